This design comes from an exercise in tuning for small area on the open sky130 flow, not from production work. Where RTL was checked, it was by simulation tests only, not by an equivalence proof against the original. Order is by start time. A run may have started before the one above it ended, and the first run may already hold edits. Some runs may be left out. An edit can pass the tests and still lose a function that they never use. No functional check of the RTL was part of runs 3 to 7. In runs 8 to 12 the design's own scripts or RTL, not TritonCTS, make the clock network. The flow treats the clock pin as an ideal source. Dropping or thinning the clock tree relies on that and would not hold on a real chip.

$ cat design.v
module spi_clk_gen
  # (
    parameter SYSTEM_CLK_FREQ = 100_000_000,
    parameter SCLK_FREQ = 1_000_000,
    parameter CPOL = 1'b0,
    parameter CPHA = 1'b0)
  (
    input  clkIn,
    input  rstIn,
    input  enIn,
    output risingSpiClkEdgePulseOut,
    output fallingSpiClkEdgePulseOut,
    output spiClkOut);
  localparam SPI_PERIOD_COUNT   = SYSTEM_CLK_FREQ / SCLK_FREQ;
  localparam SPI_CLK_HIGH_COUNT = (SPI_PERIOD_COUNT / 2) - 2;  
  localparam SPI_CLK_LOW_COUNT  = (SPI_PERIOD_COUNT / 2) - 2;  
  parameter STATE_CLK_WIDTH = 2;
  parameter STATE_CLK_LOW    = 2'b00;
  parameter STATE_CLK_L_TO_H = 2'b01;
  parameter STATE_CLK_HIGH   = 2'b10;
  parameter STATE_CLK_H_TO_L = 2'b11;
  reg [STATE_CLK_WIDTH-1:0] spiClkState;
  reg spiClkLocal;
  reg risingSpiClkEdgePulse;
  reg fallingSpiClkEdgePulse;
  integer spiClkPeriodCount;
  reg [STATE_CLK_WIDTH-1:0] spiClkStateN;
  reg spiClkLocalN;
  reg risingSpiClkEdgePulseN;
  reg fallingSpiClkEdgePulseN;
  integer spiClkPeriodCountN;
  assign spiClkOut                 = (enIn == 1'b1) ? ((CPOL == 1'b0) ? spiClkLocal : ~spiClkLocal) : CPOL;
  assign risingSpiClkEdgePulseOut  = (CPOL == 1'b0) ? risingSpiClkEdgePulse : fallingSpiClkEdgePulse;
  assign fallingSpiClkEdgePulseOut = (CPOL == 1'b0) ? fallingSpiClkEdgePulse : risingSpiClkEdgePulse;
  always @ (posedge clkIn) begin
    if (rstIn == 1'b1) begin
      spiClkLocal            <= 1'b0;
      spiClkState            <= STATE_CLK_LOW;
      spiClkPeriodCount      <= 0;
      risingSpiClkEdgePulse  <= 1'b0;
      fallingSpiClkEdgePulse <= 1'b0;
    end
    else begin
      spiClkStateN       = spiClkState;
      spiClkLocalN       = spiClkLocal;
      spiClkPeriodCountN = spiClkPeriodCount;
      risingSpiClkEdgePulseN  = 1'b0;
      fallingSpiClkEdgePulseN = 1'b0;
      if (enIn == 1'b1) begin
        case (spiClkStateN)
          STATE_CLK_LOW :
            begin
              spiClkLocalN = 1'b0;
              if (spiClkPeriodCountN == SPI_CLK_LOW_COUNT) begin
                spiClkStateN = STATE_CLK_L_TO_H;
              end
              else begin
                spiClkPeriodCountN = spiClkPeriodCountN + 1;
              end
            end
          STATE_CLK_L_TO_H :
            begin
              risingSpiClkEdgePulseN = 1'b1;
              spiClkPeriodCountN     = 0;
              spiClkStateN = STATE_CLK_HIGH;
            end
          STATE_CLK_HIGH :
            begin
              spiClkLocalN = 1'b1;
              if (spiClkPeriodCountN == SPI_CLK_HIGH_COUNT) begin
                spiClkStateN = STATE_CLK_H_TO_L;
              end
              else begin
                spiClkPeriodCountN = spiClkPeriodCountN + 1;
              end
            end
          STATE_CLK_H_TO_L :
            begin
              fallingSpiClkEdgePulseN = 1'b1;
              spiClkPeriodCountN      = 0;
              spiClkStateN = STATE_CLK_LOW;
            end
          default :
            spiClkStateN = STATE_CLK_LOW;
        endcase
      end
      else begin
        spiClkStateN       = STATE_CLK_LOW;
        spiClkPeriodCountN = 0;
      end
      spiClkState            <= spiClkStateN;
      spiClkLocal            <= spiClkLocalN;
      spiClkPeriodCount      <= spiClkPeriodCountN;
      risingSpiClkEdgePulse  <= risingSpiClkEdgePulseN;
      fallingSpiClkEdgePulse <= fallingSpiClkEdgePulseN;
    end
  end
endmodule
module spi_master
  # (
    parameter SYSTEM_CLK_FREQ = 100_000_000,
    parameter SCLK_FREQ       = 1_000_000,
    parameter SYSTEM_CLK_PER  = 10,
    parameter MIN_CS_SETUP    = 100,
    parameter MIN_CS_HOLD     = 20,
    parameter MIN_CS_DISABLE  = 20,
    parameter CPOL            = 1'b0,
    parameter CPHA            = 1'b0,
    parameter SPI_DATA_WIDTH  = 8,
    parameter CS_DEVICE_COUNT = 1)
  (
    input  clkIn,
    input  rstIn,
    input  enIn,
    output busyOut,
    input  loadDataIn,
    output validDataOut,
    input  [SPI_DATA_WIDTH-1:0] dataRxIn,
    output [SPI_DATA_WIDTH-1:0] dataTxOut,
    output spiClkOut,
    output [CS_DEVICE_COUNT-1:0] spiCsLowOut,
    output spiMosiOut,
    input  spiMisoIn);
  localparam CS_SETUP_COUNT   = MIN_CS_SETUP   / SYSTEM_CLK_PER;
  localparam CS_HOLD_COUNT    = MIN_CS_HOLD    / SYSTEM_CLK_PER;
  localparam CS_DISABLE_COUNT = MIN_CS_DISABLE / SYSTEM_CLK_PER;
  parameter STATE_WIDTH = 3;
  parameter STATE_IDLE             = 3'b000;
  parameter STATE_CS_H_TO_L        = 3'b001;
  parameter STATE_CS_SETUP_DELAY   = 3'b010;
  parameter STATE_TRANSMIT         = 3'b011;
  parameter STATE_CS_HOLD_DELAY    = 3'b100;
  parameter STATE_CS_L_TO_H        = 3'b101;
  parameter STATE_CS_DISABLE_DELAY = 3'b110;
  reg [STATE_WIDTH-1:0] spiState;
  reg [SPI_DATA_WIDTH-1:0] txData;
  reg [SPI_DATA_WIDTH-1:0] rxData;
  wire txShiftEn;  
  wire rxShiftEn;  
  reg spiClkEnIn;
  wire spiClkLocal;
  wire risingSpiClkEdgePulse;
  wire fallingSpiClkEdgePulse;
  reg spiCsLowLocal;
  reg spiMosiLocal;
  reg validDataLocal;
  reg [SPI_DATA_WIDTH-1:0] dataTxLocal;
  integer csSetupDelayCount;
  integer csHoldDelayCount;
  integer csDisableDelayCount;
  integer bitCount;  
  integer byteCount;
  reg [STATE_WIDTH-1:0] spiStateN;
  reg [SPI_DATA_WIDTH-1:0] txDataN;
  reg [SPI_DATA_WIDTH-1:0] rxDataN;
  reg spiClkEnInN;
  reg spiCsLowLocalN;
  reg spiMosiLocalN;
  reg validDataLocalN;
  reg [SPI_DATA_WIDTH-1:0] dataTxLocalN;
  integer csSetupDelayCountN;
  integer csHoldDelayCountN;
  integer csDisableDelayCountN;
  integer bitCountN;
  integer byteCountN;
  assign spiClkOut    = spiClkLocal;
  assign spiCsLowOut  = spiCsLowLocal;
  assign spiMosiOut   = spiMosiLocal;
  assign validDataOut = validDataLocal;
  assign dataTxOut    = dataTxLocal;
  assign busyOut      = (spiState != STATE_IDLE) ? 1'b1 : 1'b0;
  always @ (posedge clkIn) begin
    if (rstIn == 1'b1) begin
      spiState            <= STATE_IDLE;
      spiClkEnIn          <= 1'b0;
      spiCsLowLocal       <= 1'b1;
      spiMosiLocal        <= 1'b0;
      csSetupDelayCount   <= 0;
      csHoldDelayCount    <= 0;
      csDisableDelayCount <= 0;
      txData              <= 0;
      rxData              <= 0;
      bitCount            <= 0;
      byteCount           <= 0;
      validDataLocal      <= 0;
      dataTxLocal         <= 0;
    end
    else begin
      spiStateN            = spiState;
      spiClkEnInN          = spiClkEnIn;
      spiCsLowLocalN       = spiCsLowLocal;
      spiMosiLocalN        = spiMosiLocal;
      csSetupDelayCountN   = csSetupDelayCount;
      csHoldDelayCountN    = csHoldDelayCount;
      csDisableDelayCountN = csDisableDelayCount;
      txDataN              = txData;
      rxDataN              = rxData;
      bitCountN            = bitCount;
      byteCountN           = byteCount;
      dataTxLocalN         = dataTxLocal;
      validDataLocalN = 1'b0;
      case (spiStateN)
        STATE_IDLE :
          begin
            spiCsLowLocalN = 1'b1;
            if (enIn == 1'b1) begin
              spiStateN = STATE_CS_H_TO_L;
            end
          end
        STATE_CS_H_TO_L :
          begin
            spiCsLowLocalN = 1'b0;
            spiStateN = STATE_CS_SETUP_DELAY;
          end
        STATE_CS_SETUP_DELAY :
          begin
            if (csSetupDelayCountN == CS_SETUP_COUNT-1) begin
              csSetupDelayCountN = 0;
              rxDataN = dataRxIn;
              spiMosiLocalN = rxDataN[SPI_DATA_WIDTH-1];
              spiStateN = STATE_TRANSMIT;
            end
            else begin
              csSetupDelayCountN = csSetupDelayCountN + 1;
            end
          end
        STATE_TRANSMIT :
          begin
            spiClkEnInN = 1'b1;
            spiMosiLocalN = rxDataN[SPI_DATA_WIDTH-1];
            if (bitCountN == 0) begin
              rxDataN = dataRxIn;
            end
            if (txShiftEn == 1'b1) begin
              txDataN = {txDataN[SPI_DATA_WIDTH-2:0], spiMisoIn};
            end
            if (rxShiftEn == 1'b1) begin
              rxDataN = {rxDataN[SPI_DATA_WIDTH-2:0], 1'b0};
              bitCountN = bitCountN + 1;
              if (bitCountN == SPI_DATA_WIDTH) begin
                validDataLocalN = 1'b1;
                dataTxLocalN    = txDataN;
                byteCountN      = byteCountN + 1;
                bitCountN       = 0;
                if (enIn == 1'b0) begin
                  spiClkEnInN = 1'b0;
                  spiStateN = STATE_CS_HOLD_DELAY;
                end
              end
            end
          end
        STATE_CS_HOLD_DELAY :
          begin
            if (csHoldDelayCountN == CS_HOLD_COUNT-1) begin
              csHoldDelayCountN = 0;
              spiStateN = STATE_CS_L_TO_H;
            end
            else begin
              csHoldDelayCountN = csHoldDelayCountN + 1;
            end
          end
        STATE_CS_L_TO_H :
          begin
            spiCsLowLocalN = 1'b1;
            spiMosiLocalN  = 1'b0;
            spiStateN = STATE_CS_DISABLE_DELAY;
          end
        STATE_CS_DISABLE_DELAY :
          begin
            if (csDisableDelayCountN == CS_DISABLE_COUNT-1) begin
              csDisableDelayCountN = 0;
              spiStateN = STATE_IDLE;
            end
            else begin
              csDisableDelayCountN = csDisableDelayCountN + 1;
            end
          end
        default :
          spiStateN = STATE_IDLE;
      endcase
      spiState            <= spiStateN;
      spiClkEnIn          <= spiClkEnInN;
      spiCsLowLocal       <= spiCsLowLocalN;
      spiMosiLocal        <= spiMosiLocalN;
      csSetupDelayCount   <= csSetupDelayCountN;
      csHoldDelayCount    <= csHoldDelayCountN;
      csDisableDelayCount <= csDisableDelayCountN;
      txData              <= txDataN;
      rxData              <= rxDataN;
      bitCount            <= bitCountN;
      byteCount           <= byteCountN;
      validDataLocal      <= validDataLocalN;
      dataTxLocal         <= dataTxLocalN;
    end
  end
  spi_clk_gen # (
    .SYSTEM_CLK_FREQ(SYSTEM_CLK_FREQ),
    .SCLK_FREQ(SCLK_FREQ),
    .CPOL(CPOL),
    .CPHA(CPOL))
   SPI_CLK (
    .clkIn(clkIn),
    .rstIn(rstIn),
    .enIn(spiClkEnIn),
    .risingSpiClkEdgePulseOut(risingSpiClkEdgePulse),
    .fallingSpiClkEdgePulseOut(fallingSpiClkEdgePulse),
    .spiClkOut(spiClkLocal));
  assign txShiftEn = (CPOL == 1'b0)  ?
                     ((CPHA == 1'b0) ? risingSpiClkEdgePulse  : fallingSpiClkEdgePulse) : 
                     ((CPHA == 1'b0) ? fallingSpiClkEdgePulse : risingSpiClkEdgePulse);
  assign rxShiftEn = (CPOL == 1'b0)  ?
                     ((CPHA == 1'b0) ? fallingSpiClkEdgePulse : risingSpiClkEdgePulse) : 
                     ((CPHA == 1'b0) ? risingSpiClkEdgePulse  : fallingSpiClkEdgePulse);
endmodule
$ cat run.sh
#!/bin/bash
# synth_recipe.tcl (not shown) runs the flow's synth.tcl, then flattens the netlist and writes it again
# the make line also repeats each setting of config.mk as NAME=value (left out here)
make -C /OpenROAD-flow-scripts/flow DESIGN_CONFIG=/design/flow/config.mk WORK_HOME=/design/flow/orfs CLKGATE_MAP_FILE= SYNTH_SCRIPT=/design/flow/synth_recipe.tcl finish
$ cat config.mk
export PLATFORM = sky130hd
export DESIGN_NAME = spi_master
export DESIGN_NICKNAME = spi_master
export VERILOG_FILES = /design/flow/design.v
export SDC_FILE = /design/flow/constraint.sdc
export NUM_CORES = 4
export LEC_CHECK = 0
export CAP_MARGIN = 20
export CORE_MARGIN = 2
export CORE_UTILIZATION = 40
export SLEW_MARGIN = 20
$ cat constraint.sdc
create_clock -name core_clock -period 6.0 [get_ports {clkIn}]
set_input_delay 1.2000 -clock core_clock [delete_from_list [all_inputs] [get_ports {clkIn}]]
set_output_delay 1.2000 -clock core_clock [all_outputs]
set_load 0.01 [all_outputs]
==> results of run 1 <==
-- registers in the layout, summed over array words and instances, names as in the netlist --
signal / flops
SPI_CLK.spiClkPeriodCount: 32
bitCount: 32
csDisableDelayCount: 32
csHoldDelayCount: 32
csSetupDelayCount: 32
dataTxLocal: 8
rxData: 8
txData: 8
spiState: 3
SPI_CLK.spiClkState: 2
SPI_CLK.fallingSpiClkEdgePulse: 1
SPI_CLK.risingSpiClkEdgePulse: 1
SPI_CLK.spiClkLocal: 1
spiClkEnIn: 1
spiCsLowLocal: 1
spiMosiLocal: 1
validDataLocal: 1
-- layer usage --
layer	share of wire, %	global-route usage (%)	routed length [µm]	vias up
li1	-	-	-	4309
met1	50	24.1	11200	3941
met3	3.6	3.42	814	21
met4	1.6	5.59	369	0
met2	45	27.3	10000	143
met5	0	0	0	-
-- final cells by class --
cell class / count / area share, %
clock inverters: 15 / 1.91
repair buffers: 29 / 2.47
flip-flops and latches: 196 / 35.5
inverters: 31 / 1.05
multi-input cells: 931 / 51.6
clock buffers: 17 / 3.85
well taps: 324 / 3.67
-- layout by cell type, fill, tap and decap left out, types with 6 or more instances in the layout --
cell type,n
a21oi_1,42
and3_1,30
o22ai_1,7
nor4_1,44
nor3_1,32
nor2b_1,6
mux2i_1,19
nand2_1,97
and4_1,21
xnor2_1,41
clkbuf_16,17
and2_1,15
or3_1,21
o21ai_0,38
a31oi_1,6
a22oi_1,6
a211oi_1,9
a41oi_1,9
clkdlybuf4s50_1,23
inv_1,30
nand4_1,50
nor2_1,181
nand3_1,74
xor2_1,97
a311oi_1,9
dfxtp_1,196
ha_1,14
-- metrics by stage --
step | cell area, µm² | utilization (%)
finish | 11100 | 45.2
global route | 11100 | 45.2
CTS | 11100 | 45.2
detailed placement | 10400 | 42.6
global placement | 10400 | 42.6
floorplan | 10000 | -
-- tightest hold or removal path: stages (launching register included) --
cell and delay, ns:
dfxtp_1 0.31, nand2_1 0.05, a21oi_1 0.05
-- kinds of logic (layout without fill, tap and decap cells) --
logic type / count (synthesis) / count (layout) / share of synthesized area (%)
buffers and inverters: 94 / 92 / 3.85
muxes: 20 / 20 / 2.01
xor gates and xnor gates: 138 / 138 / 12.1
and+or+nand+nor: 608 / 608 / 31.4
DFF: 196 / 196 / 39.2
AOI/OAI and AO/OA: 151 / 151 / 9.68
adders and majority gates: 14 / 14 / 1.75
-- worst max path at each step --
stage                              from                     endpoint
3_3_place_gp   bitCount[6]$_SDFFE_PP0P_  dataTxLocal[0]$_SDFFE_PP0P_
5_1_grt        bitCount[6]$_SDFFE_PP0P_  dataTxLocal[0]$_SDFFE_PP0P_
6_report       bitCount[6]$_SDFFE_PP0P_  dataTxLocal[7]$_SDFFE_PP0P_
2_1_floorplan  bitCount[0]$_SDFFE_PP0P_  dataTxLocal[0]$_SDFFE_PP0P_
4_1_cts        bitCount[6]$_SDFFE_PP0P_  dataTxLocal[7]$_SDFFE_PP0P_
3_5_place_dp   bitCount[6]$_SDFFE_PP0P_  dataTxLocal[7]$_SDFFE_PP0P_
==> results_dict.tcl, run 1 <==
set metrics [dict create \
    nets 1233 \
    rows 57 \
    grt_max_degree 73 \
    synth_top_cell_by_area "dfxtp_1" \
    antenna_found_initial 0 \
    postLayoutSetupSlackWorst_ns 2.78 \
    dpl.hpwl_mm 15.3 \
    hold_viol 0 \
    drive_above_1_share_pct 4.59 \
    crit_fanout 12 \
    place_ws_ns 2.79 \
    whs_endpoint "SPI_CLK.spiClkLocal$_SDFFE_PP0P_" \
    end_kind "flop" \
    hold_ws_ns 0.456 \
    synth_edf_count 0 \
    gp_congestion 0.875 \
    post_drt_wl_per_cell_um 14.5 \
    path_class "reg -> reg" \
    syn_nets 1248 \
    io_pins 26 \
    syn_area_um2 10000 \
    antenna_cells 0 \
    async_flop_share_pct 0 \
    synth_flop_cell "dfxtp_1" \
    path_delay_family "simple AND/OR/NAND/NOR gates" \
    ys_seq_area_share_pct 39.2 \
    min_from "SPI_CLK.spiClkLocal$_SDFFE_PP0P_" \
    wl_mm 22.4 \
    path_buf_inv 0 \
    grt_pass1_vias 7705 \
    clk_pin_slew_ns 0.07 \
    holdPathStages 2 \
    cts_setup_buffers 0 \
    ys_ff_latch 196 \
    hold_buffers 0 \
    worst_pin_slew_ns 1.00 \
    reg2reg_to "dataTxLocal[7]$_SDFFE_PP0P_" \
    cts_sinks 196 \
    dp.cells 1511 \
    final_cells 1543 \
    hp-class "reg -> reg" \
    routed_via_density 5.45 \
    overflow 0 \
    cp_data_arrival_time_ns 3.50 \
    core_um2 24500 \
    tns_ns 0 \
    min_period_over_period_pct 53.6 \
    setup_viol 0 \
    critPathLaunchType "flop" \
    fillers 2419 \
    die_area_um2 26300 \
    port_buffers 24 \
    crit_cells 7 \
    die_w_um 162 \
    worst_path_largest_cell_delay_ns 0.62 \
    maxCapViolations 0 \
    cts_buffer_depth 2 \
    finClkSkew_ns 0.0146 \
    drt_iter0_markers 605 \
    avgSynthCellArea_um2 8.20 \
    cp_data_required_time_ns 6.28 \
    cp_cell_sequence "nand4_2, or4_4, or4_1, nand3_1, and3_1, and3_4, a311oi_1" \
    drt_pass1_iterations 5 \
    netlist_instances 1221 \
    critPathSlowestCell "dfxtp_1" \
    track_usage_pct 17.4 \
    fmax_mhz 311 \
    synth_most_common_cell "dfxtp_1" \
    clkLatencyLatePin_ns 0.44 \
    netlist_top_cells_count "dfxtp_1 (196), nor2_1 (181), nand2_1 (97), xor2_1 (97), nand3_1 (74)" \
    areaGrowthSynthToFinish_pct 10.5 \
    grt_pass1_wl_mm 38.1 \
    yosysTopAreaCellShare_pct 39.2 \
    rrSetupSlack_ns 2.78 \
    seq_area_um2 3920 \
    drtAntennaViolNets 0 \
    min_period_ns 3.22 \
    ys_types 68 \
    cts_tree "built" \
    r2r-start "bitCount[6]$_SDFFE_PP0P_" \
    die_h_um 162 \
    cts_resized 0 \
    status "finished clean" \
    drc_errors 0 \
    ys_warn_count 2 \
    numCtsBuffers 17 \
    initial_core_util_pct 40.9 \
    slew_headroom_pct 33.1 \
    num_vias 8414 \
    rsz0062_at_grt "false" \
    htree_levels 4 \
    synthTopCellsByArea "dfxtp_1 (39%), xor2_1 (8.5%), nor2_1 (6.8%)" \
    root_buffer "clkbuf_16" \
    r2r_cells 7 \
    multi_input_area_um2 5700 \
    drv_slew 0 \
]
Power of run 1 is not shown: the default activity estimate is doubtful for this run.
==> run 2: changes to the inputs <==
==> design.v (replaced) <==
module spi_master
  # (
    parameter SYSTEM_CLK_FREQ = 100_000_000,
    parameter SCLK_FREQ       = 1_000_000,
    parameter SYSTEM_CLK_PER  = 10,
    parameter MIN_CS_SETUP    = 100,
    parameter MIN_CS_HOLD     = 20,
    parameter MIN_CS_DISABLE  = 20,
    parameter CPOL            = 1'b0,
    parameter CPHA            = 1'b0,
    parameter SPI_DATA_WIDTH  = 8,
    parameter CS_DEVICE_COUNT = 1)
  (
    input  clkIn,
    input  rstIn,
    input  enIn,
    output busyOut,
    input  loadDataIn,
    output validDataOut,
    input  [SPI_DATA_WIDTH-1:0] dataRxIn,
    output [SPI_DATA_WIDTH-1:0] dataTxOut,
    output spiClkOut,
    output [CS_DEVICE_COUNT-1:0] spiCsLowOut,
    output spiMosiOut,
    input  spiMisoIn);
  localparam [5:0] C_TX_START = 6'd14;
  localparam [5:0] C_HOLD     = 6'd45;
  localparam [5:0] C_CS_HIGH  = 6'd47;
  localparam [5:0] C_IDLE     = 6'd50;
  localparam [5:0] C_LAST_SU  = 6'd61;
  reg       txMode;
  reg [5:0] cnt;
  reg       sclkQ;
  reg [2:0] bitCnt;
  reg [7:0] shReg;
  reg       mosiQ;
  reg       validQ;
  reg [7:0] dataTxQ;
  wire edge_   = &cnt;
  wire rise    = txMode & edge_ & ~sclkQ;
  wire fall    = txMode & edge_ & sclkQ;
  wire firstBit = (bitCnt == 3'd0);
  wire lastFall = fall & (&bitCnt);
  assign busyOut      = txMode | (cnt != C_IDLE);
  assign spiCsLowOut  = ~txMode & (cnt[5:2] == 4'b1100);
  assign spiClkOut    = sclkQ;
  assign spiMosiOut   = mosiQ;
  assign validDataOut = validQ;
  assign dataTxOut    = dataTxQ;
  always @ (posedge clkIn) begin
    if (rstIn) begin
      txMode  <= 1'b0;
      cnt     <= C_IDLE;
      sclkQ   <= 1'b0;
      bitCnt  <= 3'd0;
      mosiQ   <= 1'b0;
      validQ  <= 1'b0;
      dataTxQ <= 8'd0;
    end
    else begin
      validQ <= lastFall;
      if (lastFall)
        dataTxQ <= shReg;
      if (txMode) begin
        if (edge_)
          {bitCnt, sclkQ} <= {bitCnt, sclkQ} + 4'd1;
        if (lastFall & ~enIn) begin
          txMode <= 1'b0;
          cnt    <= C_HOLD;
        end
        else
          cnt <= edge_ ? C_TX_START : cnt + 6'd1;
        if (firstBit | ~sclkQ)
          mosiQ <= shReg[7];
      end
      else begin
        if (cnt != C_IDLE || enIn)
          cnt <= edge_ ? C_TX_START : cnt + 6'd1;
        if (edge_)
          txMode <= 1'b1;
        if (cnt == C_LAST_SU)
          mosiQ <= dataRxIn[7];
        else if (cnt > C_LAST_SU)
          mosiQ <= shReg[7];
        else if (cnt == C_CS_HIGH)
          mosiQ <= 1'b0;
      end
    end
  end
  always @ (posedge clkIn) begin
    if (rise)
      shReg[6:0] <= {shReg[5:0], spiMisoIn};
    else if (fall & firstBit)
      shReg[6:1] <= dataRxIn[5:0];
    if (txMode & ~firstBit)
      shReg[7] <= rise ? shReg[6] : (lastFall ? 1'b0 : shReg[7]);
    else
      shReg[7] <= fall ? dataRxIn[6] : dataRxIn[7];
  end
endmodule
==> run 2 against run 1 <==
Compared with the run above:
- non-clock buffer count decreased by 5
- critical path type is now reg -> out
- largest cell class unchanged
- hold slack improved by 0.044 ns
- wire length decreased by 87%
- design area decreased by 84%
==> results_dict.tcl, run 2 <==
set metrics [dict create \
    status "finished clean" \
    cts_tree "built" \
    num_vias 1128 \
    synth-xor-area-share_pct 2.42 \
    hp-class "reg -> reg" \
    cts_setup_buffers 0 \
    dpl-instance-area_um2 1690 \
    holdPathStages 2 \
    yosys.area_share.simple_pct 19.3 \
    cts_buffer_depth 2 \
    ys_types 43 \
    synth_compound_area_share_pct 8.97 \
    drt_pass1_iterations 4 \
    r2r_cells 4 \
    synthTopCellsByArea "dfxtp_1 (29%), edfxtp_1 (17%), mux2i_1 (7.6%)" \
    die_w_um 64.2 \
    antenna_found_initial 0 \
    grt_pass1_wl_mm 5.00 \
    drv_slew 0 \
    worst_pin_slew_ns 0.826 \
    syn_nets 157 \
    clkLatencyLatePin_ns 0.32 \
    synthAdderAreaFrac_pct 4.31 \
    drc_errors 0 \
    slew_headroom_pct 44.8 \
    track_usage_pct 15.8 \
    ys_ff_latch 29 \
    post_drt_wl_per_cell_um 14.5 \
    synth_edf_count 8 \
    final_area_um2 1740 \
    synth_most_common_cell "dfxtp_1" \
    wl_mm 2.99 \
    synth_flop_cell "dfxtp_1" \
    gp_congestion 0.805 \
    yosysTopAreaCellShare_pct 29.0 \
    clk_pin_slew_ns 0.09 \
    crit_fanout 8 \
    die_area_um2 4120 \
    fmax_mhz 322 \
    synth_top_family_by_area "simple AND/OR/NAND/NOR gates" \
    netlist_top_cells_count "dfxtp_1 (21), nor2_1 (16), mux2i_1 (11)" \
    cp_data_arrival_time_ns 1.91 \
    ys_warn_count 1 \
    cts_sinks 29 \
    hold_buffers 0 \
    routed_via_density 5.45 \
    async_flop_share_pct 0 \
    cts_resized 0 \
    overflow 0 \
    avgSynthCellArea_um2 10.4 \
    grt_max_degree 19 \
    maxCapViolations 0 \
    synth_top_cell_by_area "dfxtp_1" \
    min_period_over_period_pct 51.8 \
    rsz0062_at_grt "false" \
    ys_seq_area_share_pct 45.6 \
    drive_above_1_share_pct 11.2 \
    core_um2 3420 \
    final_common_cell "clkdlybuf4s50_1" \
    io_pins 26 \
    numCtsBuffers 5 \
    min_period_ns 3.11 \
    end_kind "output pin" \
    dpl.hpwl_mm 2.11 \
    cp_data_required_time_ns 4.80 \
    hold_viol 0 \
    grt_pass1_vias 1071 \
    path_class "reg -> out" \
    initial_core_util_pct 42.5 \
    antenna_cells 0 \
    fillers 348 \
    syn_area_um2 1450 \
    die_h_um 64.2 \
    synth.area.mux_share_pct 13.8 \
    finish.utilization_pct 50.8 \
    areaGrowthSynthToFinish_pct 19.8 \
    mostFrequentLayoutCells "clkdlybuf4s50_1 (24), dfxtp_1 (21), nor2_1 (16)" \
    netlist_instances 139 \
    critPathLaunchType "flop" \
    tns_ns 0 \
    root_buffer "clkbuf_4" \
    nets 178 \
    drt_iter0_markers 42 \
    drtAntennaViolNets 0 \
    port_buffers 24 \
    setup_viol 0 \
    rows 21 \
    finClkSkew_ns 0.00807 \
    top_regs "dataTxQ x8, shReg x8, cnt x6" \
    htree_levels 2 \
]
[run 2: worst max-delay path, stage by stage (launching register included)]
cell and delay [ns]:
dfxtp_1 0.47, inv_1 0.10, ha_1 0.21, nand4_1 0.22, clkdlybuf4s50_1 0.58
[run 2: path summary, 6_finish.rpt]
| path | start | to | slack [ns] |
|---|---|---|---|
| max | cnt[0]$_SDFFE_PP0P_ | busyOut | 2.89 |
| min reg2reg | dataTxQ[0]$_SDFFE_PP0P_ | dataTxQ[0]$_SDFFE_PP0P_ | 0.50 |
| max reg2reg | cnt[0]$_SDFFE_PP0P_ | cnt[1]$_SDFFE_PP1P_ | 3.75 |
| min | dataTxQ[0]$_SDFFE_PP0P_ | dataTxQ[0]$_SDFFE_PP0P_ | 0.50 |
[run 2: layout make-up]
class,count,area [µm²],area share (%)
tap,46,57.6,3.31
sequential,29,661,38.0
clock buffer,6,41.3,2.38
timing repair buffer,24,240,13.8
inverter,5,18.8,1.08
clock inverter,2,10.0,0.576
multi-input combinational,95,708,40.8
[run 2: cell families after synthesis]
group | Yosys count
buffers and inverters | 15
XOR/XNOR | 4
adder cells (fa/ha/maj) | 5
multiplexers | 17
AND/OR/NAND/NOR | 51
flip-flops | 29
AO/OA/AOI/OAI | 18
[run 2: per-layer routing]
metal	part of all wire [%]	track usage, %	vias to the layer above
li1	-	-	544
met3	5.6	4.23	6
met2	46	24.6	48
met4	1.6	7.98	0
met1	46	20.2	530
met5	0	0	-
[run 2: metrics by stage]
step,worst slack (ns),hold slack (ns),instances
global placement,3.29,0.481,199
global route,2.69,0.541,207
CTS,2.87,0.505,207
detailed placement,3.24,0.483,199
finish,2.89,0.500,207
floorplan,3.93,0.478,139
Power of run 2 is not shown: the default activity estimate is doubtful for this run.
==> run 3: changes to the inputs <==
--- a/design.v
+++ b/design.v
@@ -47,6 +47,10 @@
   assign spiMosiOut   = mosiQ;
   assign validDataOut = validQ;
   assign dataTxOut    = dataTxQ;
+  wire inc    = busyOut | enIn;
+  wire tick   = txMode & edge_;
+  wire exitTx = lastFall & ~enIn;
+  wire [5:0] cntInc = cnt + {5'd0, inc};
   always @ (posedge clkIn) begin
     if (rstIn) begin
       txMode  <= 1'b0;
@@ -61,23 +65,14 @@
       validQ <= lastFall;
       if (lastFall)
         dataTxQ <= shReg;
+      {bitCnt, sclkQ} <= {bitCnt, sclkQ} + {3'd0, tick};
+      cnt <= cntInc | (edge_ ? (exitTx ? C_HOLD : C_TX_START) : 6'd0);
+      txMode <= txMode ? ~exitTx : edge_;
       if (txMode) begin
-        if (edge_)
-          {bitCnt, sclkQ} <= {bitCnt, sclkQ} + 4'd1;
-        if (lastFall & ~enIn) begin
-          txMode <= 1'b0;
-          cnt    <= C_HOLD;
-        end
-        else
-          cnt <= edge_ ? C_TX_START : cnt + 6'd1;
         if (firstBit | ~sclkQ)
           mosiQ <= shReg[7];
       end
       else begin
-        if (cnt != C_IDLE || enIn)
-          cnt <= edge_ ? C_TX_START : cnt + 6'd1;
-        if (edge_)
-          txMode <= 1'b1;
         if (cnt == C_LAST_SU)
           mosiQ <= dataRxIn[7];
         else if (cnt > C_LAST_SU)
==> flow/run.sh (new file) <==
#!/bin/bash
set -euo pipefail
export BUFFER_PORTS_ARGS="-buffer_cell sky130_fd_sc_hd__buf_1"
bash standard.sh > standard.log 2>&1
==> standard.sh (new file) <==
#!/bin/bash
# synth_recipe.tcl (not shown) runs the flow's synth.tcl, then flattens the netlist and writes it again
# the make line also repeats each setting of config.mk as NAME=value (left out here)
make -C /OpenROAD-flow-scripts/flow DESIGN_CONFIG=/design/flow/config.mk WORK_HOME=/design/flow/orfs CLKGATE_MAP_FILE= SYNTH_SCRIPT=/design/flow/synth_recipe.tcl "${@:-finish}"
removed: run.sh
==> run 3 against run 2 <==
Compared with the run above:
- via count fell by 16%
- critical path type unchanged
- critical path depth did not move
- synthesized cell count fell by 10%
- hold slack got worse by 0.042 ns
- non-clock buffer count did not move
- first-iteration DRC count fell by 29%
- wire length fell by 22%
- still clean
- synthesized area fell by 13%
- final cell count fell by 5.3%
- worst setup slack improved by 0.50 ns
- utilization fell by 3.5 points
==> results_dict.tcl, run 3 <==
set metrics [dict create \
    finClkSkew_ns 0.00717 \
    tns_ns 0 \
    crit_fanout 6 \
    drt_iter0_markers 30 \
    die_w_um 60.1 \
    rsz0062_at_grt "false" \
    clk_pin_slew_ns 0.09 \
    htree_levels 2 \
    yosysTopAreaCellShare_pct 33.4 \
    ys_types 33 \
    track_usage_pct 14.5 \
    synth_most_common_cell "dfxtp_1" \
    num_vias 948 \
    hold_ws_ns 0.458 \
    gp_congestion 0.749 \
    cts_sinks 29 \
    die_h_um 60.1 \
    syn_nets 143 \
    route.met3.wl_um 126 \
    slew_headroom_pct 36.7 \
    wl_met2_mm 1.05 \
    top_regs "dataTxQ x8, shReg x8, cnt x6" \
    routed_via_density 4.84 \
    root_buffer "clkbuf_4" \
    core_um2 3030 \
    seq_area_um2 661 \
    synth.area.mux_share_pct 6.16 \
    path_class "reg -> out" \
    ys_warn_count 1 \
    drtAntennaViolNets 0 \
    cts_setup_buffers 0 \
    cts_resized 0 \
    synth_top_family_by_area "simple AND/OR/NAND/NOR gates" \
    final_area_um2 1430 \
    fillers 283 \
    grt_pass1_vias 862 \
    clkLatencyLatePin_ns 0.32 \
    drv_slew 0 \
    netlist_instances 125 \
    initial_core_util_pct 41.6 \
    drt_pass1_iterations 4 \
    fmax_mhz 382 \
    ys_ff_latch 29 \
    top_layer "met4" \
    areaGrowthSynthToFinish_pct 13.8 \
    synth_flop_cell "dfxtp_1" \
    async_flop_share_pct 0 \
    wl_mm 2.33 \
    critPathLaunchType "flop" \
    ys_seq_area_share_pct 52.4 \
    dpl-instance-area_um2 1380 \
    syn_area_um2 1260 \
    hold_viol 0 \
    antenna_found_initial 0 \
    drive_above_1_share_pct 10.5 \
    synthTopCellsByArea "dfxtp_1 (33%), edfxtp_1 (19%), mux2_2 (5.4%)" \
    final_common_cell "buf_1" \
    cp_data_required_time_ns 4.80 \
    numCtsBuffers 5 \
    cts_buffer_depth 2 \
    avgSynthCellArea_um2 10.1 \
    worst_pin_slew_ns 0.949 \
    synth-xor-area-share_pct 4.87 \
    min_period_ns 2.62 \
    mostFrequentLayoutCells "buf_1 (24), dfxtp_1 (21), nand2_1 (17)" \
    end_kind "output pin" \
    status "finished clean" \
    cp_data_arrival_time_ns 1.42 \
    synth_top_cell_by_area "dfxtp_1" \
    setup_viol 0 \
    post_drt_wl_per_cell_um 11.9 \
    grt_pass1_wl_mm 3.81 \
    netlist_top_cells_count "dfxtp_1 (21), nand2_1 (17), a21oi_1 (12)" \
    dpl.hpwl_mm 1.66 \
    maxCapViolations 0 \
    synth_edf_count 8 \
    hold_buffers 0 \
    io_pins 26 \
    grt_max_degree 22 \
    antenna_cells 0 \
    hp-class "reg -> reg" \
    overflow 0 \
    rows 20 \
    multi_input_area_um2 562 \
    drc_errors 0 \
    die_area_um2 3620 \
    yosys.area_share.simple_pct 17.9 \
    synthAdderAreaFrac_pct 4.97 \
    min_period_over_period_pct 43.6 \
    nets 169 \
    synth_compound_area_share_pct 10.7 \
    port_buffers 24 \
    m1WireLength_mm 1.12 \
    cts_tree "built" \
]
## run 3: cell types whose count changed after synthesis, sizes merged, moves of 3 or more
cell,previous run,this run
xnor2,1,4
buf,6,1
nand3b,0,3
nor2,16,11
mux2i,11,1
and4,3,0
nand2,5,17
a21oi,5,12
## run 3: logic make-up after synthesis
family / Yosys count
compound gates: 21
xor+xnor: 7
fa+ha+maj: 5
buf+inv: 9
flops: 29
mux: 7
simple gates: 47
## run 3: final timing paths
path / from / to / slack (ns) / cells after the start
hold / removal: dataTxQ[6]$_SDFFE_PP0N_ / dataTxQ[6]$_SDFFE_PP0N_ / 0.46 / 2
setup reg to reg: cnt[1]$_SDFF_PP1_ / txMode$_SDFF_PP0_ / 3.50 / 7
setup / recovery: txMode$_SDFF_PP0_ / busyOut / 3.38 / 4
hold reg to reg: dataTxQ[6]$_SDFFE_PP0N_ / dataTxQ[6]$_SDFFE_PP0N_ / 0.46 / 2
## run 3: layer usage
metal,global-route usage [%],up-vias
met5,0,-
met2,21.9,18
met1,18.0,435
met3,6.71,4
met4,5.40,0
li1,-,491
## run 3: final cells by class
cell class,instances,share of cell area (%)
clock buffers,6,2.88
clock inverters,2,0.698
repair buffers,24,6.28
multi-input cells,87,39.2
flip-flops and latches,29,46.1
inverters,4,1.05
well taps,44,3.84
## run 3: through the flow
step	std cells	utilization, %	worst slack [ns]
after CTS	196	47.4	3.37
after global placement	188	45.7	3.50
after global routing	196	47.4	3.17
after floorplan	125	-	3.78
after detailed placement	188	45.7	3.47
final	196	47.4	3.38
## run 3: worst max-delay path: stages (launching register included)
cell      delay (ns)
dfxtp_1         0.38
nand3b_1        0.21
nor3_1          0.23
nand3b_1        0.13
buf_1           0.14
Power of run 3 is not shown: the default activity estimate is doubtful for this run.
==> run 4: changes to the inputs <==
==> flow/run.sh (replaced) <==
#!/bin/bash
# The standard layout with two changes:
#  - yosys maps the logic with an area-oriented ABC script (flow/abc_area.script)
#  - the port buffers are the smallest buffer cell
set -euo pipefail
rm -rf scripts
cp -r "$FLOW_HOME/scripts" scripts
cp flow/abc_area.script scripts/abc_speed.script
export SCRIPTS_DIR="$PWD/scripts"
export BUFFER_PORTS_ARGS="-buffer_cell sky130_fd_sc_hd__buf_1"
bash standard.sh > standard.log 2>&1
==> flow/abc_area.script (new file) <==
strash
&get -n
&st
&dc2
&dch -f
&nf -R 1000 -a
&put
==> run 4 against run 3 <==
Compared with the run above:
- still clean
- maximum frequency up 0.34%
- synthesized cell count down 17%
- hold slack worse by 0.0045 ns
- worst setup slack better by 0.0088 ns
- design area down 4.7%
- clock skew down 0.0023 ns
- flip-flop and latch count unchanged
- first-iteration DRC count down 63%
- critical path type unchanged
==> results_dict.tcl, run 4 <==
set metrics [dict create \
    initial_core_util_pct 42.3 \
    num_vias 880 \
    grt_pass1_vias 814 \
    reg2reg_to "dataTxQ[2]$_SDFFE_PP0N_" \
    wl_mm 2.07 \
    core_um2 2780 \
    netlist_instances 104 \
    rsz0062_at_grt "false" \
    synth_top_cell_by_area "dfxtp_1" \
    ys_warn_count 1 \
    whs_endpoint "mosiQ$_SDFFE_PP0P_" \
    seq_area_um2 661 \
    syn_area_um2 1180 \
    slew_headroom_pct 59.9 \
    synthAdderAreaFrac_pct 5.31 \
    overflow 0 \
    ys_seq_area_share_pct 56.1 \
    min_from "mosiQ$_SDFFE_PP0P_" \
    drv_slew 0 \
    clkLatencyLatePin_ns 0.33 \
    synth_most_common_cell "dfxtp_1" \
    path_delay_family "simple AND/OR/NAND/NOR gates" \
    grt_pass1_wl_mm 3.55 \
    yosys.area_share.simple_pct 13.7 \
    track_usage_pct 14.8 \
    synth.area.mux_share_pct 6.59 \
    rows 19 \
    post_drt_wl_per_cell_um 12.4 \
    fmax_mhz 384 \
    synth_compound_area_share_pct 14.0 \
    antenna_found_initial 0 \
    die_w_um 58.3 \
    numCtsBuffers 5 \
    synth_top_family_by_area "compound AO/OA/AOI/OAI gates" \
    grt_max_degree 15 \
    cp_cell_sequence "nand2_1, nor4_1, nand3b_1, buf_1" \
    multi_input_area_um2 502 \
    port_buffers 24 \
    fillers 270 \
    critPathLaunchType "flop" \
    die_area_um2 3390 \
    htree_levels 2 \
    cts_buffer_depth 2 \
    yosysTopAreaCellShare_pct 35.7 \
    root_buffer "clkbuf_4" \
    cts_resized 0 \
    rrSetupSlack_ns 3.62 \
    path_class "reg -> out" \
    cts_setup_buffers 0 \
    worst_path_largest_cell_delay_ns 0.39 \
    path_buf_inv 1 \
    netlist_top_cells_count "dfxtp_1 (21), nor2_1 (11), a22o_1 (8), edfxtp_1 (8), a21oi_1 (7)" \
    worst_pin_slew_ns 0.601 \
    gp_congestion 0.817 \
    tns_ns 0 \
    dpl.hpwl_mm 1.53 \
    drc_errors 0 \
    maxCapViolations 0 \
    ys_ff_latch 29 \
    avgSynthCellArea_um2 11.3 \
    holdPathStages 2 \
    min_period_over_period_pct 43.4 \
    drive_above_1_share_pct 5.15 \
    synth-xor-area-share_pct 2.98 \
    io_pins 26 \
    drt_pass1_iterations 4 \
    drtAntennaViolNets 0 \
    finClkSkew_ns 0.00488 \
    areaGrowthSynthToFinish_pct 16.0 \
    clk_pin_slew_ns 0.09 \
    cts_tree "built" \
    mostFrequentLayoutCells "buf_1 (24), dfxtp_1 (21), nor2_1 (11)" \
    crit_fanout 5 \
    critPathSlowestCell "dfxtp_1" \
    drt_iter0_markers 11 \
    r2r_cells 8 \
    min_period_ns 2.61 \
    ys_types 29 \
    top_regs "dataTxQ x8, shReg x8, cnt x6" \
    hp-class "reg -> reg" \
    synth_flop_cell "dfxtp_1" \
    synthTopCellsByArea "dfxtp_1 (36%), edfxtp_1 (20%), a22o_1 (6.0%)" \
    cts_sinks 29 \
    cp_data_required_time_ns 4.80 \
    cp_data_arrival_time_ns 1.41 \
    setup_viol 0 \
    syn_nets 122 \
    die_h_um 58.3 \
    routed_via_density 5.27 \
    hold_buffers 0 \
    antenna_cells 0 \
    end_kind "output pin" \
    final_common_cell "buf_1" \
    hold_viol 0 \
    r2r-start "cnt[3]$_SDFF_PP0_" \
    nets 153 \
    async_flop_share_pct 0 \
    synth_edf_count 8 \
    status "finished clean" \
]
## run 4: cell count changes in the layout (fill, tap and decap cells not counted), moves of 2 or more
cell	change
nand2_1	-15
a22o_1	+7
mux2_1	+6
mux2_2	-6
a21oi_1	-5
clkinv_1	+5
inv_1	-4
xor2_1	-3
nand4_1	-2
or3_1	+2
## run 4: layout make-up
type	count	area share, %
clock buffers	6	3.75
clock inverters	2	0.641
inverters	4	1.10
multi-input cells	71	36.7
flip-flops and latches	29	48.4
well taps	31	2.84
repair buffers	24	6.59
## run 4: logic make-up after synthesis
kind of cell	after synthesis
XOR/XNOR	4
multiplexers	7
AND/OR/NAND/NOR	31
flip-flops	29
adder cells (fa/ha/maj)	5
AO/OA/AOI/OAI	24
buffers and inverters	4
## run 4: through the flow
step                area (µm²)  utilization, %  setup WS, ns  hold WS [ns]  instances
finish                    1370            49.1          3.39         0.454        167
global route              1370            49.1          3.28         0.486        167
CTS                       1370            49.1          3.39         0.458        167
detailed placement        1310            47.0          3.50         0.446        159
global placement          1310            47.0          3.52         0.445        159
floorplan                 1180               -          3.66         0.457        104
## run 4: how the worst max path moves through the flow
stage	startpoint	to	slack [ns]	depth (start not counted)
2_1_floorplan	enIn	cnt[5]$_SDFF_PP1_	3.66	6
3_3_place_gp	enIn	cnt[5]$_SDFF_PP1_	3.52	7
3_5_place_dp	enIn	cnt[5]$_SDFF_PP1_	3.50	7
4_1_cts	cnt[4]$_SDFF_PP1_	busyOut	3.39	4
5_1_grt	cnt[4]$_SDFF_PP1_	busyOut	3.28	4
6_report	cnt[4]$_SDFF_PP1_	busyOut	3.39	4
## run 4: layer usage
layer	GRT usage (%)	up-vias	share of wire (%)
li1	-	452	-
met1	19.0	402	49
met2	19.8	19	41
met3	5.80	7	6.9
met4	11.0	0	2.7
met5	0	-	0
## run 4: worst min-delay path: cells and delay by family (launching register included)
family,cells,cell delay (ns)
AOI/OAI and AO/OA,1,0.05
buffers and inverters,1,0.04
DFF,1,0.32
Power of run 4 is not shown: the default activity estimate is doubtful for this run.
==> run 5: changes to the inputs <==
--- a/flow/run.sh
+++ b/flow/run.sh
@@ -8,4 +8,5 @@
 cp flow/abc_area.script scripts/abc_speed.script
 export SCRIPTS_DIR="$PWD/scripts"
 export BUFFER_PORTS_ARGS="-buffer_cell sky130_fd_sc_hd__buf_1"
+export CTS_ARGS="-sink_clustering_enable -sink_clustering_size 40 -sink_clustering_max_diameter 500 -buf_list sky130_fd_sc_hd__clkbuf_8 -root_buf sky130_fd_sc_hd__clkbuf_8 -dont_use_dummy_load -repair_clock_nets"
 bash standard.sh > standard.log 2>&1
==> run 5 against run 4 <==
Compared with the run above:
- clock skew is 0.0075 ns higher
- highest routed layer unchanged
- global-route usage is 0.70 points lower
- wire length fell by 2.6%
- die area unchanged
- non-clock buffer count stayed put
- synthesized cell count unchanged
- still clean
- register-to-register slack hardly changed
==> results_dict.tcl, run 5 <==
set metrics [dict create \
    initial_core_util_pct 42.3 \
    min_period_over_period_pct 42.2 \
    syn_area_um2 1180 \
    core_um2 2780 \
    cp_data_required_time_ns 4.80 \
    ys_warn_count 1 \
    synth_compound_area_share_pct 14.0 \
    io_pins 26 \
    rsz0062_at_grt "false" \
    hp-class "reg -> reg" \
    ys_ff_latch 29 \
    drt_iter0_markers 14 \
    min_period_ns 2.53 \
    gp_congestion 0.817 \
    seq_area_um2 661 \
    antenna_found_initial 0 \
    crit_fanout 5 \
    rows 19 \
    drive_above_1_share_pct 3.76 \
    hold_buffers 0 \
    cp_cell_sequence "nand2_1, nor4_1, nand3b_1, buf_1" \
    grt_pass1_vias 802 \
    synth_top_family_by_area "compound AO/OA/AOI/OAI gates" \
    synth_edf_count 8 \
    r2r-start "cnt[3]$_SDFF_PP0_" \
    wl_mm 2.02 \
    busiest_layer "met2" \
    worst_pin_slew_ns 0.601 \
    yosysTopAreaCellShare_pct 35.7 \
    cts_resized 0 \
    drv_slew 0 \
    ys_seq_area_share_pct 56.1 \
    dpl.hpwl_mm 1.53 \
    num_vias 868 \
    worst_path_largest_cell_delay_ns 0.38 \
    startpoint "cnt[4]$_SDFF_PP1_" \
    end_kind "output pin" \
    avgSynthCellArea_um2 11.3 \
    slew_headroom_pct 59.9 \
    maxCapViolations 0 \
    synthTopCellsByArea "dfxtp_1 (36%), edfxtp_1 (20%), a22o_1 (6.0%)" \
    die_area_um2 3390 \
    cts_setup_buffers 0 \
    min_from "mosiQ$_SDFFE_PP0P_" \
    clkLatencyLatePin_ns 0.27 \
    setup_viol 0 \
    grt_pass1_wl_mm 3.48 \
    track_usage_pct 14.1 \
    path_class "reg -> out" \
    critPathLaunchType "flop" \
    port_buffers 24 \
    cts_tree "built" \
    synth_most_common_cell "dfxtp_1" \
    mostFrequentLayoutCells "buf_1 (24), dfxtp_1 (21), nor2_1 (11)" \
    synth_top_cell_by_area "dfxtp_1" \
    drc_errors 0 \
    syn_nets 122 \
    critPathSlowestCell "dfxtp_1" \
    async_flop_share_pct 0 \
    multi_input_area_um2 502 \
    drtAntennaViolNets 0 \
    clk_pin_slew_ns 0.05 \
    fmax_mhz 395 \
    met3_usage_pct 5.80 \
    synth_flop_cell "dfxtp_1" \
    drt_pass1_iterations 4 \
    final_common_cell "buf_1" \
    routed_via_density 5.29 \
    htree_levels 2 \
    numCtsBuffers 5 \
    root_buffer "clkbuf_8" \
    ys_types 29 \
    cts_buffer_depth 2 \
    finClkSkew_ns 0.0124 \
    grt_util_met2_pct 19.6 \
    netlist_instances 104 \
    synthAdderAreaFrac_pct 5.31 \
    areaGrowthSynthToFinish_pct 16.8 \
    cts_sinks 29 \
    synth-xor-area-share_pct 2.98 \
    hold_viol 0 \
    grt_max_degree 15 \
    yosys.area_share.simple_pct 13.7 \
    netlist_top_cells_count "dfxtp_1 (21), nor2_1 (11), a22o_1 (8), edfxtp_1 (8), a21oi_1 (7)" \
    met1_usage_pct 18.7 \
    nets 153 \
    top_regs "dataTxQ x8, shReg x8, cnt x6" \
    overflow 0 \
    antenna_cells 0 \
    post_drt_wl_per_cell_um 12.3 \
    cp_data_arrival_time_ns 1.33 \
    die_w_um 58.3 \
    fillers 267 \
    tns_ns 0 \
    synth.area.mux_share_pct 6.59 \
    die_h_um 58.3 \
    status "finished clean" \
]
==> run 5: cell counts after synthesis <==
No cell type changed its count.
==> run 5: metrics by stage <==
step	setup slack [ns]	util, %	cell area (µm²)	cells	hold WS (ns)
finish	3.47	49.4	1380	164	0.449
global route	3.31	49.4	1380	164	0.480
CTS	3.47	49.4	1380	164	0.453
detailed placement	3.50	47.0	1310	159	0.446
global placement	3.52	47.0	1310	159	0.445
floorplan	3.66	-	1180	104	0.457
==> run 5: kinds of logic after synthesis <==
| logic type | count (synthesis) |
|---|---|
| adder cells (fa/ha/maj) | 5 |
| flip-flops | 29 |
| buffers and inverters | 4 |
| XOR/XNOR | 4 |
| multiplexers | 7 |
| AND/OR/NAND/NOR | 31 |
| AO/OA/AOI/OAI | 24 |
==> run 5: final timing paths <==
path                                           endpoint  slack [ns]  cells after the start
worst max-delay path                            busyOut        3.47                      4
worst min-delay path                 mosiQ$_SDFFE_PP0P_        0.45                      2
worst max register to register  dataTxQ[2]$_SDFFE_PP0N_        3.62                      8
worst min register to register       mosiQ$_SDFFE_PP0P_        0.45                      2
==> run 5: area by class of cell <==
type                    instances  area share [%]
well taps                      31            2.82
multi-input cells              71            36.5
inverters                       4            1.09
repair buffers                 24            6.55
clock buffers                   5            5.00
flip-flops and latches         29            48.0
==> run 5: layer usage <==
layer	vias to the layer above	part of all wire, %
li1	448	-
met1	399	51
met2	19	43
met3	2	5.4
met4	0	0.40
met5	-	0
==> run 5: worst max-delay path, delay by kind of cell (launching register included) <==
| family | cells | cell delay, ns |
|---|---|---|
| DFF | 1 | 0.38 |
| buffers and inverters | 1 | 0.15 |
| and+or+nand+nor | 3 | 0.54 |
Power of run 5 is not shown: the default activity estimate is doubtful for this run.
==> run 6: changes to the inputs <==
==> flow/run.sh (replaced) <==
#!/bin/bash
# The standard layout with two changes:
#  - yosys maps the logic with an area-oriented ABC script (flow/abc_area.script)
#  - the port buffers are the smallest buffer cell
set -euo pipefail
rm -rf scripts
cp -r "$FLOW_HOME/scripts" scripts
cp flow/abc_area.script scripts/abc_speed.script
export SCRIPTS_DIR="$PWD/scripts"
export BUFFER_PORTS_ARGS="-buffer_cell sky130_fd_sc_hd__buf_1"
export CTS_ARGS="-sink_clustering_enable -sink_clustering_size 40 -sink_clustering_max_diameter 500 -buf_list sky130_fd_sc_hd__clkbuf_4 -root_buf sky130_fd_sc_hd__clkbuf_4 -dont_use_dummy_load -repair_clock_nets"
bash standard.sh > standard.log 2>&1
==> run 6 against run 5 <==
Compared with the run above:
- via count shrank 0.46%
- maximum frequency shrank 2.4%
- still clean
- critical path depth is the same
- highest routed layer unchanged
- critical path type unchanged
- largest cell class unchanged
==> results_dict.tcl, run 6 <==
set metrics [dict create \
    hp-class "reg -> reg" \
    synth_flop_cell "dfxtp_1" \
    syn_nets 122 \
    worst_path_largest_cell_delay_ns 0.39 \
    end_kind "output pin" \
    ys_warn_count 1 \
    gp_congestion 0.817 \
    min_period_over_period_pct 43.2 \
    cts_sinks 29 \
    die_area_um2 3390 \
    drtAntennaViolNets 0 \
    tns_ns 0 \
    antenna_cells 0 \
    synth_edf_count 8 \
    areaGrowthSynthToFinish_pct 14.1 \
    clkLatencyLatePin_ns 0.32 \
    dpl.hpwl_mm 1.53 \
    drt_iter0_markers 7 \
    initial_core_util_pct 42.3 \
    top_regs "dataTxQ x8, shReg x8, cnt x6" \
    cts_tree "built" \
    cp_data_arrival_time_ns 1.39 \
    die_h_um 58.3 \
    slew_headroom_pct 58.0 \
    finClkSkew_ns 0.0170 \
    netlist_top_cells_count "dfxtp_1 (21), nor2_1 (11), a22o_1 (8), edfxtp_1 (8), a21oi_1 (7)" \
    finish.utilization_pct 48.3 \
    cts_buffer_depth 2 \
    final_area_um2 1340 \
    die_w_um 58.3 \
    dpl-instance-area_um2 1310 \
    setup_viol 0 \
    track_usage_pct 14.5 \
    io_pins 26 \
    cp_data_required_time_ns 4.80 \
    critPathLaunchType "flop" \
    rows 19 \
    rrSetupSlack_ns 3.64 \
    maxCapViolations 0 \
    root_buffer "clkbuf_4" \
    hold_buffers 0 \
    drive_above_1_share_pct 3.76 \
    crit_fanout 5 \
    cts_setup_buffers 0 \
    drt_pass1_iterations 4 \
    critPathSlowestCell "dfxtp_1" \
    drv_slew 0 \
    fillers 267 \
    r2r-start "cnt[3]$_SDFF_PP0_" \
    mostFrequentLayoutCells "buf_1 (24), dfxtp_1 (21), nor2_1 (11)" \
    wl_mm 2.06 \
    ys_ff_latch 29 \
    status "finished clean" \
    netlist_instances 104 \
    cp_cell_sequence "nand2_1, nor4_1, nand3b_1, buf_1" \
    final_common_cell "buf_1" \
    routed_via_density 5.27 \
    synth_top_cell_by_area "dfxtp_1" \
    multi_input_area_um2 502 \
    num_vias 864 \
    port_buffers 24 \
    grt_pass1_vias 803 \
    path_class "reg -> out" \
    grt_max_degree 15 \
    worst_pin_slew_ns 0.630 \
    startpoint "cnt[4]$_SDFF_PP1_" \
    htree_levels 2 \
    clk_pin_slew_ns 0.08 \
    fmax_mhz 386 \
    avgSynthCellArea_um2 11.3 \
    yosysTopAreaCellShare_pct 35.7 \
    synthTopCellsByArea "dfxtp_1 (36%), edfxtp_1 (20%), a22o_1 (6.0%)" \
    cts_resized 0 \
    async_flop_share_pct 0 \
    ys_seq_area_share_pct 56.1 \
    min_period_ns 2.59 \
    core_um2 2780 \
    drc_errors 0 \
    numCtsBuffers 5 \
    synth_most_common_cell "dfxtp_1" \
    hold_viol 0 \
    post_drt_wl_per_cell_um 12.6 \
    nets 153 \
    hold_ws_ns 0.453 \
    syn_area_um2 1180 \
    overflow 0 \
    ys_types 29 \
    grt_pass1_wl_mm 3.46 \
    rsz0062_at_grt "false" \
    min_from "mosiQ$_SDFFE_PP0P_" \
    antenna_found_initial 0 \
    seq_area_um2 661 \
]
[run 6: cell counts after synthesis]
No cell type changed its count.
[run 6: cells by family (layout without fill, tap and decap cells)]
logic type               after synthesis  count (layout)  share of synthesized area, %
adder cells (fa/ha/maj)                5               5                          5.31
AO/OA/AOI/OAI                         24              24                          14.0
buffers and inverters                  4              33                          1.27
flip-flops                            29              29                          56.1
multiplexers                           7               7                          6.59
AND/OR/NAND/NOR                       31              31                          13.7
XOR/XNOR                               4               4                          2.98
[run 6: per-stage QoR]
stage,setup WS [ns],cells
after floorplan,3.66,104
after global placement,3.52,159
after detailed placement,3.50,159
after CTS,3.41,164
after global routing,3.29,164
final,3.41,164
[run 6: worst max-delay path: cells and delay by family (launching register included)]
| family | cells | cell delay [ns] |
|---|---|---|
| buffers and inverters | 1 | 0.15 |
| flip-flops | 1 | 0.39 |
| AND/OR/NAND/NOR | 3 | 0.54 |
[run 6: metal layers]
metal / vias up / global-route usage, % / wire length [µm]
li1: 449 / - / -
met1: 386 / 18.6 / 1040
met2: 21 / 19.3 / 827
met3: 8 / 5.80 / 128
met4: 0 / 11.0 / 65
met5: - / 0 / 0
[run 6: layout make-up]
class                      count  area share, %
timing repair buffer          24           6.70
multi-input combinational     71           37.3
inverter                       4           1.12
sequential                    29           49.2
clock buffer                   5           2.79
tap                           31           2.89
[run 6: path summary, 6_finish.rpt]
path / end / cells past startpoint
setup / recovery: busyOut / 4
hold / removal: mosiQ$_SDFFE_PP0P_ / 2
setup reg to reg: dataTxQ[2]$_SDFFE_PP0N_ / 8
hold reg to reg: mosiQ$_SDFFE_PP0P_ / 2
Power of run 6 is not shown: the default activity estimate is doubtful for this run.
==> run 7: changes to the inputs <==
==> design.v (replaced) <==
module spi_master
  # (
    parameter SYSTEM_CLK_FREQ = 100_000_000,
    parameter SCLK_FREQ       = 1_000_000,
    parameter SYSTEM_CLK_PER  = 10,
    parameter MIN_CS_SETUP    = 100,
    parameter MIN_CS_HOLD     = 20,
    parameter MIN_CS_DISABLE  = 20,
    parameter CPOL            = 1'b0,
    parameter CPHA            = 1'b0,
    parameter SPI_DATA_WIDTH  = 8,
    parameter CS_DEVICE_COUNT = 1)
  (
    input  clkIn,
    input  rstIn,
    input  enIn,
    output busyOut,
    input  loadDataIn,
    output validDataOut,
    input  [SPI_DATA_WIDTH-1:0] dataRxIn,
    output [SPI_DATA_WIDTH-1:0] dataTxOut,
    output spiClkOut,
    output [CS_DEVICE_COUNT-1:0] spiCsLowOut,
    output spiMosiOut,
    input  spiMisoIn);
  reg       txMode;
  reg [5:0] cnt;
  reg       sclkQ;
  reg [2:0] bitCnt;
  reg [7:0] shReg;
  reg       mosiQ;
  reg       validQ;
  reg [7:0] dataTxQ;
  wire edge_    = &cnt;
  wire tick     = txMode & edge_;
  wire rise     = tick & ~sclkQ;
  wire fall     = tick & sclkQ;
  wire firstBit = ~|bitCnt;
  wire lastFall = fall & (&bitCnt);
  wire exitTx   = lastFall & ~enIn;
  wire idle     = ~txMode & ~cnt[5] & cnt[4] & cnt[1] & cnt[0];                   
  wire csHigh   = ~txMode & cnt[4] & ~cnt[3] & ~cnt[2] & (cnt[1] | cnt[0]);       
  wire lastSu   = cnt[4] & cnt[3] & cnt[2] & ~cnt[1] & cnt[0];                    
  wire txStart  = cnt[4] & cnt[3] & cnt[2] & cnt[1];                              
  wire csToHigh = ~cnt[5] & cnt[4];                                               
  wire start    = idle & enIn;
  assign busyOut      = ~idle;
  assign spiCsLowOut  = csHigh;
  assign spiClkOut    = sclkQ;
  assign spiMosiOut   = mosiQ;
  assign validDataOut = validQ;
  assign dataTxOut    = dataTxQ;
  always @ (posedge clkIn) begin
    if (rstIn) begin
      txMode  <= 1'b0;
      cnt     <= 6'd19;
      sclkQ   <= 1'b0;
      bitCnt  <= 3'd0;
      mosiQ   <= 1'b0;
      validQ  <= 1'b0;
      dataTxQ <= 8'd0;
    end
    else begin
      validQ <= lastFall;
      if (lastFall)
        dataTxQ <= shReg;
      {bitCnt, sclkQ} <= {bitCnt, sclkQ} + {3'd0, tick};
      cnt <= (cnt + {5'd0, ~idle}) | {start, 1'b0, {3{edge_}}, 1'b0};
      txMode <= txMode ? ~exitTx : edge_;
      if (txMode) begin
        if (firstBit | ~sclkQ)
          mosiQ <= shReg[7];
      end
      else if (txStart)
        mosiQ <= shReg[7];
      else if (lastSu)
        mosiQ <= dataRxIn[7];
      else if (csToHigh)
        mosiQ <= 1'b0;
    end
  end
  wire load = fall & firstBit;
  wire keep = ~rise & ~load;
  wire keep7 = txMode & ~firstBit & ~rise & ~lastFall;
  always @ (posedge clkIn) begin
    shReg[0]   <= (rise & spiMisoIn) | (~rise & shReg[0]);
    shReg[6:1] <= ({6{rise}} & shReg[5:0]) | ({6{load}} & dataRxIn[5:0]) | ({6{keep}} & shReg[6:1]);
    shReg[7]   <= (txMode & ~firstBit & rise & shReg[6]) | (keep7 & shReg[7]) |
                  (~(txMode & ~firstBit) & (fall ? dataRxIn[6] : dataRxIn[7]));
  end
endmodule
==> flow/run.sh (replaced) <==
#!/bin/bash
# The standard layout (standard.sh) with these changes:
#  - yosys maps the logic with an area-oriented ABC script (flow/abc_area.script)
#    and leaves adders to ABC instead of mapping them to half/full-adder cells
#  - the port buffers are the smallest buffer cell
#  - the clock is buffered by a few clock buffers placed by flow/cts_manual.tcl
#    instead of TritonCTS's H-tree
# ORFS writes each step's full log under orfs/logs; make's output goes to standard.log.
set -euo pipefail
rm -rf scripts
cp -r "$FLOW_HOME/scripts" scripts
cp flow/abc_area.script scripts/abc_speed.script
sed -i 's#^log_cmd clock_tree_synthesis {\*}\$cts_args#source $::env(CTS_MANUAL_TCL)#' scripts/cts.tcl
grep -q CTS_MANUAL_TCL scripts/cts.tcl
export SCRIPTS_DIR="$PWD/scripts"
export ADDER_MAP_FILE=
export BUFFER_PORTS_ARGS="-buffer_cell sky130_fd_sc_hd__buf_1"
export CTS_MANUAL_TCL="$PWD/flow/cts_manual.tcl"
export CTS_MANUAL_K=3
export CTS_MANUAL_CELL=sky130_fd_sc_hd__clkbuf_4
export CTS_CLOCK_PORT=clkIn
bash standard.sh > standard.log 2>&1
==> flow/cts_manual.tcl (new file) <==
# Replaces TritonCTS: the clock port drives CTS_MANUAL_K buffers of type
# CTS_MANUAL_CELL, each placed at the centre of its group of registers
# (groups are runs of registers sorted by x).
set dbu [[ord::get_db_tech] getDbUnitsPerMicron]
set clk_port_net [get_nets -of_objects [get_ports $::env(CTS_CLOCK_PORT)]]
set sinks {}
foreach pin [get_pins -of_objects $clk_port_net -filter "direction==input"] {
  set inst [[sta::sta_to_db_pin $pin] getInst]
  set bb [$inst getBBox]
  lappend sinks [list [expr {([$bb xMin] + [$bb xMax]) / 2.0 / $dbu}] \
                      [expr {([$bb yMin] + [$bb yMax]) / 2.0 / $dbu}] $pin]
}
set k $::env(CTS_MANUAL_K)
set sorted [lsort -real -index 0 $sinks]
set n [llength $sorted]
for {set g 0} {$g < $k} {incr g} {
  set grp [lrange $sorted [expr {$g * $n / $k}] [expr {($g + 1) * $n / $k - 1}]]
  set sx 0.0
  set sy 0.0
  set pins {}
  foreach s $grp {
    set sx [expr {$sx + [lindex $s 0]}]
    set sy [expr {$sy + [lindex $s 1]}]
    lappend pins [lindex $s 2]
  }
  set m [llength $grp]
  log_cmd insert_buffer -buffer_cell $::env(CTS_MANUAL_CELL) -net [get_full_name $clk_port_net] \
    -load_pins $pins -location [list [expr {$sx / $m}] [expr {$sy / $m}]] \
    -buffer_name clkbuf_manual_$g -net_name clknet_manual_$g
}
foreach net [[ord::get_db_block] getNets] {
  if {[string match "clknet_manual_*" [$net getName]] || [$net getName] == [get_full_name $clk_port_net]} {
    $net setSigType CLOCK
  }
}
set_propagated_clock [all_clocks]
==> run 7 against run 6 <==
Compared with the run above:
- the flow now stops in clock tree synthesis (4_1_cts)
- synthesized cell count is 8.7% higher
- synthesized area down 8.1%
==> results_dict.tcl, run 7 <==
set metrics [dict create \
    netlist_top_cells_count "dfxtp_1 (28), nand2_1 (18), nor2_1 (9)" \
    ys_types 31 \
    gp_congestion 0.801 \
    ys_ff_latch 29 \
    ys_warn_count 1 \
    die_w_um 56.0 \
    port_buffers 24 \
    synthTopCellsByArea "dfxtp_1 (52%), a22o_1 (6.5%), nand2_1 (6.2%)" \
    syn_nets 126 \
    status "did not finish" \
    dpl.hpwl_mm 1.58 \
    synth_top_cell_by_area "dfxtp_1" \
    synth_flop_cell "dfxtp_1" \
    synth_edf_count 1 \
    io_pins 26 \
    error_line "[ERROR STA-0100] unsupported object type Port." \
    dp.cells 168 \
    async_flop_share_pct 0 \
    yosysTopAreaCellShare_pct 51.8 \
    dpl-instance-area_um2 1220 \
    synth_most_common_cell "dfxtp_1" \
    initial_core_util_pct 42.9 \
    netlist_instances 113 \
    avgSynthCellArea_um2 9.58 \
    die_h_um 56.0 \
    ys_seq_area_share_pct 54.6 \
    syn_area_um2 1080 \
    rows 18 \
    stop_stage "clock tree synthesis (4_1_cts)" \
]
## run 7: changes by cell type after synthesis, sizes merged, moves of 5 or more
| cell | before | now |
|---|---|---|
| dfxtp | 21 | 28 |
| nand2 | 2 | 18 |
| edfxtp | 8 | 1 |
| mux2 | 6 | 0 |
| ha | 5 | 0 |
| a22oi | 0 | 6 |
## run 7: worst max-delay path by stage
stage,endpoint,slack (ns),cells after the start
after detailed placement,dataTxQ[0]$_SDFFE_PP0P_,3.31,8
after global placement,dataTxQ[5]$_SDFFE_PP0P_,3.34,8
after floorplan,shReg[1]$_DFF_P_,3.46,8
## run 7: logic make-up after synthesis
family,share of synthesized area (%)
multiplexers,0.925
buffers and inverters,0.694
AND/OR/NAND/NOR,19.3
AO/OA/AOI/OAI,22.9
XOR/XNOR,1.62
flip-flops,54.6
## run 7: through the flow
| stage | hold WS, ns | setup WS (ns) |
|---|---|---|
| 2_1_floorplan | 0.431 | 3.46 |
| 3_3_place_gp | 0.451 | 3.34 |
| 3_5_place_dp | 0.453 | 3.31 |
==> run 8: changes to the inputs <==
--- a/design.v
+++ b/design.v
@@ -40,10 +40,12 @@
   wire exitTx   = lastFall & ~enIn;
   wire idle     = ~txMode & ~cnt[5] & cnt[4] & cnt[1] & cnt[0];                   
   wire csHigh   = ~txMode & cnt[4] & ~cnt[3] & ~cnt[2] & (cnt[1] | cnt[0]);       
-  wire lastSu   = cnt[4] & cnt[3] & cnt[2] & ~cnt[1] & cnt[0];                    
+  wire lastSu   = ~txMode & cnt[4] & cnt[3] & cnt[2] & ~cnt[1] & cnt[0];          
   wire txStart  = cnt[4] & cnt[3] & cnt[2] & cnt[1];                              
   wire csToHigh = ~cnt[5] & cnt[4];                                               
   wire start    = idle & enIn;
+  wire mosiFollow = txMode ? (firstBit | ~sclkQ) : txStart;
+  wire mosiHold   = txMode ? (~firstBit & sclkQ) : ~cnt[4];
   assign busyOut      = ~idle;
   assign spiCsLowOut  = csHigh;
   assign spiClkOut    = sclkQ;
@@ -67,23 +69,15 @@
       {bitCnt, sclkQ} <= {bitCnt, sclkQ} + {3'd0, tick};
       cnt <= (cnt + {5'd0, ~idle}) | {start, 1'b0, {3{edge_}}, 1'b0};
       txMode <= txMode ? ~exitTx : edge_;
-      if (txMode) begin
-        if (firstBit | ~sclkQ)
-          mosiQ <= shReg[7];
-      end
-      else if (txStart)
-        mosiQ <= shReg[7];
-      else if (lastSu)
-        mosiQ <= dataRxIn[7];
-      else if (csToHigh)
-        mosiQ <= 1'b0;
+      mosiQ <= (mosiFollow & shReg[7] & ~validQ) | (lastSu & dataRxIn[7]) | (mosiHold & mosiQ);
     end
   end
   wire load = fall & firstBit;
   wire keep = ~rise & ~load;
-  wire keep7 = txMode & ~firstBit & ~rise & ~lastFall;
+  wire keep7 = txMode & ~firstBit & ~rise;
   always @ (posedge clkIn) begin
-    shReg[0]   <= (rise & spiMisoIn) | (~rise & shReg[0]);
+    if (rise)
+      shReg[0] <= spiMisoIn;
     shReg[6:1] <= ({6{rise}} & shReg[5:0]) | ({6{load}} & dataRxIn[5:0]) | ({6{keep}} & shReg[6:1]);
     shReg[7]   <= (txMode & ~firstBit & rise & shReg[6]) | (keep7 & shReg[7]) |
                   (~(txMode & ~firstBit) & (fall ? dataRxIn[6] : dataRxIn[7]));
--- a/flow/cts_manual.tcl
+++ b/flow/cts_manual.tcl
@@ -2,7 +2,7 @@
 # CTS_MANUAL_CELL, each placed at the centre of its group of registers
 # (groups are runs of registers sorted by x).
 set dbu [[ord::get_db_tech] getDbUnitsPerMicron]
-set clk_port_net [get_nets -of_objects [get_ports $::env(CTS_CLOCK_PORT)]]
+set clk_port_net [get_nets $::env(CTS_CLOCK_PORT)]
 set sinks {}
 foreach pin [get_pins -of_objects $clk_port_net -filter "direction==input"] {
   set inst [[sta::sta_to_db_pin $pin] getInst]
--- a/config.mk
+++ b/config.mk
@@ -6,6 +6,7 @@
 export NUM_CORES = 4
 export LEC_CHECK = 0
 export CAP_MARGIN = 20
-export CORE_MARGIN = 2
-export CORE_UTILIZATION = 40
+export CORE_AREA = 2.3 2.72 67.62 67.28
+export DIE_AREA = 0 0 70 70
+export GPL_TIMING_DRIVEN = 0
 export SLEW_MARGIN = 20
==> run 8 against run 7 <==
Compared with the run above:
- now clean on timing, DRC and antenna
- synthesized area down 0.12%
- synthesized cell count grew 1.8%
==> results_dict.tcl, run 8 <==
set metrics [dict create \
    status "finished clean" \
    path_buf_inv 0 \
    critPathLaunchType "flop" \
    cp_cell_sequence "nand2b_1, nor2_1, nor2_1, and3_1, and3_1, and3_1, and3_1, nand2_1, nor2_1, a22o_1" \
    synth_edf_count 1 \
    hp-class "reg -> reg" \
    path_class "reg -> reg" \
    grt_pass1_wl_mm 4.04 \
    ys_types 28 \
    drt_pass1_iterations 4 \
    hold_ws_ns 0.425 \
    clk_pin_slew_ns 0.12 \
    wl_mm 2.26 \
    finClkSkew_ns 0.0277 \
    path_delay_family "simple AND/OR/NAND/NOR gates" \
    netlist_instances 115 \
    core_um2 4090 \
    cp_data_required_time_ns 6.10 \
    end_kind "flop" \
    rsz0062_at_grt "false" \
    async_flop_share_pct 0 \
    min_period_ns 3.12 \
    synth_top_cell_by_area "dfxtp_1" \
    hold_buffers 0 \
    drive_above_1_share_pct 2.11 \
    die_w_um 70 \
    synthTopCellsByArea "dfxtp_1 (52%), nand2_1 (6.6%), a22o_1 (6.5%)" \
    hold_viol 0 \
    final_cells 192 \
    final_common_cell "dfxtp_1" \
    synth_flop_cell "dfxtp_1" \
    initial_core_util_pct 26.5 \
    tns_ns 0 \
    multi_input_area_um2 483 \
    netlist_top_cells_count "dfxtp_1 (28), nand2_1 (19), nor2_1 (10)" \
    crit_fanout 9 \
    synth_most_common_cell "dfxtp_1" \
    num_vias 894 \
    drtAntennaViolNets 0 \
    seq_area_um2 591 \
    cts_setup_buffers 0 \
    syn_area_um2 1080 \
    port_buffers 24 \
    maxCapViolations 0 \
    avgSynthCellArea_um2 9.40 \
    dpl.hpwl_mm 1.62 \
    drv_slew 0 \
    fmax_mhz 320 \
    min_period_over_period_pct 52.1 \
    areaGrowthSynthToFinish_pct 16.2 \
    grt_pass1_vias 878 \
    cts_resized 0 \
    slew_headroom_pct 53.7 \
    setup_viol 0 \
    drt_iter0_markers 24 \
    critPathSlowestCell "nor2_1" \
    cp_data_arrival_time_ns 3.22 \
    die_area_um2 4900 \
    io_pins 26 \
    gp_congestion 0.730 \
    overflow 0 \
    die_h_um 70 \
    fillers 458 \
    ys_warn_count 1 \
    cp_common_cell "and3_1" \
    ys_ff_latch 29 \
    antenna_cells 0 \
    worst_path_largest_cell_delay_ns 0.49 \
    routed_via_density 4.66 \
    worst_pin_slew_ns 0.695 \
    clkLatencyLatePin_ns 0.18 \
    post_drt_wl_per_cell_um 11.8 \
    top_regs "dataTxQ x8, shReg x8, cnt x6" \
    mostFrequentLayoutCells "dfxtp_1 (28), buf_1 (24), nand2_1 (19)" \
    nets 157 \
    dp.cells 189 \
    drc_errors 0 \
    rows 23 \
    yosysTopAreaCellShare_pct 51.9 \
    syn_nets 128 \
    ys_seq_area_share_pct 54.6 \
    antenna_found_initial 0 \
    grt_max_degree 14 \
    track_usage_pct 9.41 \
]
==> run 8: area by class of cell, clock buffers not listed <==
type	count	area share, %
inverters	2	0.598
flip-flops and latches	29	47.0
multi-input cells	84	38.4
well taps	50	4.98
repair buffers	24	7.17
==> run 8: worst paths after layout <==
check,from,endpoint,slack [ns],cells past startpoint
max,txMode$_SDFF_PP0_,dataTxQ[3]$_SDFFE_PP0P_,2.88,10
min,shReg[2]$_DFF_P_,shReg[3]$_DFF_P_,0.42,2
max reg2reg,txMode$_SDFF_PP0_,dataTxQ[3]$_SDFFE_PP0P_,2.88,10
min reg2reg,shReg[2]$_DFF_P_,shReg[3]$_DFF_P_,0.42,2
==> run 8: cells by family (layout without fill, tap and decap cells) <==
kind of cell / Yosys count / after routing / share of synthesized area [%]
buffers and inverters: 2 / 29 / 0.695
and+or+nand+nor: 51 / 51 / 22.7
muxes: 1 / 1 / 0.926
AOI/OAI and AO/OA: 30 / 30 / 19.4
DFF: 29 / 29 / 54.6
xor gates and xnor gates: 2 / 2 / 1.62
==> run 8: metal layers <==
| layer | share of wire (%) | track usage (%) | up-vias |
|---|---|---|---|
| met5 | 0 | 0 | - |
| met2 | 49 | 17.2 | 9 |
| met1 | 47 | 12.3 | 409 |
| li1 | - | - | 474 |
| met3 | 2.6 | 0.722 | 2 |
| met4 | 1.2 | 1.28 | 0 |
==> run 8: metrics by stage <==
stage | instance area (µm²) | utilization, % | worst slack (ns)
5_1_grt | 1260 | 30.7 | 2.50
4_1_cts | 1260 | 30.7 | 2.84
6_report | 1260 | 30.7 | 2.88
3_5_place_dp | 1230 | 30.2 | 2.87
3_3_place_gp | 1230 | 30.2 | 2.87
2_1_floorplan | 1080 | - | 3.51
==> run 8: worst min-delay path, stage by stage, from the launching register on <==
cell and delay (ns):
dfxtp_1 0.33, nand2_1 0.05, nand2_1 0.04
Power of run 8 is not shown: the default activity estimate is doubtful for this run.
==> run 9: changes to the inputs <==
--- a/config.mk
+++ b/config.mk
@@ -9,4 +9,5 @@
 export CORE_AREA = 2.3 2.72 67.62 67.28
 export DIE_AREA = 0 0 70 70
 export GPL_TIMING_DRIVEN = 0
+export PLACE_DENSITY = 0.85
 export SLEW_MARGIN = 20
==> run 9 against run 8 <==
Compared with the run above:
- critical endpoint is now dataTxQ[4]$_SDFFE_PP0P_
- synthesized area is the same
- worst setup slack better by 0.013 ns
- maximum frequency increased by 0.42%
- final cell count unchanged
- design area stayed put
- hold slack gained 0.030 ns
- via count up 2.7%
==> results_dict.tcl, run 9 <==
set metrics [dict create \
    ys_warn_count 1 \
    maxCapViolations 0 \
    postLayoutSetupSlackWorst_ns 2.89 \
    port_buffers 24 \
    place_ws_ns 2.94 \
    areaGrowthSynthToFinish_pct 16.2 \
    final_common_cell "dfxtp_1" \
    core_um2 4090 \
    synth_flop_cell "dfxtp_1" \
    worst_pin_slew_ns 0.706 \
    min_period_over_period_pct 51.8 \
    ys_ff_latch 29 \
    grt_max_degree 14 \
    synth_top_cell_by_area "dfxtp_1" \
    syn_area_um2 1080 \
    dpl-instance-area_um2 1230 \
    hold_buffers 0 \
    multi_input_area_um2 483 \
    drv_slew 0 \
    antenna_cells 0 \
    async_flop_share_pct 0 \
    clkLatencyLatePin_ns 0.17 \
    rsz0062_at_grt "false" \
    netlist_instances 115 \
    tns_ns 0 \
    initial_core_util_pct 26.5 \
    antenna_found_initial 0 \
    drtAntennaViolNets 0 \
    synthTopCellsByArea "dfxtp_1 (52%), nand2_1 (6.6%), a22o_1 (6.5%)" \
    cts_setup_buffers 0 \
    die_h_um 70 \
    seq_area_um2 591 \
    fillers 435 \
    yosysTopAreaCellShare_pct 51.9 \
    holdPathStages 2 \
    num_vias 918 \
    worst_path_largest_cell_delay_ns 0.49 \
    routed_via_density 4.78 \
    path_class "reg -> reg" \
    rows 23 \
    top_regs "dataTxQ x8, shReg x8, cnt x6" \
    wl_mm 2.24 \
    hold_viol 0 \
    min_period_ns 3.11 \
    syn_nets 128 \
    synth_most_common_cell "dfxtp_1" \
    critPathLaunchType "flop" \
    nets 157 \
    gp_congestion 0.782 \
    cp_common_cell "and3_1" \
    critPathSlowestCell "nor2_1" \
    mostFrequentLayoutCells "dfxtp_1 (28), buf_1 (24), nand2_1 (19)" \
    hp-class "reg -> reg" \
    avgSynthCellArea_um2 9.40 \
    dpl.hpwl_mm 1.67 \
    ys_types 28 \
    die_w_um 70 \
    drc_errors 0 \
    synth_edf_count 1 \
    die_area_um2 4900 \
    end_kind "flop" \
    crit_fanout 9 \
    fmax_mhz 322 \
    cp_data_arrival_time_ns 3.21 \
    io_pins 26 \
    clk_pin_slew_ns 0.11 \
    finClkSkew_ns 0.0170 \
    cts_resized 0 \
    setup_viol 0 \
    cp_data_required_time_ns 6.10 \
    overflow 0 \
    ys_seq_area_share_pct 54.6 \
    drive_above_1_share_pct 2.11 \
    grt_pass1_vias 860 \
    drt_pass1_iterations 4 \
    cp_cell_sequence "nand2b_1, nor2_1, nor2_1, and3_1, and3_1, and3_1, and3_1, nand2_1, nor2_1, a22o_1" \
    final_area_um2 1260 \
    status "finished clean" \
    track_usage_pct 8.79 \
    slew_headroom_pct 52.9 \
    post_drt_wl_per_cell_um 11.7 \
    grt_pass1_wl_mm 3.72 \
    netlist_top_cells_count "dfxtp_1 (28), nand2_1 (19), nor2_1 (10)" \
    drt_iter0_markers 31 \
    r2r_cells 10 \
]
## run 9: kinds of logic after synthesis
family,synth area share (%)
AND/OR/NAND/NOR,22.7
AO/OA/AOI/OAI,19.4
flip-flops,54.6
XOR/XNOR,1.62
buffers and inverters,0.695
multiplexers,0.926
## run 9: critical path: cells and delay by family, from the launching register on
kind | cells | cell delay, ns
AO/OA/AOI/OAI | 1 | 0.22
flip-flops | 1 | 0.45
AND/OR/NAND/NOR | 9 | 2.37
## run 9: final cells by class, clock buffers not listed
class	count	share of cell area [%]
inverter	2	0.598
multi-input combinational	84	38.4
sequential	29	47.0
tap	50	4.98
timing repair buffer	24	7.17
## run 9: stage by stage
stage | hold WS [ns] | utilization, % | std cells
final | 0.455 | 30.7 | 192
after global routing | 0.486 | 30.7 | 192
after CTS | 0.462 | 30.7 | 192
after detailed placement | 0.448 | 30.2 | 189
after global placement | 0.447 | 30.2 | 189
after floorplan | 0.429 | - | 115
## run 9: worst paths after layout
check,startpoint,to,slack [ns]
setup / recovery,txMode$_SDFF_PP0_,dataTxQ[4]$_SDFFE_PP0P_,2.89
setup reg to reg,txMode$_SDFF_PP0_,dataTxQ[4]$_SDFFE_PP0P_,2.89
hold reg to reg,shReg[5]$_DFF_P_,shReg[6]$_DFF_P_,0.45
hold / removal,shReg[5]$_DFF_P_,shReg[6]$_DFF_P_,0.45
## run 9: metal layers
metal	track usage, %	wire (µm)	share of wire (%)
met4	1.71	14	0.63
met5	0	0	0
met3	2.02	115	5.1
met1	11.5	1000	45
met2	14.8	1110	49
Power of run 9 is not shown: the default activity estimate is doubtful for this run.
==> run 10: changes to the inputs <==
==> flow/abc_area.script (replaced) <==
strash
&get -n
&st
&deepsyn -T 60
&dch -f
&nf -R 1000 -a
&put
mfs3 -a
==> run 10 against run 9 <==
Compared with the run above:
- register-to-register slack lost 0.06 ns
- critical path depth grew 1
- final cell count shrank 1.0%
- maximum frequency shrank 1.9%
- global-route usage shrank 0.26 points
- utilization shrank 0.58 points
- wire length shrank 5.8%
- die area is the same
- flip-flop and latch count is the same
- critical endpoint is now dataTxQ[1]$_SDFFE_PP0P_
- largest cell class unchanged
==> results_dict.tcl, run 10 <==
set metrics [dict create \
    crit_fanout 11 \
    min_period_over_period_pct 52.8 \
    die_w_um 70 \
    rows 23 \
    grt_pass1_vias 833 \
    netlist_instances 113 \
    cp_data_arrival_time_ns 3.22 \
    initial_core_util_pct 25.9 \
    synthAdderAreaFrac_pct 0 \
    synth_top_cell_by_area "dfxtp_1" \
    drt_pass1_iterations 4 \
    synth.area.mux_share_pct 0.947 \
    tns_ns 0 \
    dpl.hpwl_mm 1.61 \
    synth-xor-area-share_pct 0.828 \
    gp_congestion 0.859 \
    min_period_ns 3.17 \
    slew_headroom_pct 57.7 \
    syn_nets 126 \
    clkLatencyLatePin_ns 0.16 \
    synth_top_family_by_area "simple AND/OR/NAND/NOR gates" \
    hold_viol 0 \
    die_h_um 70 \
    cts_setup_buffers 0 \
    wl_mm 2.11 \
    ys_ff_latch 29 \
    synth_edf_count 1 \
    ys_types 26 \
    postLayoutSetupSlackWorst_ns 2.83 \
    maxCapViolations 0 \
    synthTopCellsByArea "dfxtp_1 (53%), nand2_1 (7.8%), a22o_1 (6.6%)" \
    overflow 0 \
    post_drt_wl_per_cell_um 11.1 \
    avgSynthCellArea_um2 9.36 \
    cts_resized 0 \
    yosys.area_share.simple_pct 21.5 \
    drv_slew 0 \
    fmax_mhz 315 \
    io_pins 26 \
    finClkSkew_ns 0.0131 \
    status "finished clean" \
    drive_above_1_share_pct 2.14 \
    track_usage_pct 8.52 \
    antenna_found_initial 0 \
    ys_seq_area_share_pct 55.9 \
    cp_data_required_time_ns 6.05 \
    drc_errors 0 \
    hp-class "reg -> reg" \
    worst_pin_slew_ns 0.632 \
    critPathLaunchType "flop" \
    top_regs "dataTxQ x8, shReg x8, cnt x6" \
    netlist_top_cells_count "dfxtp_1 (28), nand2_1 (22), nor2_1 (12)" \
    ys_warn_count 1 \
    mostFrequentLayoutCells "dfxtp_1 (28), buf_1 (24), nand2_1 (22)" \
    rsz0062_at_grt "false" \
    die_area_um2 4900 \
    areaGrowthSynthToFinish_pct 16.6 \
    drt_iter0_markers 38 \
    async_flop_share_pct 0 \
    final_common_cell "dfxtp_1" \
    path_class "reg -> reg" \
    place_ws_ns 2.90 \
    antenna_cells 0 \
    clk_pin_slew_ns 0.10 \
    port_buffers 24 \
    syn_area_um2 1060 \
    setup_viol 0 \
    synth_most_common_cell "dfxtp_1" \
    grt_pass1_wl_mm 3.63 \
    routed_via_density 4.63 \
    yosysTopAreaCellShare_pct 53.0 \
    core_um2 4090 \
    nets 155 \
    hold_buffers 0 \
    finish.utilization_pct 30.2 \
    grt_max_degree 13 \
    num_vias 879 \
    hold_ws_ns 0.478 \
    end_kind "flop" \
    drtAntennaViolNets 0 \
    synth_flop_cell "dfxtp_1" \
    synth_compound_area_share_pct 20.1 \
]
run 10: worst max-delay path, stage by stage (launching register included):
cell      delay [ns]
dfxtp_1         0.46
nand2b_1        0.22
nor2_1          0.07
nor2_1          0.21
nand2_1         0.13
nor2_1          0.20
and2_0          0.28
and3_1          0.33
and3_1          0.23
and3_1          0.43
nor2_1          0.26
a22o_1          0.25
run 10: metrics by stage:
stage / area [µm²] / cells
after floorplan: 1060 / 113
after global placement: 1210 / 187
after detailed placement: 1210 / 187
after CTS: 1230 / 190
after global routing: 1230 / 190
final: 1230 / 190
run 10: cell type report, clock buffers not listed:
cell class	count	area, µm²
Sequential cell	29	591
Fill cell	440	2850
Tap cell	50	62.6
Inverter	2	7.51
Timing Repair Buffer	24	90.1
Multi-Input combinational cell	82	459
run 10: cell families (layout without fill, tap and decap cells):
family,after synthesis,after routing
simple gates,50,50
flops,29,29
buf+inv,2,29
xor+xnor,1,1
compound gates,30,30
mux,1,1
run 10: worst paths after layout:
kind,from,endpoint,slack [ns],cells past startpoint
setup / recovery,txMode$_SDFF_PP0_,dataTxQ[1]$_SDFFE_PP0P_,2.83,11
hold / removal,cnt[0]$_SDFF_PP1_,cnt[0]$_SDFF_PP1_,0.48,1
setup reg to reg,txMode$_SDFF_PP0_,dataTxQ[1]$_SDFFE_PP0P_,2.83,11
hold reg to reg,cnt[0]$_SDFF_PP1_,cnt[0]$_SDFF_PP1_,0.48,1
run 10: per-layer routing:
layer / GRT usage [%] / vias to the layer above / share of wire, %
met3: 1.59 / 0 / 4.4
met1: 11.4 / 391 / 47
met5: 0 / - / 0
met4: 0.641 / 0 / 0
met2: 14.9 / 18 / 48
li1: - / 470 / -
Power of run 10 is not shown: the default activity estimate is doubtful for this run.
==> run 11: changes to the inputs <==
--- a/design.v
+++ b/design.v
@@ -33,8 +33,8 @@
   reg [7:0] dataTxQ;
   wire edge_    = &cnt;
   wire tick     = txMode & edge_;
-  wire rise     = tick & ~sclkQ;
-  wire fall     = tick & sclkQ;
+  wire rise     = edge_ & ~sclkQ;
+  wire fall     = edge_ & sclkQ;
   wire firstBit = ~|bitCnt;
   wire lastFall = fall & (&bitCnt);
   wire exitTx   = lastFall & ~enIn;
@@ -72,14 +72,13 @@
       mosiQ <= (mosiFollow & shReg[7] & ~validQ) | (lastSu & dataRxIn[7]) | (mosiHold & mosiQ);
     end
   end
-  wire load = fall & firstBit;
-  wire keep = ~rise & ~load;
-  wire keep7 = txMode & ~firstBit & ~rise;
+  wire keep7 = ~firstBit & ~rise;
   always @ (posedge clkIn) begin
     if (rise)
       shReg[0] <= spiMisoIn;
-    shReg[6:1] <= ({6{rise}} & shReg[5:0]) | ({6{load}} & dataRxIn[5:0]) | ({6{keep}} & shReg[6:1]);
-    shReg[7]   <= (txMode & ~firstBit & rise & shReg[6]) | (keep7 & shReg[7]) |
-                  (~(txMode & ~firstBit) & (fall ? dataRxIn[6] : dataRxIn[7]));
+    shReg[6:1] <= ({6{firstBit}} & dataRxIn[5:0]) | ({6{~firstBit & rise}} & shReg[5:0]) |
+                  ({6{~firstBit & ~rise}} & shReg[6:1]);
+    shReg[7]   <= (~firstBit & rise & shReg[6]) | (keep7 & shReg[7]) |
+                  (firstBit & (fall ? dataRxIn[6] : dataRxIn[7]));
   end
 endmodule
==> run 11 against run 10 <==
Compared with the run above:
- critical path depth decreased by 1
- register-to-register slack improved by 0.44 ns
- via count increased by 1.1%
- flip-flop and latch count unchanged
- clock skew about the same
- first-iteration DRC count decreased by 87%
- die area unchanged
- synthesized cell count increased by 0.88%
- critical path type unchanged
- largest cell class unchanged
- highest routed layer is now met4
==> results_dict.tcl, run 11 <==
set metrics [dict create \
    die_area_um2 4900 \
    drv_slew 0 \
    critPathSlowestCell "nor2_1" \
    drt_pass1_iterations 4 \
    grt_pass1_wl_mm 3.46 \
    rsz0062_at_grt "false" \
    netlist_instances 114 \
    synth_most_common_cell "dfxtp_1" \
    drt_iter0_markers 5 \
    min_period_ns 2.73 \
    mostFrequentLayoutCells "dfxtp_1 (28), buf_1 (24), nor2_1 (23)" \
    overflow 0 \
    startpoint "txMode$_SDFF_PP0_" \
    fillers 439 \
    syn_nets 127 \
    cp_cell_sequence "nand2b_1, nor2_1, nor3_1, and2_0, nand2_1, clkinv_1, and2_0, nand4_1, nor2_1, a22o_1" \
    end_kind "flop" \
    ys_warn_count 1 \
    met3_usage_pct 0.866 \
    num_vias 889 \
    worst_pin_slew_ns 0.719 \
    rrSetupSlack_ns 3.27 \
    crit_cells 10 \
    maxCapViolations 0 \
    io_pins 26 \
    path_delay_family "simple AND/OR/NAND/NOR gates" \
    final_common_cell "dfxtp_1" \
    dpl-instance-area_um2 1200 \
    track_usage_pct 8.13 \
    ys_types 26 \
    met1_usage_pct 8.97 \
    avgSynthCellArea_um2 9.21 \
    areaGrowthSynthToFinish_pct 16.7 \
    grt_pass1_vias 823 \
    critPathLaunchType "flop" \
    antenna_found_initial 0 \
    hold_buffers 0 \
    port_buffers 24 \
    netlist_top_cells_count "dfxtp_1 (28), nor2_1 (23), a21oi_1 (9)" \
    drtAntennaViolNets 0 \
    cp_data_required_time_ns 6.10 \
    grt_util_met2_pct 16.5 \
    initial_core_util_pct 25.7 \
    crit_fanout 9 \
    clk_pin_slew_ns 0.11 \
    core_um2 4090 \
    slew_headroom_pct 51.5 \
    busiest_layer "met2" \
    status "finished clean" \
    antenna_cells 0 \
    finClkSkew_ns 0.0132 \
    r2r-start "txMode$_SDFF_PP0_" \
    post_drt_wl_per_cell_um 11.0 \
    async_flop_share_pct 0 \
    hold_viol 0 \
    synth_edf_count 1 \
    dpl.hpwl_mm 1.57 \
    drive_above_1_share_pct 2.13 \
    drc_errors 0 \
    wl_mm 2.11 \
    nets 156 \
    hp-class "reg -> reg" \
    tns_ns 0 \
    cp_data_arrival_time_ns 2.83 \
    syn_area_um2 1050 \
    yosysTopAreaCellShare_pct 53.4 \
    ys_ff_latch 29 \
    grt_max_degree 13 \
    routed_via_density 4.65 \
    final_area_um2 1220 \
    synth_top_cell_by_area "dfxtp_1" \
    path_buf_inv 1 \
    die_w_um 70 \
    synthTopCellsByArea "dfxtp_1 (53%), nor2_1 (8.2%), a22o_1 (6.7%)" \
    r2r_cells 10 \
    setup_viol 0 \
    cts_setup_buffers 0 \
    gp_congestion 0.802 \
    worst_path_largest_cell_delay_ns 0.47 \
    crit_end "dataTxQ[4]$_SDFFE_PP0P_" \
    synth_flop_cell "dfxtp_1" \
    top_regs "dataTxQ x8, shReg x8, cnt x6" \
    rows 23 \
    cts_resized 0 \
    min_period_over_period_pct 45.5 \
    clkLatencyLatePin_ns 0.16 \
    path_class "reg -> reg" \
    ys_seq_area_share_pct 56.3 \
    die_h_um 70 \
    finish.utilization_pct 30.0 \
    reg2reg_to "dataTxQ[4]$_SDFFE_PP0P_" \
    fmax_mhz 366 \
]
[run 11: cell types whose count changed after synthesis, sizes merged, moves of 2 or more]
cell and change:
o21ai +2, o22ai +6, a21oi +4, nand2 -15, a31oi -2, nor2 +11
o21a -2, and3 -2, o21bai +2, a22oi -6
[run 11: cell type report, clock buffers not listed]
cell class,count,area (µm²),share of cell area (%)
Inverter,3,11.3,0.919
Multi-Input combinational cell,82,448,36.6
Sequential cell,29,591,48.2
Tap cell,50,62.6,5.11
Timing Repair Buffer,24,90.1,7.35
[run 11: logic make-up after synthesis]
kind of cell           synth area share, %
AND/OR/NAND/NOR                       20.6
AO/OA/AOI/OAI                         21.2
flip-flops                            56.3
buffers and inverters                 1.07
XOR/XNOR                             0.834
[run 11: worst min path at each step]
stage | start | end | slack (ns) | cells past startpoint
2_1_floorplan | cnt[0]$_SDFF_PP1_ | cnt[0]$_SDFF_PP1_ | 0.42 | 1
3_3_place_gp | cnt[0]$_SDFF_PP1_ | cnt[0]$_SDFF_PP1_ | 0.45 | 1
3_5_place_dp | cnt[0]$_SDFF_PP1_ | cnt[0]$_SDFF_PP1_ | 0.45 | 1
4_1_cts | cnt[0]$_SDFF_PP1_ | cnt[0]$_SDFF_PP1_ | 0.48 | 1
5_1_grt | dataTxQ[3]$_SDFFE_PP0P_ | dataTxQ[3]$_SDFFE_PP0P_ | 0.52 | 1
6_report | cnt[0]$_SDFF_PP1_ | cnt[0]$_SDFF_PP1_ | 0.48 | 1
[run 11: stage by stage]
stage          setup WS (ns)  instances  hold slack, ns
3_5_place_dp            3.29        188           0.455
5_1_grt                 2.97        191           0.517
4_1_cts                 3.26        191           0.482
3_3_place_gp            3.33        188           0.448
6_report                3.27        191           0.481
2_1_floorplan           3.79        114           0.422
[run 11: metal layers]
layer	vias to the layer above	wire length, µm	share of wire, %
met2	16	1060	50
met5	-	0	0
met3	5	71	3.4
li1	468	-	-
met4	0	44	2.1
met1	400	932	44
Power of run 11 is not shown: the default activity estimate is doubtful for this run.
==> run 12: changes to the inputs <==
--- a/flow/run.sh
+++ b/flow/run.sh
@@ -16,7 +16,7 @@
 export ADDER_MAP_FILE=
 export BUFFER_PORTS_ARGS="-buffer_cell sky130_fd_sc_hd__buf_1"
 export CTS_MANUAL_TCL="$PWD/flow/cts_manual.tcl"
-export CTS_MANUAL_K=3
-export CTS_MANUAL_CELL=sky130_fd_sc_hd__clkbuf_4
+export CTS_MANUAL_K=1
+export CTS_MANUAL_CELL=sky130_fd_sc_hd__buf_12
 export CTS_CLOCK_PORT=clkIn
 bash standard.sh > standard.log 2>&1
==> run 12 against run 11 <==
Compared with the run above:
- hold slack barely moved
- still clean on timing, DRC and antenna
- critical path depth rose by 1
- worst setup slack lost 0.028 ns
- final cell count fell by 1.0%
- flip-flop and latch count stayed put
- critical endpoint is now txMode$_SDFF_PP0_
- register-to-register slack got worse by 0.03 ns
- critical path type unchanged
- wire length down 1.7%
- highest routed layer unchanged
- design area is 0.20% lower
==> results_dict.tcl, run 12 <==
set metrics [dict create \
    status "finished clean" \
    hp-class "reg -> reg" \
    gp_congestion 0.802 \
    clkLatencyLatePin_ns 0.14 \
    ys_ff_latch 29 \
    fillers 439 \
    drtAntennaViolNets 0 \
    grt_pass1_wl_mm 3.37 \
    cts_setup_buffers 0 \
    clk_pin_slew_ns 0.11 \
    drv_slew 0 \
    drive_above_1_share_pct 0.719 \
    synth_most_common_cell "dfxtp_1" \
    holdPathStages 1 \
    num_vias 893 \
    end_kind "flop" \
    top_regs "dataTxQ x8, shReg x8, cnt x6" \
    grt_max_degree 30 \
    hold_viol 0 \
    r2r_cells 11 \
    whs_endpoint "dataTxQ[7]$_SDFFE_PP0P_" \
    drt_pass1_iterations 4 \
    critPathLaunchType "flop" \
    io_pins 26 \
    dpl.hpwl_mm 1.57 \
    ys_types 26 \
    final_common_cell "dfxtp_1" \
    syn_nets 127 \
    cp_data_required_time_ns 6.08 \
    final_cells 189 \
    maxCapViolations 0 \
    min_period_over_period_pct 46.0 \
    critPathSlowestCell "nor2b_1" \
    nets 154 \
    cts_resized 0 \
    netlist_instances 114 \
    wl_mm 2.07 \
    grt_pass1_vias 790 \
    reg2reg_to "txMode$_SDFF_PP0_" \
    overflow 0 \
    path_delay_family "simple AND/OR/NAND/NOR gates" \
    worst_pin_slew_ns 0.759 \
    slew_headroom_pct 48.9 \
    syn_area_um2 1050 \
    yosysTopAreaCellShare_pct 53.4 \
    routed_via_density 4.72 \
    synthTopCellsByArea "dfxtp_1 (53%), nor2_1 (8.2%), a22o_1 (6.7%)" \
    async_flop_share_pct 0 \
    cp_cell_sequence "nand2b_1, nor2_1, nor3_1, and2_0, nand2_1, clkinv_1, and2_0, nand4_1, nor2b_1, nor2_1, a21oi_1" \
    synth_edf_count 1 \
    drc_errors 0 \
    dp.cells 188 \
    antenna_found_initial 0 \
    synth_top_cell_by_area "dfxtp_1" \
    path_buf_inv 1 \
    setup_viol 0 \
    crit_fanout 9 \
    min_from "shReg[7]$_DFF_P_" \
    cp_data_arrival_time_ns 2.84 \
    synth_flop_cell "dfxtp_1" \
    die_h_um 70 \
    core_um2 4090 \
    path_class "reg -> reg" \
    port_buffers 24 \
    finClkSkew_ns 0.00506 \
    ys_warn_count 1 \
    netlist_top_cells_count "dfxtp_1 (28), nor2_1 (23), a21oi_1 (9)" \
    rrSetupSlack_ns 3.24 \
    die_w_um 70 \
    drt_iter0_markers 11 \
    seq_area_um2 591 \
    worst_path_largest_cell_delay_ns 0.55 \
    min_period_ns 2.76 \
    rows 23 \
    areaGrowthSynthToFinish_pct 16.4 \
    hold_ws_ns 0.480 \
    r2r-start "txMode$_SDFF_PP0_" \
    avgSynthCellArea_um2 9.21 \
    antenna_cells 0 \
    hold_buffers 0 \
    tns_ns 0 \
    track_usage_pct 7.92 \
    die_area_um2 4900 \
    post_drt_wl_per_cell_um 10.9 \
    initial_core_util_pct 25.7 \
    fmax_mhz 363 \
    multi_input_area_um2 448 \
    rsz0062_at_grt "false" \
    mostFrequentLayoutCells "dfxtp_1 (28), buf_1 (24), nor2_1 (23)" \
    ys_seq_area_share_pct 56.3 \
]
-- run 12: cell types whose count changed in the layout (fill, tap and decap cells not counted), sizes merged --
cell / previous run / this run
clkbuf: 3 / 0
buf: 24 / 25
-- run 12: per-layer routing --
| layer | wire, µm | global-route usage (%) |
|---|---|---|
| met1 | 960 | 9.59 |
| met2 | 1010 | 15.2 |
| met3 | 59 | 0.722 |
| met4 | 40 | 1.28 |
| met5 | 0 | 0 |
-- run 12: cell families after synthesis --
group	Yosys count	share of synthesized area [%]
AOI/OAI and AO/OA	34	21.2
xor gates and xnor gates	1	0.834
buffers and inverters	3	1.07
DFF	29	56.3
and+or+nand+nor	47	20.6
-- run 12: worst max path at each step --
stage	startpoint	endpoint	slack [ns]	cells past startpoint
floorplan	txMode$_SDFF_PP0_	txMode$_SDFF_PP0_	3.79	11
global placement	txMode$_SDFF_PP0_	txMode$_SDFF_PP0_	3.33	11
detailed placement	txMode$_SDFF_PP0_	txMode$_SDFF_PP0_	3.29	11
CTS	txMode$_SDFF_PP0_	txMode$_SDFF_PP0_	3.26	11
global route	txMode$_SDFF_PP0_	txMode$_SDFF_PP0_	2.97	11
finish	txMode$_SDFF_PP0_	txMode$_SDFF_PP0_	3.24	11
-- run 12: worst reg2reg max path, cell delays in order (launching register included) --
cell and delay [ns]:
dfxtp_1 0.38, nand2b_1 0.22, nor2_1 0.20, nor3_1 0.12, and2_0 0.20, nand2_1 0.19, clkinv_1 0.16, and2_0 0.26
nand4_1 0.14, nor2b_1 0.55, nor2_1 0.14, a21oi_1 0.16
-- run 12: final cells by class, clock buffers not listed --
type	instances	area share, %
Sequential cell	29	48.3
Multi-Input combinational cell	82	36.6
Tap cell	50	5.12
Timing Repair Buffer	24	7.37
Inverter	3	0.921
-- run 12: stage by stage --
stage / cell area (µm²) / util [%] / setup WS, ns
after global routing: 1220 / 29.9 / 2.97
after CTS: 1220 / 29.9 / 3.26
after floorplan: 1050 / - / 3.79
final: 1220 / 29.9 / 3.24
after global placement: 1200 / 29.4 / 3.33
after detailed placement: 1200 / 29.4 / 3.29
Power of run 12 is not shown: the default activity estimate is doubtful for this run.

-- re-timing with driven ports --
How much do the figures lean on ideal ports? The routed layouts below were timed once more, with nothing changed but the port constraints.
Step 1: set_driving_cell puts a clkbuf_16 on clkIn and a buf_2 on each other input, an assumption about the parent block.
Step 2 moves the port delays by t, midway between the first and last clock arrival at a register: inputs arrive t later, outputs are due t later. That takes back most of the time a late clock gives input paths.
Slacks: ideal ports / drivers / drivers and shift; pairs: ideal ports / drivers.
run	t, ns	setup slack, ns	hold WS [ns]	worst setup path at the end	worst data-port slew with drivers (ns)
run 1	0.476	2.784 / 2.784 / 2.784	0.456 / 0.456 / 0.456	register to register	0.04
run 2	0.344	2.890 / 2.866 / 3.210	0.500 / 0.500 / 0.500	register to output	0.03
run 3	0.340	3.385 / 3.364 / 3.502	0.458 / 0.458 / 0.458	register to register	0.03
run 4	0.348	3.394 / 3.369 / 3.519	0.454 / 0.454 / 0.454	input to register	0.03
run 5	0.287	3.470 / 3.447 / 3.513	0.449 / 0.449 / 0.449	input to register	0.03
run 6	0.339	3.407 / 3.382 / 3.517	0.453 / 0.453 / 0.453	input to register	0.03
run 8	0.199	2.877 / 2.877 / 2.877	0.425 / 0.425 / 0.425	register to register	0.03
run 9	0.189	2.890 / 2.890 / 2.890	0.455 / 0.455 / 0.455	register to register	0.03
run 10	0.189	2.830 / 2.830 / 2.830	0.478 / 0.478 / 0.478	register to register	0.03
run 11	0.192	3.270 / 3.270 / 3.270	0.481 / 0.481 / 0.481	register to register	0.03
run 12	0.172	3.242 / 3.242 / 3.242	0.480 / 0.480 / 0.480	register to register	0.03
After both steps every run listed still meets setup and hold.
